Context: an optimization exercise on an open-source flow, tuned for small area. The choices shown serve that exercise and are no tape-out recipe.
Where RTL was checked, it was by simulation tests only, not by an equivalence proof against the original.
The runs stand in the order in which they began. Some may have run side by side, so a run need not build on the results above it, and the first need not be the original design.
Not every run is shown, and edits may drop behaviour that the tests do not exercise.
For runs 1, 4, 6 and 7, only the layout was checked, not whether the RTL still works.
Power and IR drop assume default switching activity.

<file path="design/flow/run.sh">
#!/bin/bash
# synth_recipe.tcl (not shown) runs the flow's synth.tcl, then flattens the netlist and writes it again
# the make line also repeats each setting of config.mk as NAME=value (left out here)
make -C /OpenROAD-flow-scripts/flow DESIGN_CONFIG=/design/flow/config.mk WORK_HOME=/design/flow/orfs CLKGATE_MAP_FILE= SYNTH_SCRIPT=/design/flow/synth_recipe.tcl finish
</file>
<file path="design/flow/design.v">
`timescale 1ns / 1ps
module buttons(input clk,input btn_in,output btn_out);
reg temp1,temp2,temp3;
always@(posedge clk)
    begin
        temp1<=btn_in;
        temp2<=temp1;
        temp3<=temp2;
    end
assign btn_out = temp3;    
endmodule
`timescale 1ns / 1ps
module clock_divider(input clk, input reset, output tick);
reg [25:0] count;
reg clkOut;
always @(posedge clk)
begin
    if (reset)
    begin
        count <= 0;
        clkOut <= 0;
    end
    else
    begin
        count <= count + 1;
        if (count == 199)
        begin
            clkOut <= ~clkOut;
            count <=0;
        end
    end
end
assign tick = (count == 199) && !clkOut;
endmodule
`timescale 1ns / 1ps
module clk_divider(input clk, input reset, output tick);
reg [25:0] count;
reg clkOut;
always @(posedge clk)
begin
    if (reset)
    begin
        count <= 0;
        clkOut <= 0;
    end
    else
    begin
        count <= count + 1;
        if (count == 1)
        begin
            clkOut <= ~clkOut;
            count <=0;
        end
    end
end
assign tick = (count == 1) && !clkOut;
endmodule
`timescale 1ns / 1ps
module Digital_Clock(
    input clk,
    input reset,
    input set_time,
    input set_time_unchnged,
    input [5:0] set_min,
    input [5:0] set_sec,
    input up,
    input down,
    input set_alarm,
    input left,
    input right,
    input stop_watch,
    input timer,
    input start,
    input stop,
    output reg led,
    output reg [3:0] Anode_Activation,
    output reg [6:0] Cathode_Activation,
    output reg [4:0] hrs     
);
    reg [6:0] secs;
    reg [6:0] mins;
    reg [6:0] hrs2;
    reg [6:0] secs2;
    reg [6:0] mins2;
    reg [6:0] hrs3;
    reg [6:0] secs3;
    reg [6:0] mins3;
    reg [5:0] hrs9;
    reg [6:0] secs4;
    reg [5:0] mins4;
    reg [3:0]count;
    wire tick_1Hz;
    wire tick_100Hz;
    wire up1, down1;
    buttons up2(clk,up,up1);
    buttons down2(clk,down,down1);
    clock_divider cd(clk, reset, tick_1Hz);
    clk_divider cd1(clk, reset, tick_100Hz);
    always @(posedge clk) begin
        if (reset) begin  
            secs2 <= 0;
            mins2 <= 0;
            hrs2 <= 0;
            led<=0;
            secs <= 0;
            mins <= 0;
            hrs <= 0;
            secs3 <= 0;
            mins3 <= 0;
            hrs3 <= 0;
            count <= 11;
        end
        else if (tick_1Hz) begin
        begin              
                secs2 <= secs2 + 1;
                if (secs2 == 59) begin
                    secs2 <= 0;
                    mins2 <= mins2 + 1;
                    if (mins2 == 59) begin
                        mins2 <= 0;
                        hrs2 <= hrs2 + 1;
                        if (hrs2 == 23) begin
                            hrs2<=0;
                        end
                    end
                end
            end
     if(!stop_watch)begin
           if(!set_time && !timer && !set_time_unchnged)begin
             hrs<=hrs2;
             mins<=mins2;
             secs<=secs2;
           end
           else if(set_time) begin
                secs2<=secs;
                if(!right && up1) begin
                    if(mins2==59 && hrs2==23) begin
                        mins2 <= 0;
                        hrs2<=0;
                        mins <= 0;
                        hrs<=0;
                    end
                    else if(mins2==59) begin
                        mins2 <= 0;
                        hrs2<=hrs2+1;
                        mins <= 0;
                        hrs<=hrs+1;
                    end
                    else begin
                        mins2 <= mins2 + 1;
                        mins <= mins + 1;
                    end
                end
                if(right && up1) begin
                    if(hrs2==23) begin
                        hrs2<=0; 
                        hrs<=0;                  
                    end
                    else begin
                        hrs2 <= hrs2 + 1;
                        hrs <= hrs + 1;
                    end
                end
                if(!right && down1) begin
                    if(mins2==0 && hrs2==0) begin
                        mins2 <= 59;
                        hrs2<=23;
                        mins <= 59;
                        hrs<=23;
                    end
                    else if(mins2==0) begin
                        mins2 <= 59;
                        hrs2<=hrs2-1;
                        mins <= 59;
                        hrs<=hrs-1;
                    end
                    else begin
                        mins2 <= mins2 - 1;
                        mins <= mins - 1;
                    end
                end
                if(right && down1) begin
                    if(hrs2==0) begin
                        hrs2<=23; 
                        hrs<=23;                  
                    end
                    else begin
                        hrs2 <= hrs2 - 1;
                        hrs <= hrs - 1;
                    end
                end
            end
            else if(set_time_unchnged) begin
            if(timer)begin
            if(!(mins==0 && secs==0))begin
              if(secs==0)begin
                secs<=59;
                mins<=mins-1;      
              end
              else secs<=secs-1;
             end 
             end 
             else if(set_alarm) begin
                mins3 <= mins;
                secs3 <= secs;
                hrs3 <= hrs;
             end
              else if(!right && up1) begin
                    if(mins==59) begin
                        mins <= 0;
                        hrs<=hrs+1;
                    end
                    else begin
                        mins <= mins + 1;
                    end
                end
                if(right && up1) begin
                    if(hrs==23) begin
                        hrs <= 0;
                    end
                    else begin
                        hrs <= hrs + 1;
                    end
                end
            end
        if(set_alarm ==1 && hrs2 == hrs3 && mins2 == mins3 && secs2 == secs3) begin
            led <= 1;
            count<=0;
        end
        if(count<=10) begin
            if(count %2==0) begin
                led <= 0;
            end
            if(count %2==1) begin
                led <= 1;
            end
            count <= count +1;
        end
        end
        end
        end
      always@(posedge clk) begin
            if(reset) begin
              secs4<=0;
              mins4<=0;
              hrs9<=0;
            end
            else if(tick_100Hz) begin
            if(stop_watch && !start && !stop)begin
              secs4<=0;
              mins4<=0;
              hrs9<=0;
            end
            else if(stop_watch && start && !stop) begin
                secs4<= secs4+1;
                if(secs4==99) begin
                    secs4<=0;
                    mins4<=mins4+1;
                    if(mins4==59) begin
                        mins4<=0;
                        hrs9<=hrs9+1'b1;
                    end
                end
             end
            end
        end
    reg [3:0] LED_BCD;
    reg [7:0] refresh_counter;
    wire [1:0] LED_activation_counter;
    always @(posedge clk) begin
        if (reset == 1) begin
            refresh_counter <= 0;
        end else begin
            refresh_counter <= refresh_counter + 1;
        end
    end
    assign LED_activation_counter = refresh_counter[7:6];
    always @(*) begin
        case(LED_activation_counter)
            2'b00: begin
                Anode_Activation = 4'b0111; 
                if(!stop_watch)begin
                LED_BCD = mins/10;
                end
                else begin
                LED_BCD = mins4/10;
                end
            end
            2'b01: begin
                Anode_Activation = 4'b1011; 
                if(!stop_watch)begin
                LED_BCD = mins %10;
                end
                else begin
                LED_BCD = mins4 % 10;
                end
            end
            2'b10: begin
                Anode_Activation = 4'b1101; 
                if(!stop_watch)begin
                LED_BCD = secs/10;
                end
                else begin
                LED_BCD = secs4/10;
                end
            end
            2'b11: begin
                Anode_Activation = 4'b1110; 
               if(!stop_watch)begin
                LED_BCD = secs %10;
                end
                else begin
                LED_BCD = secs4%10;
                end
            end
        endcase
    end
    always @(*) begin
        case(LED_BCD)
            4'b0000: Cathode_Activation = 7'b0000001;  
            4'b0001: Cathode_Activation = 7'b1001111;  
            4'b0010: Cathode_Activation = 7'b0010010;  
            4'b0011: Cathode_Activation = 7'b0000110;  
            4'b0100: Cathode_Activation = 7'b1001100;  
            4'b0101: Cathode_Activation = 7'b0100100;  
            4'b0110: Cathode_Activation = 7'b0100000;  
            4'b0111: Cathode_Activation = 7'b0001111;  
            4'b1000: Cathode_Activation = 7'b0000000;  
            4'b1001: Cathode_Activation = 7'b0000100;  
            default: Cathode_Activation = 7'b0000001;  
        endcase
    end
endmodule
</file>
<file path="design/flow/constraint.sdc">
create_clock -name core_clock -period 10.0 [get_ports {clk}]
set_input_delay 2.0000 -clock core_clock [delete_from_list [all_inputs] [get_ports {clk}]]
set_output_delay 2.0000 -clock core_clock [all_outputs]
set_load 0.01 [all_outputs]
</file>
<file path="design/flow/config.mk">
export PLATFORM = sky130hd
export DESIGN_NAME = Digital_Clock
export DESIGN_NICKNAME = Digital_Clock
export VERILOG_FILES = /design/flow/design.v
export SDC_FILE = /design/flow/constraint.sdc
export NUM_CORES = 4
export LEC_CHECK = 0
export CAP_MARGIN = 20
export CORE_MARGIN = 2
export CORE_UTILIZATION = 40
export SLEW_MARGIN = 20
</file>
==> summary.txt, run 1 <==
status timing/DRC/antenna clean; clock buffer depth 2; synthesized cell area 0.00909 sq mm; Cells after DPL 1436; Max-Cap Viols 0; Clk Latency, worst-skew pair 430 ps; ratio of cells with drive above 1 in the final layout 0.0669; clk sinks 145; ANT cells 0; hpwl dp 15.7 mm; fin crit share 0.813; drt initial violations 697; Worst EP required around 8000 ps; clock power share 0.491; Setup CP Type primary input to primary output; power per cell area 129 mW/mm^2; crit-path max FO 29; Warnings, synthesis 4; TritonCTS clock tree done; min-delay src up2.temp1; core area 0.0224 sq mm; asr flop ratio synth 0; Final nets 1219; P_leak 3.50 nW; switching share of power 0.235; Die Y approximately 150 um; Post-CTS Setup Repair Bufs 0; logic gate share of total power 0.055; Main synth FF type dfxtp_1; Final Hold Violating Endpoints 0; first-pass GRT wire length roughly 38 mm; port bufs 28; Hold/Removal Path Class register to register; Hold-fix buffers, CTS 0; CP Launch Type primary input; synthesized area per cell 7.67 sq um; width of the die ~150 um; fmax 123 MHz; RSZ-0062 raised after global routing false; Total GRT Usage 0.192; Vias/cell between 5 and 6; H-tree levels 4; Crit Reg-Reg Startpoint mins2[0]; clock tree root driver cell clkbuf_16; Int Power between 0.9 and 1 mW; Yosys cell types 82; Detailed Route WL 22.8 mm; slew margin rel. 0.321; total gr overflow 0; Core Util, Final 0.450; sw power between 0.3 and 0.4 mW; sequential share of power 0.454; Vias 8380; wire length per cell between 15 and 20 um; Worst setup EP type primary output; measured slew at the worst slew-check pin roughly 1000 ps; Final Skew 13.1 ps; Synth Net Count 1233; DR pass1 iterations 5; leading registers by flop count cd.count (26), cd1.count (26), refresh_counter (8); minimum clock period 8130 ps; Worst EP arrival 6130 ps; Fillers 2241; Seq/Total Area, Yosys 0.319; Antenna Violating Nets Remaining 0; max-slew violations 0; flops & latches, synth 145; drt drc 0; row count 55; EDFF count, synth 0; count of final setup violators 0; cts bufs inserted 17; # IOs 42; Final Instance Count excl. Fillers 1466; largest net degree at the start of global routing 81; Clk pin slew, worst setup/hold paths 60 ps; # resized after CTS 0; Setup Total Neg Slack 0 ps; Cells after Synth 1184; GPL Wtd Cong approximately 0.81; Initial Util 0.405; crit path from stop_watch; vias in the first global route between 7k and 8k; Area growth syn-to-layout 11.0%; maximum vdd drop 0.101 mV; initial antenna violation count 0; Die ar. 0.0239 sq mm
-- power groups by stage --
stage          clock network, mW  logic [mW]  registers [mW]
3_3_place_gp                   0      0.0708           0.603
2_1_floorplan                  0      0.0526           0.601
3_5_place_dp                   0      0.0702           0.603
5_1_grt                    0.678      0.0790           0.591
4_1_cts                    0.653      0.0708           0.590
6_report                   0.638      0.0710           0.590
-- through the flow --
stage | instance area (sq um) | power, mW | setup WS, ps | hold slack (ps)
after detailed placement | 9510 | 0.673 | 1880 | 312
after global placement | 9510 | 0.674 | 1950 | 315
after global routing | 10100 | 1.35 | 1490 | 335
after floorplan | 9090 | 0.654 | 3220 | 310
final | 10100 | 1.30 | 1870 | 326
after CTS | 10100 | 1.31 | 1880 | 327
-- cells in the mapped netlist (all sizes together), types with 12 or more instances --
library cell	count	area share
nor2	147	0.061
dfxtp	145	0.32
nand2	122	0.050
a21oi	96	0.053
clkbuf	60	0.025
nand3	58	0.032
xor2	56	0.054
o21ai	55	0.030
inv	44	0.018
nor3	36	0.020
xnor2	33	0.032
ha	24	0.033
nand4	23	0.016
a211oi	21	0.017
nor4	20	0.015
and3	18	0.012
nand2b	17	0.012
or3	17	0.012
mux2i	14	0.016
and2	12	0.0085
buf	12	0.0087
-- final timing paths --
kind                                               to  slack, ps  cells past startpoint
worst min-delay path                        up2.temp2        330                      0
worst max register to register                 hrs[2]       6410                     12
worst min register to register              up2.temp2        330                      0
worst max-delay path            Cathode_Activation[2]       1870                     16
-- critical path: stages --
cell and delay, ps:
clkdlybuf4s50_1 450, buf_4 310, mux2i_1 460, mux2i_2 190, xnor2_1 300, o32ai_2 160, nor2_1 150, ha_1 240
o31ai_2 100, a2111o_1 410, o211a_2 170, inv_2 80, ha_1 180, nor2_1 60, o32ai_1 260, clkdlybuf4s50_1 580
-- logic make-up after synthesis --
family	count (synthesis)	share of synthesized area
and+or+nand+nor	513	0.275
AOI/OAI and AO/OA	266	0.186
xor gates and xnor gates	89	0.0858
DFF	145	0.319
buffers and inverters	116	0.0516
muxes	29	0.0468
adders and majority gates	26	0.0354
-- layout make-up --
class / count / area (sq um) / area share
Clock buffer: 22 / 474 / 0.0470
Multi-Input combinational cell: 923 / 5720 / 0.568
Timing Repair Buffer: 39 / 358 / 0.0355
Clock inverter: 8 / 104 / 0.0103
Sequential cell: 145 / 2900 / 0.288
Tap cell: 285 / 357 / 0.0354
Inverter: 44 / 165 / 0.0164
-- layer usage --
layer / track usage / routed length (um) / vias to the layer above
li1: - / - / 4197
met3: 0.0331 / 885 / 34
met5: 0 / 0 / -
met2: 0.303 / 10500 / 187
met4: 0.0600 / 367 / 0
met1: 0.268 / 11100 / 3962
-- cells in the final DEF (no fill, tap or decap), drive strengths merged, types with 5 or more instances in the layout --
| cell type | n |
|---|---|
| buf | 12 |
| a31oi | 11 |
| clkbuf | 22 |
| mux2 | 5 |
| o21a | 5 |
| or3 | 17 |
| o211ai | 7 |
| nand4 | 23 |
| inv | 46 |
| mux4 | 10 |
| nand3 | 58 |
| nor2 | 147 |
| xor2 | 56 |
| mux2i | 14 |
| xnor2 | 33 |
| nor4b | 7 |
| and3 | 18 |
| ha | 24 |
| nand2b | 17 |
| or2 | 5 |
| and2 | 12 |
| o22ai | 8 |
| o32ai | 5 |
| o21ai | 55 |
| nand2 | 122 |
| nor2b | 11 |
| dfxtp | 145 |
| o221ai | 5 |
| a21oi | 96 |
| nor4 | 20 |
| clkdlybuf4s50 | 27 |
| nor3 | 36 |
| o31ai | 10 |
| a211oi | 21 |
==> inputs of run 2 (changes only) <==
==> design/flow/design.v (replaced) <==
`timescale 1ns / 1ps
module Digital_Clock(
    input clk,
    input reset,
    input set_time,
    input set_time_unchnged,
    input [5:0] set_min,
    input [5:0] set_sec,
    input up,
    input down,
    input set_alarm,
    input left,
    input right,
    input stop_watch,
    input timer,
    input start,
    input stop,
    output reg led,
    output reg [3:0] Anode_Activation,
    output reg [6:0] Cathode_Activation,
    output reg [4:0] hrs
);
    reg [7:0] rc;
    reg [4:0] c25;
    always @(posedge clk) begin
        if (reset) begin
            rc <= 0;
            c25 <= 12;
        end else begin
            rc <= rc + 1;
            if (rc[3:0] == 4'd15)
                c25 <= (c25[4] & c25[3]) ? 5'd0 : c25 + 1;
        end
    end
    wire c_top = c25[4] & c25[3];
    wire tick_1Hz = c_top && rc[3:0] == 4'd7;
    wire samp = c_top && rc[3:0] == 4'd4;
    wire tick_100Hz = rc[1:0] == 2'b01;
    reg up1, down1;
    always @(posedge clk)
        if (samp) begin
            up1 <= up;
            down1 <= down;
        end
    reg [5:0] secs2, secs, secs3;
    reg [5:0] mins2;
    reg [6:0] mins, mins3;
    reg [4:0] hrs2, hrs3;
    reg [3:0] count;
    always @(posedge clk) begin
        if (reset) begin
            secs2 <= 0; mins2 <= 0; hrs2 <= 0;
            secs <= 0; mins <= 0; hrs <= 0;
            secs3 <= 0; mins3 <= 0; hrs3 <= 0;
            count <= 11;
        end else if (tick_1Hz) begin
            secs2 <= secs2 + 1;
            if (secs2 == 59) begin
                secs2 <= 0;
                mins2 <= mins2 + 1;
                if (mins2 == 59) begin
                    mins2 <= 0;
                    hrs2 <= hrs2 + 1;
                    if (hrs2 == 23) hrs2 <= 0;
                end
            end
            if (!stop_watch) begin
                if (!set_time && !timer && !set_time_unchnged) begin
                    hrs <= hrs2; mins <= mins2; secs <= secs2;
                end else if (set_time) begin
                    secs2 <= secs;
                    if (!right && up1) begin
                        if (mins2 == 59 && hrs2 == 23) begin
                            mins2 <= 0; hrs2 <= 0; mins <= 0; hrs <= 0;
                        end else if (mins2 == 59) begin
                            mins2 <= 0; hrs2 <= hrs2 + 1; mins <= 0; hrs <= hrs + 1;
                        end else begin
                            mins2 <= mins2 + 1; mins <= mins + 1;
                        end
                    end
                    if (right && up1) begin
                        if (hrs2 == 23) begin hrs2 <= 0; hrs <= 0; end
                        else begin hrs2 <= hrs2 + 1; hrs <= hrs + 1; end
                    end
                    if (!right && down1) begin
                        if (mins2 == 0 && hrs2 == 0) begin
                            mins2 <= 59; hrs2 <= 23; mins <= 59; hrs <= 23;
                        end else if (mins2 == 0) begin
                            mins2 <= 59; hrs2 <= hrs2 - 1; mins <= 59; hrs <= hrs - 1;
                        end else begin
                            mins2 <= mins2 - 1; mins <= mins - 1;
                        end
                    end
                    if (right && down1) begin
                        if (hrs2 == 0) begin hrs2 <= 23; hrs <= 23; end
                        else begin hrs2 <= hrs2 - 1; hrs <= hrs - 1; end
                    end
                end else if (set_time_unchnged) begin
                    if (timer) begin
                        if (!(mins == 0 && secs == 0)) begin
                            if (secs == 0) begin secs <= 59; mins <= mins - 1; end
                            else secs <= secs - 1;
                        end
                    end else if (set_alarm) begin
                        mins3 <= mins; secs3 <= secs; hrs3 <= hrs;
                    end else if (!right && up1) begin
                        if (mins == 59) begin mins <= 0; hrs <= hrs + 1; end
                        else mins <= mins + 1;
                    end
                    if (right && up1) begin
                        if (hrs == 23) hrs <= 0;
                        else hrs <= hrs + 1;
                    end
                end
                if (count == 11) begin
                    if (set_alarm && hrs2 == hrs3 && mins2 == mins3 && secs2 == secs3)
                        count <= 0;
                end else
                    count <= count + 1;
            end
        end
    end
    always @(*) led = ~count[0];
    reg [6:0] secs4;
    reg [5:0] mins4;
    always @(posedge clk) begin
        if (reset) begin
            secs4 <= 0; mins4 <= 0;
        end else if (tick_100Hz && stop_watch && !stop) begin
            if (!start) begin
                secs4 <= 0; mins4 <= 0;
            end else begin
                secs4 <= secs4 + 1;
                if (secs4 == 99) begin
                    secs4 <= 0;
                    mins4 <= (mins4 == 59) ? 6'd0 : mins4 + 1;
                end
            end
        end
    end
    wire [1:0] sel = rc[7:6];
    wire [6:0] v = sel[1] ? (stop_watch ? secs4 : {1'b0, secs})
                          : (stop_watch ? {1'b0, mins4} : mins);
    wire [3:0] LED_BCD = sel[0] ? v % 10 : v / 10;
    always @(*) begin
        case (sel)
            2'b00: Anode_Activation = 4'b0111;
            2'b01: Anode_Activation = 4'b1011;
            2'b10: Anode_Activation = 4'b1101;
            default: Anode_Activation = 4'b1110;
        endcase
        case (LED_BCD)
            4'd1: Cathode_Activation = 7'b1001111;
            4'd2: Cathode_Activation = 7'b0010010;
            4'd3: Cathode_Activation = 7'b0000110;
            4'd4: Cathode_Activation = 7'b1001100;
            4'd5: Cathode_Activation = 7'b0100100;
            4'd6: Cathode_Activation = 7'b0100000;
            4'd7: Cathode_Activation = 7'b0001111;
            4'd8: Cathode_Activation = 7'b0000000;
            4'd9: Cathode_Activation = 7'b0000100;
            default: Cathode_Activation = 7'b0000001;
        endcase
    end
endmodule
--- a/design/flow/config.mk
+++ b/design/flow/config.mk
@@ -5,7 +5,8 @@
 export SDC_FILE = /design/flow/constraint.sdc
 export NUM_CORES = 4
 export LEC_CHECK = 0
+export ABC_AREA = 1
 export CAP_MARGIN = 20
 export CORE_MARGIN = 2
-export CORE_UTILIZATION = 40
+export CORE_UTILIZATION = 65
 export SLEW_MARGIN = 20
==> summary.txt, run 2 <==
power per cell area 86.2 mW/mm^2 (-33%); DR pass1 iterations 5 (unchanged); GPL Wtd Cong 0.944 (+16%); Final Skew 7.17 ps (-5.93 ps); TritonCTS clock tree done; ratio of cells with drive above 1 in the final layout 0.0772 (+0.0103); Setup CP Type primary input to primary output; asr flop ratio synth 0 (unchanged); minimum clock period 9200 ps (+1070 ps); max reg flops 8; max-slew violations 0 (unchanged); ranking of synthesized cells by area dfxtp_1 (25%), nand2_1 (11%), inv_1 (6.9%); top-area cell type share of the netlist area 0.253 (-0.0663); Final Instance Count excl. Fillers 1156 (-21%); EDFF count, synth 2 (+2); Detailed Route WL 17.0 mm (-25%); total power 0.611 mW (-53%); CP endpoint Cathode_Activation[5]; clk sinks 85 (-41%); Synth top cells by count nand2_1 (200), inv_1 (121), nor2_1 (96); post-place instance area 0.00692 sq mm (-27%); Max-Cap Viols 0 (unchanged); first-pass GRT wire length 28.5 mm (-25%); synthesized cell area 0.00656 sq mm (-28%); cts bufs inserted 9 (-8); # IOs 42 (unchanged); wire length per cell 14.7 um (-5.3%); Setup Total Neg Slack 0 ps (unchanged); Reg2Reg Setup Slack 6850 ps (+440 ps); hold_ws 477 ps (+151 ps); port bufs 28 (unchanged); worst setup margin 799 ps (-1070 ps); CP max stage delay 760 ps (+180 ps); fin crit share 0.920 (+0.107); Crit Reg-Reg Startpoint rc[0]; Total GRT Usage 0.316 (+0.124); P_leak 3.07 nW (-12%); most common cell after layout, fill and taps aside nand2_1; Worst EP arrival 7200 ps (+1070 ps); slew margin rel. 0.602 (+0.281); ANT cells 0 (unchanged); # resized after CTS 0 (unchanged); crit-path max FO 11 (-62%); worst r2r dst mins[5]; Hold/Removal Path Class register to register; status timing/DRC/antenna clean; clock tree root driver cell clkbuf_8; largest net degree at the start of global routing 36 (-56%); measured slew at the worst slew-check pin 595 ps (-416 ps); Antenna Violating Nets Remaining 0 (unchanged); Yosys top cell by area dfxtp_1; Clk Latency, worst-skew pair 370 ps (-60 ps); Final Hold Violating Endpoints 0 (unchanged); Vias/cell 5.80 (+1.5%); CP Launch Type primary input; drt initial violations 621 (-11%); Worst EP required 8000 ps (about the same); maximum vdd drop 0.0926 mV (-8.7%); Post-CTS Setup Repair Bufs 0 (unchanged); Synth Net Count 1055 (-14%); Largest Register rc; H-tree levels 3 (-1); count of final setup violators 0 (unchanged); Warnings, synthesis 1 (-3); Clk pin slew, worst setup/hold paths 90 ps (+30 ps); clock buffer depth 2 (unchanged); Die Y 104 um (-32%); core area 0.00977 sq mm (-56%); Cells after DPL 1140 (-21%); Main synth FF type dfxtp_1; Area growth syn-to-layout 8.08%; Fillers 876 (-61%); Seq/Total Area, Yosys 0.262 (-0.0572); fmax 109 MHz (-12%); Final nets 1071 (-12%); Most common cell on crit path nand2_1; Yosys cell types 55 (-33%); most frequent cells in the layout nand2_1 (200), inv_1 (121), nor2_1 (96), dfxtp_1 (83), a21oi_1 (77); Hold-fix buffers, CTS 0 (unchanged); RSZ-0062 raised after global routing false; worst hold path depth 2 (+2); flops & latches, synth 85 (-41%); Vias 6706 (-20%); worst r2r path cells 15 (+3); vias in the first global route 6177 (-19%); row count 36 (-35%); Initial Util 0.672 (+0.267); synthesized area per cell 6.55 sq um (-15%); total gr overflow 0 (unchanged); count leader, synth nand2_1; width of the die 104 um (-32%); crit path max-delay cell type clkdlybuf4s50_1; drt drc 0 (unchanged); Die ar. 0.0109 sq mm (-54%); pre-CTS WS 843 ps (-1040 ps); post-route design area 0.00709 sq mm (-30%); Cells after Synth 1002 (-15%); crit path from stop_watch; hpwl dp 12.6 mm (-20%); Core Util, Final 0.726 (+0.276); initial antenna violation count 0 (unchanged); Worst setup EP type primary output
run 2: area by class of cell:
class | count | area [sq um] | area share
multi-input combinational | 754 | 4190 | 0.591
timing repair buffer | 37 | 348 | 0.0490
tap | 133 | 166 | 0.0235
inverter | 131 | 494 | 0.0697
sequential | 85 | 1720 | 0.243
clock inverter | 7 | 50.0 | 0.00705
clock buffer | 9 | 124 | 0.0175
run 2: cell families after synthesis:
group | count (synthesis) | share of synthesized area
DFF | 85 | 0.262
xor gates and xnor gates | 35 | 0.0467
adders and majority gates | 28 | 0.0534
buffers and inverters | 163 | 0.0993
and+or+nand+nor | 455 | 0.320
AOI/OAI and AO/OA | 236 | 0.218
run 2: worst min path at each step:
stage / start / slack, ps / endpoint
2_1_floorplan: mins3[2] / 440 / mins3[2]
3_3_place_gp: mins3[2] / 460 / mins3[2]
3_5_place_dp: mins3[2] / 470 / mins3[2]
4_1_cts: mins3[2] / 480 / mins3[2]
5_1_grt: mins3[2] / 520 / mins3[2]
6_report: mins3[2] / 480 / mins3[2]
run 2: worst max-delay path, delay by kind of cell:
kind,cells,cell delay [ps]
AOI/OAI and AO/OA,2,600
buffers and inverters,8,1920
and+or+nand+nor,20,2040
adders and majority gates,3,610
run 2: routing by layer:
layer	vias to the layer above	part of all wire	routed length, um	GRT usage
met1	3040	0.44	7540	0.405
li1	3402	-	-	-
met2	219	0.47	7990	0.535
met4	0	0.026	443	0.126
met3	45	0.062	1050	0.0445
met5	-	0	0	0
run 2: power breakdown:
part	leakage, nW	total, mW	internal [mW]	switching, mW
combinational	2.30	0.0386	0.0126	0.0260
clock	0.0853	0.231	0.0913	0.139
sequential	0.687	0.342	0.341	0.00137
total	3.07	0.611	0.445	0.167
==> inputs of run 3 (changes only) <==
==> design/flow/flow/run.sh (new file) <==
#!/bin/bash
# Standard synthesis, then the combinational logic re-mapped for area with a
# stronger ABC script (flip-flops untouched), then the standard layout.
set -euo pipefail
R=$PWD/orfs/results/sky130hd/Digital_Clock/base
bash standard.sh synth > synth_std.log 2>&1
cp $R/1_2_yosys.v synth_std.v
yosys -s flow/resynth.ys > resynth.log 2>&1
cp synth_resynth.v $R/1_2_yosys.v
rm -f $R/1_synth.odb $R/1_synth.sdc
bash standard.sh > layout.log 2>&1
==> design/flow/flow/resynth.abc (new file) <==
strash; &get -n; &deepsyn -T 30; &put; dch -f; map -a; topo; dnsize
==> design/flow/flow/resynth.ys (new file) <==
read_liberty -ignore_miss_func /OpenROAD-flow-scripts/flow/platforms/sky130hd/lib/sky130_fd_sc_hd__tt_025C_1v80.lib
read_verilog synth_std.v
hierarchy -top Digital_Clock
setattr -mod -set keep_hierarchy 1 sky130_fd_sc_hd__dfxtp_1 sky130_fd_sc_hd__edfxtp_1
flatten
opt -purge
abc -liberty /OpenROAD-flow-scripts/flow/platforms/sky130hd/lib/sky130_fd_sc_hd__tt_025C_1v80.lib -dont_use sky130_fd_sc_hd__lpflow_bleeder_1 -dont_use sky130_fd_sc_hd__lpflow_clkbufkapwr_1 -dont_use sky130_fd_sc_hd__lpflow_clkbufkapwr_16 -dont_use sky130_fd_sc_hd__lpflow_clkbufkapwr_2 -dont_use sky130_fd_sc_hd__lpflow_clkbufkapwr_4 -dont_use sky130_fd_sc_hd__lpflow_clkbufkapwr_8 -dont_use sky130_fd_sc_hd__lpflow_clkinvkapwr_1 -dont_use sky130_fd_sc_hd__lpflow_clkinvkapwr_16 -dont_use sky130_fd_sc_hd__lpflow_clkinvkapwr_2 -dont_use sky130_fd_sc_hd__lpflow_clkinvkapwr_4 -dont_use sky130_fd_sc_hd__lpflow_clkinvkapwr_8 -dont_use sky130_fd_sc_hd__lpflow_decapkapwr_12 -dont_use sky130_fd_sc_hd__lpflow_decapkapwr_3 -dont_use sky130_fd_sc_hd__lpflow_decapkapwr_4 -dont_use sky130_fd_sc_hd__lpflow_decapkapwr_6 -dont_use sky130_fd_sc_hd__lpflow_decapkapwr_8 -dont_use sky130_fd_sc_hd__lpflow_inputiso0n_1 -dont_use sky130_fd_sc_hd__lpflow_inputiso0p_1 -dont_use sky130_fd_sc_hd__lpflow_inputiso1n_1 -dont_use sky130_fd_sc_hd__lpflow_inputiso1p_1 -dont_use sky130_fd_sc_hd__lpflow_inputisolatch_1 -dont_use sky130_fd_sc_hd__lpflow_isobufsrc_1 -dont_use sky130_fd_sc_hd__lpflow_isobufsrc_16 -dont_use sky130_fd_sc_hd__lpflow_isobufsrc_2 -dont_use sky130_fd_sc_hd__lpflow_isobufsrc_4 -dont_use sky130_fd_sc_hd__lpflow_isobufsrc_8 -dont_use sky130_fd_sc_hd__lpflow_isobufsrckapwr_16 -dont_use sky130_fd_sc_hd__lpflow_lsbuf_lh_hl_isowell_tap_1 -dont_use sky130_fd_sc_hd__lpflow_lsbuf_lh_hl_isowell_tap_2 -dont_use sky130_fd_sc_hd__lpflow_lsbuf_lh_hl_isowell_tap_4 -dont_use sky130_fd_sc_hd__lpflow_lsbuf_lh_isowell_4 -dont_use sky130_fd_sc_hd__lpflow_lsbuf_lh_isowell_tap_1 -dont_use sky130_fd_sc_hd__lpflow_lsbuf_lh_isowell_tap_2 -dont_use sky130_fd_sc_hd__lpflow_lsbuf_lh_isowell_tap_4 -dont_use sky130_fd_sc_hd__probe_p_8 -dont_use sky130_fd_sc_hd__probec_p_8  -script flow/resynth.abc
opt_clean -purge
hilomap -singleton -hicell sky130_fd_sc_hd__conb_1 HI -locell sky130_fd_sc_hd__conb_1 LO
splitnets
opt_clean -purge
insbuf -buf sky130_fd_sc_hd__buf_1 A X
tee -o resynth_stat.txt stat -liberty /OpenROAD-flow-scripts/flow/platforms/sky130hd/lib/sky130_fd_sc_hd__tt_025C_1v80.lib
select Digital_Clock
write_verilog -noattr -nohex -nodec -selected synth_resynth.v
==> design/flow/standard.sh (new file) <==
#!/bin/bash
# synth_recipe.tcl (not shown) runs the flow's synth.tcl, then flattens the netlist and writes it again
# the make line also repeats each setting of config.mk as NAME=value (left out here)
make -C /OpenROAD-flow-scripts/flow DESIGN_CONFIG=/design/flow/config.mk WORK_HOME=/design/flow/orfs CLKGATE_MAP_FILE= SYNTH_SCRIPT=/design/flow/synth_recipe.tcl "${@:-finish}"
--- a/design/flow/config.mk
+++ b/design/flow/config.mk
@@ -5,7 +5,6 @@
 export SDC_FILE = /design/flow/constraint.sdc
 export NUM_CORES = 4
 export LEC_CHECK = 0
-export ABC_AREA = 1
 export CAP_MARGIN = 20
 export CORE_MARGIN = 2
 export CORE_UTILIZATION = 65
removed: design/flow/run.sh
==> summary.txt, run 3 <==
clock buffer depth 2 (unchanged); Detailed Route WL 12.8 mm (-25%); H-tree levels 3 (unchanged); fmax 117 MHz (+7.4%); core area 0.00683 sq mm (-30%); # resized after CTS 0 (unchanged); power per cell area 129 mW/mm^2 (+50%); CP Launch Type primary input; Clk Latency, worst-skew pair 360 ps (about the same); DR pass1 iterations 7 (+2); ANT cells 0 (unchanged); Met1 Wirelength 5.16 mm (-32%); post-place instance area 0.00502 sq mm (-27%); Max-Cap Viols 0 (unchanged); Clk pin slew, worst setup/hold paths 90 ps (about the same); vias in the first global route 4612 (-25%); Vias 5078 (-24%); Final Hold Violating Endpoints 0 (unchanged); most common cell after layout, fill and taps aside clkinv_1; uppermost layer routed met4; Final Skew 6.06 ps (-1.11 ps); max-slew violations 0 (unchanged); crit path max-delay cell type clkdlybuf4s50_1; Warnings, synthesis 1 (unchanged); minimum clock period 8570 ps (-632 ps); Vias/cell 6.02 (+3.7%); max reg flops 8 (unchanged); WL met3 1.26 mm (+20%); Setup CP Type primary input to primary output; Hold/Removal Path Class register to register; clock tree root driver cell clkbuf_8; Initial Util 0.676 (+0.00484); cts bufs inserted 9 (unchanged); slew margin rel. 0.445 (-0.158); Fillers 564 (-36%); initial antenna violation count 0 (unchanged); maximum vdd drop 0.0949 mV (+2.5%); Worst EP arrival 6570 ps (-630 ps); wire length per cell 15.1 um (+2.7%); # IOs 42 (unchanged); CP max stage delay 570 ps (-190 ps); Die ar. 0.00780 sq mm (-29%); Final nets 768 (-28%); Hold-fix buffers, CTS 0 (unchanged); Total GRT Usage 0.340 (+0.0239); largest net degree at the start of global routing 29 (-19%); status timing/DRC/antenna clean; drt drc 0 (unchanged); GPL Wtd Cong 0.973 (+3.1%); Die Y 88.3 um (-15%); worst setup margin 1430 ps (+632 ps); Setup Total Neg Slack 0 ps (unchanged); TritonCTS clock tree done; Worst EP required 8000 ps (about the same); Most common cell on crit path clkinv_1; measured slew at the worst slew-check pin 826 ps (+231 ps); pre-CTS WS 1550 ps (+702 ps); Area growth syn-to-layout 13.4%; synthesized area per cell 6.54 sq um (-0.23%); RSZ-0062 raised after global routing false; Largest Register rc; Antenna Violating Nets Remaining 0 (unchanged); ratio of cells with drive above 1 in the final layout 0.0241 (-0.0532); drt initial violations 513 (-17%); fin crit share 0.857 (-0.0632); hpwl dp 9.40 mm (-26%); Synth Net Count 732 (-31%); count of final setup violators 0 (unchanged); met2 wire length 5.95 mm (-26%); synthesized cell area 0.00462 sq mm (-30%); width of the die 88.3 um (-15%); crit-path max FO 6 (-5); total gr overflow 0 (unchanged); Post-CTS Setup Repair Bufs 0 (unchanged); clk sinks 85 (unchanged); P_leak 1.83 nW (-40%); worst-path cell chain clkdlybuf4s50_1 > clkinv_1 > nor2_1 > clkinv_1 > nor2_1 > a21oi_1 > o221ai_1 > clkinv_1 > nand2_1 > clkinv_1 > o21ai_0 > a21oi_1 > clkinv_1 > nor2_1 > a22oi_1 > nand2_1 > o21ai_0 > nand3_1 > o21ai_0 > nor3_1 > o21ai_0 > clkdlybuf4s50_1; first-pass GRT wire length 20.8 mm (-27%); post-route design area 0.00524 sq mm (-26%); row count 30 (-17%); port bufs 28 (unchanged); most frequent cells in the layout clkinv_1 (136), nor2_1 (116), nand2_1 (95), dfxtp_1 (83), o21ai_0 (58); Cells after Synth 707 (-29%); Worst setup EP type primary output
-- run 3: cell type report --
type	count	area, sq um	area share
clock buffers	9	124	0.0236
clock inverters	7	97.6	0.0186
inverters	135	507	0.0967
multi-input cells	482	2370	0.453
flip-flops and latches	85	1720	0.329
well taps	96	120	0.0229
repair buffers	30	295	0.0564
-- run 3: worst paths after layout --
path / from / end / slack, ps / cells past startpoint
hold reg to reg: rc[5] / rc[5] / 450 / 2
hold / removal: rc[5] / rc[5] / 450 / 2
setup / recovery: stop_watch / Cathode_Activation[0] / 1430 / 22
setup reg to reg: c25[3] / mins[3] / 6350 / 17
-- run 3: worst max-delay path: cells and delay by family --
| kind | cells | cell delay (ps) |
|---|---|---|
| buf+inv | 7 | 1910 |
| compound gates | 8 | 1600 |
| simple gates | 7 | 1040 |
-- run 3: metal layers --
metal | global-route usage | vias to the layer above
met1 | 0.430 | 2255
met5 | 0 | -
met4 | 0.156 | 0
met2 | 0.569 | 309
met3 | 0.0560 | 47
li1 | - | 2467
-- run 3: power breakdown --
group / switching (mW) / internal, mW
logic: 0.0374 / 0.0226
clock network: 0.134 / 0.142
registers: 0.00119 / 0.341
total: 0.173 / 0.505
-- run 3: through the flow --
step | cells | power, mW | hold slack [ps] | utilization
global placement | 828 | 0.405 | 422 | 0.734
detailed placement | 828 | 0.408 | 437 | 0.734
floorplan | 707 | 0.382 | 411 | -
global route | 844 | 0.697 | 469 | 0.767
finish | 844 | 0.678 | 451 | 0.767
CTS | 844 | 0.676 | 451 | 0.767
==> inputs of run 4 (changes only) <==
==> design/flow/design.v (replaced) <==
`timescale 1ns / 1ps
module Digital_Clock(
    input clk,
    input reset,
    input set_time,
    input set_time_unchnged,
    input [5:0] set_min,
    input [5:0] set_sec,
    input up,
    input down,
    input set_alarm,
    input left,
    input right,
    input stop_watch,
    input timer,
    input start,
    input stop,
    output reg led,
    output reg [3:0] Anode_Activation,
    output reg [6:0] Cathode_Activation,
    output reg [4:0] hrs
);
    reg [7:0] rc;
    reg [4:0] c25;
    always @(posedge clk) begin
        if (reset) begin
            rc <= 0;
            c25 <= 12;
        end else begin
            rc <= rc + 1;
            if (rc[3:0] == 4'd15)
                c25 <= (c25[4] & c25[3]) ? 5'd0 : c25 + 1;
        end
    end
    wire c_top = c25[4] & c25[3];
    wire tick = c_top && rc[3:0] == 4'd7;
    wire samp = c_top && rc[3:0] == 4'd4;
    wire t100 = rc[1:0] == 2'b01;
    reg U, D;
    always @(posedge clk)
        if (samp) begin
            U <= up;
            D <= down;
        end
    function [6:0] pm7(input [6:0] x, input dn);
        integer i;
        reg t;
        begin
            t = 1'b1;
            for (i = 0; i < 7; i = i + 1) begin
                pm7[i] = x[i] ^ t;
                t = t & (x[i] ^ dn);
            end
        end
    endfunction
    reg [5:0] S, M, s, As;
    reg [6:0] m, Am;
    reg [4:0] H, Ah;
    reg [3:0] count;
    wire W = stop_watch;
    wire R = right;
    wire Smax = S[5] & S[4] & S[3] & S[1] & S[0];
    wire Mmax = M[5] & M[4] & M[3] & M[1] & M[0];
    wire Mz = M == 0;
    wire Hmax = H[4] & H[2] & H[1] & H[0];
    wire Hz = H == 0;
    wire s0 = s == 0;
    wire m0 = m == 0;
    wire m59 = m == 59;
    wire h23 = hrs == 23;
    wire stm = set_time & !W;
    wire unm = !set_time & set_time_unchnged & !W;
    wire nrm = !set_time & !set_time_unchnged & !timer & !W;
    wire mdn = !R & D;
    wire mup = !R & U & !D;
    wire hdn = R ? D : (D & Mz);
    wire hup = R ? (U & !D) : (U & Mmax);
    wire Mdir = stm & mdn;
    wire [5:0] Mpm = pm7({1'b0, M}, Mdir);
    wire [5:0] Mnew = Mdir ? (Mz ? 6'd59 : Mpm) : (Mmax ? 6'd0 : Mpm);
    wire Men = stm & (mdn | mup) | Smax;
    wire Hdir = stm & hdn;
    wire [4:0] Hpm = pm7({2'b0, H}, Hdir);
    wire [4:0] Hnew = Hdir ? (Hz ? 5'd23 : Hpm) : (Hmax ? 5'd0 : Hpm);
    wire Hen = stm & (hdn | hup) | Smax & Mmax;
    wire mdir = set_time ? D : timer;
    wire [6:0] mpm = pm7(m, mdir);
    wire hdir = set_time & hdn;
    wire [4:0] hpm = pm7({2'b0, hrs}, hdir);
    wire [5:0] sdec = pm7({1'b0, s}, 1'b1);
    wire un_up = unm & !timer & !set_alarm & !R & U;
    wire tdec = unm & timer & !(m0 & s0);
    wire alarm_eq = set_alarm && H == Ah && M == Am && S == As;
    always @(posedge clk) begin
        if (reset) begin
            S <= 0; M <= 0; H <= 0;
            s <= 0; m <= 0; hrs <= 0;
            As <= 0; Am <= 0; Ah <= 0;
            count <= 11;
        end else if (tick) begin
            S <= stm ? s : (Smax ? 6'd0 : S + 6'd1);
            if (Men) M <= Mnew;
            if (Hen) H <= Hnew;
            if (nrm) begin
                s <= S; m <= {1'b0, M}; hrs <= H;
            end
            if (stm & mdn) m <= Mz ? 7'd59 : mpm;
            if (stm & mup) m <= Mmax ? 7'd0 : mpm;
            if (stm & hdn) hrs <= Hz ? 5'd23 : hpm;
            if (stm & hup) hrs <= Hmax ? 5'd0 : hpm;
            if (tdec) begin
                s <= s0 ? 6'd59 : sdec;
                if (s0) m <= mpm;
            end
            if (unm & !timer & set_alarm) begin
                As <= s; Am <= m; Ah <= hrs;
            end
            if (un_up) begin
                m <= m59 ? 7'd0 : mpm;
                if (m59) hrs <= hpm;
            end
            if (unm & R & U) hrs <= h23 ? 5'd0 : hpm;
            if (!W) begin
                if (count[3] & count[1] & count[0]) begin
                    if (alarm_eq) count <= 0;
                end else
                    count <= count + 1;
            end
        end
    end
    always @(*) led = ~count[0];
    reg [3:0] Xt, Xo, Wo;
    reg [2:0] Wt;
    wire sw_en = t100 & W & !stop;
    wire z = reset | (sw_en & !start);
    wire c0 = sw_en;
    wire c1 = c0 & Xo[0] & Xo[3];
    wire c2 = c1 & Xt[0] & Xt[3];
    wire c3 = c2 & Wo[0] & Wo[3];
    always @(posedge clk) begin
        Xo[0] <= !z & (Xo[0] ^ c0);
        Xo[1] <= !z & (Xo[1] ^ (c0 & Xo[0] & !Xo[3]));
        Xo[2] <= !z & (Xo[2] ^ (c0 & Xo[0] & Xo[1]));
        Xo[3] <= !z & (Xo[3] ^ (c0 & Xo[0] & (Xo[1] & Xo[2] | Xo[3])));
        Xt[0] <= !z & (Xt[0] ^ c1);
        Xt[1] <= !z & (Xt[1] ^ (c1 & Xt[0] & !Xt[3]));
        Xt[2] <= !z & (Xt[2] ^ (c1 & Xt[0] & Xt[1]));
        Xt[3] <= !z & (Xt[3] ^ (c1 & Xt[0] & (Xt[1] & Xt[2] | Xt[3])));
        Wo[0] <= !z & (Wo[0] ^ c2);
        Wo[1] <= !z & (Wo[1] ^ (c2 & Wo[0] & !Wo[3]));
        Wo[2] <= !z & (Wo[2] ^ (c2 & Wo[0] & Wo[1]));
        Wo[3] <= !z & (Wo[3] ^ (c2 & Wo[0] & (Wo[1] & Wo[2] | Wo[3])));
        Wt[0] <= !z & (Wt[0] ^ c3);
        Wt[1] <= !z & (Wt[1] ^ (c3 & Wt[0] & !Wt[2]));
        Wt[2] <= !z & (Wt[2] ^ (c3 & Wt[0] & (Wt[1] | Wt[2])));
    end
    wire [1:0] sel = rc[7:6];
    wire [6:0] v = sel[1] ? {1'b0, s} : m;
    wire [3:0] tdig = sel[0] ? v % 10 : v / 10;
    reg [3:0] wdig;
    always @(*)
        case (sel)
            2'b00: wdig = {1'b0, Wt};
            2'b01: wdig = Wo;
            2'b10: wdig = Xt;
            default: wdig = Xo;
        endcase
    wire [3:0] LED_BCD = W ? wdig : tdig;
    always @(*) begin
        case (sel)
            2'b00: Anode_Activation = 4'b0111;
            2'b01: Anode_Activation = 4'b1011;
            2'b10: Anode_Activation = 4'b1101;
            default: Anode_Activation = 4'b1110;
        endcase
        case (LED_BCD)
            4'd1: Cathode_Activation = 7'b1001111;
            4'd2: Cathode_Activation = 7'b0010010;
            4'd3: Cathode_Activation = 7'b0000110;
            4'd4: Cathode_Activation = 7'b1001100;
            4'd5: Cathode_Activation = 7'b0100100;
            4'd6: Cathode_Activation = 7'b0100000;
            4'd7: Cathode_Activation = 7'b0001111;
            4'd8: Cathode_Activation = 7'b0000000;
            4'd9: Cathode_Activation = 7'b0000100;
            default: Cathode_Activation = 7'b0000001;
        endcase
    end
endmodule
==> design/flow/flow/run.sh (replaced) <==
#!/bin/bash
# Standard synthesis, then the combinational logic re-mapped for area with a
# stronger ABC script (flip-flops untouched), then the standard layout
# with smaller port buffers and clock buffers and power (area) recovery.
set -euo pipefail
R=$PWD/orfs/results/sky130hd/Digital_Clock/base
bash standard.sh synth > synth_std.log 2>&1
cp $R/1_2_yosys.v synth_std.v
yosys -s flow/resynth.ys > resynth.log 2>&1
cp synth_resynth.v $R/1_2_yosys.v
rm -f $R/1_synth.odb $R/1_synth.sdc
bash standard.sh finish \
  "BUFFER_PORTS_ARGS=-buffer_cell sky130_fd_sc_hd__buf_1" \
  "CTS_ARGS=-sink_clustering_enable -repair_clock_nets -dont_use_dummy_load -buf_list {sky130_fd_sc_hd__clkbuf_8}" \
  "RECOVER_POWER=100" > layout.log 2>&1
--- a/design/flow/config.mk
+++ b/design/flow/config.mk
@@ -7,5 +7,5 @@
 export LEC_CHECK = 0
 export CAP_MARGIN = 20
 export CORE_MARGIN = 2
-export CORE_UTILIZATION = 65
+export CORE_UTILIZATION = 70
 export SLEW_MARGIN = 20
==> summary.txt, run 4 <==
Final Hold Violating Endpoints 0 (unchanged); # resized after CTS 0 (unchanged); Worst EP arrival 4410 ps (-2160 ps); delay-heaviest family, CP compound AO/OA/AOI/OAI gates; CP max stage delay 560 ps (about the same); # IOs 42 (unchanged); slew margin rel. 0.122 (-0.323); synthesized cell area 0.00472 sq mm (+2.2%); worst setup margin 3590 ps (+2160 ps); sequential share of power 0.586 (+0.082); CP Launch Type primary input; Initial Util 0.735 (+0.0587); CP bufs+invs 3 (-4); most common cell after layout, fill and taps aside clkinv_1; drt initial violations 552 (+7.6%); maximum vdd drop 0.144 mV (+52%); ANT cells 0 (unchanged); port bufs 28 (unchanged); Core Util, Final 0.787 (+0.0204); minimum clock period 6410 ps (-2160 ps); most frequent cells in the layout clkinv_1 (129), nor2_1 (116), nand2_1 (91), dfxtp_1 (85), o21ai_0 (75); Post-CTS Setup Repair Bufs 0 (unchanged); clk sinks 87 (+2.4%); Detailed Route WL 12.6 mm (-1.7%); hpwl dp 9.41 mm (+0.13%); width of the die 86.1 um (-2.5%); Antenna Violating Nets Remaining 0 (unchanged); Largest Register rc; crit path max-delay cell type clkbuf_1; Die ar. 0.00742 sq mm (-4.9%); ratio of cells with drive above 1 in the final layout 0.0213 (-0.00276); Cells after Synth 715 (+1.1%); Final Skew 30.0 ps (+23.9 ps); Max-Cap Viols 0 (unchanged); largest net degree at the start of global routing 29 (unchanged); Total GRT Usage 0.358 (+0.0180); Worst setup EP type primary output; fin crit share 0.641 (-0.216); fmax 156 MHz (+34%); status timing/DRC/antenna clean; clock power share 0.321 (-0.087); logic gate share of total power 0.093 (+0.005); first-pass GRT wire length 21.2 mm (+1.9%); drt drc 0 (unchanged); core area 0.00642 sq mm (-6.0%); Warnings, synthesis 1 (unchanged); clock buffer depth 2 (unchanged); P_leak 1.73 nW (-5.4%); Hold-fix buffers, CTS 0 (unchanged); count of final setup violators 0 (unchanged); TritonCTS clock tree done; pre-CTS WS 3720 ps (+2170 ps); Area growth syn-to-layout 7.10%; Clk pin slew, worst setup/hold paths 70 ps (-20 ps); sw power 0.156 mW (-9.8%); Int Power 0.449 mW (-11%); clock tree root driver cell clkbuf_8; max-slew violations 0 (unchanged); Hold/Removal Path Class register to register; row count 29 (-3.3%); Setup CP Type primary input to primary output; switching share of power 0.258 (+0.00269); Clk Latency, worst-skew pair 370 ps (about the same); Synth Net Count 740 (+1.1%); synthesized area per cell 6.60 sq um (+1.0%); crit-path max FO 12 (+6); Setup Total Neg Slack 0 ps (unchanged); leading registers by flop count rc (8), Am (7), m (7); vias in the first global route 4590 (-0.48%); power per cell area 120 mW/mm^2 (-7.5%); hold_ws 464 ps (+12.9 ps); H-tree levels 3 (unchanged); DR pass1 iterations 5 (-2); wire length per cell 15.2 um (+0.22%); worst-path cell chain clkbuf_1 > nor2_1 > o21ai_0 > o22ai_1 > a31oi_1 > clkinv_1 > a21oi_1 > a21oi_1 > nor2_1 > o221a_2 > and2_0 > buf_1; cts bufs inserted 9 (unchanged); GPL Wtd Cong 0.976 (+0.34%); Vias/cell 6.21 (+3.2%); initial antenna violation count 0 (unchanged); total power 0.605 mW (-11%); Final nets 778 (+1.3%); Worst EP required 8000 ps (about the same); total gr overflow 0 (unchanged); RSZ-0062 raised after global routing false; max reg flops 8 (unchanged); Die Y 86.1 um (-2.5%); measured slew at the worst slew-check pin 1320 ps (+492 ps); Vias 5141 (+1.2%)
==> run 4: tightest hold or removal path, cell delays in order, from the launching register on <==
cell,delay [ps]
dfxtp_1,320
clkinv_1,50
a21oi_1,50
==> run 4: final timing paths <==
check | start | end | slack, ps | cells after the start
worst max-delay path | stop_watch | Cathode_Activation[6] | 3590 | 12
worst min-delay path | Wt[0] | Wt[0] | 460 | 2
worst max register to register | c25[3] | Am[2] | 6360 | 10
worst min register to register | Wt[0] | Wt[0] | 460 | 2
==> run 4: layout make-up <==
cell class | count | area, sq um
clock buffers | 9 | 124
fillers | 498 | 1370
inverters | 129 | 484
multi-input cells | 494 | 2460
flip-flops and latches | 87 | 1760
well taps | 77 | 96.3
repair buffers | 32 | 128
==> run 4: layer usage <==
metal,part of all wire,wire length (um),global-route usage
met1,0.43,5350,0.500
met2,0.43,5440,0.540
met3,0.12,1460,0.0962
met4,0.025,310,0.114
met5,0,0,0
==> run 4: power groups by stage <==
stage / Clock, mW / Combinational [mW] / Sequential [mW]
after global routing: 0.206 / 0.0629 / 0.355
after global placement: 0 / 0.0530 / 0.363
after detailed placement: 0 / 0.0547 / 0.363
final: 0.194 / 0.0563 / 0.355
after floorplan: 0 / 0.0385 / 0.362
after CTS: 0.191 / 0.0550 / 0.355
==> run 4: stage by stage <==
stage	instance area [sq um]	instances
floorplan	4720	715
global placement	4940	819
detailed placement	4940	819
CTS	5060	828
global route	5060	828
finish	5060	828
==> inputs of run 5 (changes only) <==
==> design/flow/design.v: back to that of run 2 <==
==> design/flow/flow/resynth.abc (replaced) <==
strash; &get -n; &deepsyn -T 30; &put; dch -f; amap -F 50 -A 100 -C 5000 -E 0.01; topo; dnsize
==> summary.txt, run 5 <==
status failed layout checks; SO Viols max-capacitance violations, max-slew violations; post-place instance area 0.00464 sq mm (-6.0%); count of final setup violators 0 (unchanged); area of the multi-input gates 0.00232 sq mm (-5.9%); Final Instance Count excl. Fillers 711 (-14%); clock buffer depth 2 (unchanged); P_leak 1.50 nW (-13%); core area 0.00624 sq mm (-2.8%); row count 29 (unchanged); Synth Net Count 626 (-15%); Clk pin slew, worst setup/hold paths 80 ps (about the same); Cells after DPL 702 (-14%); Setup Total Neg Slack 0 ps (unchanged); slew margin rel. -0.0829 (-0.205); total gr overflow 0 (unchanged); Final Skew 29.8 ps (-0.189 ps); most frequent cells in the layout clkinv_1 (106), nor2_1 (85), dfxtp_1 (83), o22ai_1 (43), o21ai_0 (40); Initial Util 0.714 (-0.0213); delay-heaviest family, CP compound AO/OA/AOI/OAI gates; Die Y 83.8 um (-2.7%); fin crit share 0.813 (+0.172); post-route design area 0.00476 sq mm (-5.8%); hpwl dp 9.44 mm (+0.38%); width of the die 83.8 um (-2.7%); maximum vdd drop 0.130 mV (-10%); port bufs 28 (unchanged); Worst EP arrival 6130 ps (+1720 ps); Worst EP required 8000 ps (about the same); Hold/Removal Path Class register to register; ratio of cells with drive above 1 in the final layout 0.0142 (-0.00711); Detailed Route WL 12.8 mm (+2.0%); # resized after CTS 0 (unchanged); Clk Latency, worst-skew pair 380 ps (about the same); Largest Register rc; worst-path cell chain clkbuf_1 > clkinv_1 > nand2_1 > o22ai_1 > o21ai_0 > clkinv_1 > a22oi_1 > or2_0 > a21oi_1 > a31oi_1 > clkinv_1 > o21ai_0 > a31o_1 > o21ai_0 > nor2_1 > nor2_1 > nor2_1 > clkinv_1 > a2bb2oi_1 > buf_1; DR pass1 iterations 8 (+3); RSZ-0062 raised after global routing false; worst r2r path cells 18 (+8); max reg flops 8 (unchanged); Final Hold Violating Endpoints 0 (unchanged); CP max stage delay 450 ps (-110 ps); Vias/cell 6.87 (+11%); Max-Cap Viols 1 (+1); largest net degree at the start of global routing 35 (+21%); CP Depth 20 (+8); vias in the first global route 4401 (-4.1%); synthesized area per cell 7.41 sq um (+12%); Reg area 0.00172 sq mm (-2.3%); crit path from stop_watch; ANT cells 0 (unchanged); CP endpoint Cathode_Activation[0]; Warnings, synthesis 1 (unchanged); measured slew at the worst slew-check pin 1620 ps (+307 ps); worst r2r dst mins[2]; GPL Wtd Cong 0.952 (-2.5%); Total GRT Usage 0.373 (+0.0154); synthesized cell area 0.00445 sq mm (-5.6%); TritonCTS clock tree done; minimum clock period 8130 ps (+1720 ps); Reg2Reg Setup Slack 4580 ps (-1780 ps); Area growth syn-to-layout 6.97%; crit path max-delay cell type o21ai_0; Most Crowded Layer GR met2; Antenna Violating Nets Remaining 0 (unchanged); grt met1 use 0.491 (-0.00855); M2 GR Usage 0.608 (+0.0682); Vias 4886 (-5.0%); initial antenna violation count 0 (unchanged); first-pass GRT wire length 21.1 mm (-0.88%); Setup CP Type primary input to primary output; crit-path max FO 7 (-5); most common cell after layout, fill and taps aside clkinv_1; Worst setup EP type primary output; Cells after Synth 601 (-16%); hold_ws 457 ps (-7.16 ps); power per cell area 119 mW/mm^2 (-0.80%); Crit Reg-Reg Startpoint rc[0]; clk sinks 85 (-2.3%); Hold-fix buffers, CTS 0 (unchanged); drt drc 0 (unchanged); cts bufs inserted 9 (unchanged); drt initial violations 596 (+8.0%); grt met3 use 0.0663 (-0.0300); CP bufs+invs 6 (+3); Final nets 661 (-15%); H-tree levels 3 (unchanged); CP Launch Type primary input; # IOs 42 (unchanged); clock tree root driver cell clkbuf_8; Post-CTS Setup Repair Bufs 0 (unchanged); max-slew violations 35 (+35); Fillers 491 (-1.4%); fmax 123 MHz (-21%); Die ar. 0.00702 sq mm (-5.4%); Most common cell on crit path clkinv_1; wire length per cell 18.0 um (+19%)
run 5: layer usage:
| metal | routed length, um | vias to the layer above |
|---|---|---|
| li1 | - | 2290 |
| met1 | 5220 | 2223 |
| met2 | 5750 | 320 |
| met3 | 1360 | 53 |
| met4 | 489 | 0 |
| met5 | 0 | - |
run 5: metrics by stage:
step	total power [mW]	utilization	worst slack, ps
after floorplan	0.368	-	2950
after global placement	0.379	0.744	2250
after detailed placement	0.380	0.744	2020
after CTS	0.563	0.764	1990
after global routing	0.577	0.763	1330
final	0.566	0.763	1870
run 5: cell type report:
class	instances	area share
timing repair buffer	29	0.0228
multi-input combinational	405	0.486
clock buffer	9	0.0260
inverter	106	0.0835
tap	77	0.0202
sequential	85	0.361
run 5: how the worst min path moves through the flow:
stage,end,slack (ps),cells after the start,startpoint
3_3_place_gp,rc[0],440,1,rc[0]
4_1_cts,secs4[6],460,1,secs4[6]
5_1_grt,mins4[3],500,2,mins4[3]
3_5_place_dp,secs4[6],450,1,secs4[6]
2_1_floorplan,rc[0],420,1,rc[0]
6_report,secs4[6],460,1,secs4[6]
run 5: report_power, final:
part           internal, mW  switching [mW]  leakage, nW
clock network        0.0806           0.112       0.0647
registers             0.341         0.00117        0.687
logic               0.00864          0.0225        0.746
total                 0.430           0.136         1.50
==> inputs of run 6 (changes only) <==
==> design/flow/design.v: back to that of run 4 <==
==> summary.txt, run 6 <==
Cells after Synth 614 (+2.2%); GPL Wtd Cong 0.973 (+2.3%); max reg flops 8 (unchanged); width of the die 84.8 um (+1.2%); synthesized area per cell 7.44 sq um (+0.33%); Initial Util 0.723 (+0.00943); # resized after CTS 0 (unchanged); CP Launch Type primary input; crit-path max FO 11 (+4); delay-heaviest family, CP compound AO/OA/AOI/OAI gates; ratio of cells with drive above 1 in the final layout 0.0184 (+0.00421); core area 0.00631 sq mm (+1.2%); most common cell after layout, fill and taps aside clkinv_1; Final Hold Violating Endpoints 0 (unchanged); Synth Net Count 639 (+2.1%); worst setup margin 3470 ps (+1600 ps); crit path max-delay cell type o311ai_0; max-slew violations 32 (-8.6%); fin crit share 0.653 (-0.160); worst r2r dst s[1]; first-pass GRT wire length 22.1 mm (+5.1%); drt drc 0 (unchanged); CP max stage delay 600 ps (+150 ps); pre-CTS WS 3500 ps (+1480 ps); Setup Total Neg Slack 0 ps (unchanged); ANT cells 0 (unchanged); Warnings, synthesis 1 (unchanged); hpwl dp 9.81 mm (+3.9%); cts bufs inserted 9 (unchanged); Final nets 679 (+2.7%); drt initial violations 542 (-9.1%); Antenna Violating Nets Remaining 0 (unchanged); Total GRT Usage 0.380 (+0.00710); hold_ws 477 ps (+19.5 ps); # IOs 42 (unchanged); Die Y 84.8 um (+1.2%); Area growth syn-to-layout 7.45%; worst-path cell chain clkbuf_1 > clkinv_1 > o311ai_0 > o21bai_1 > nor3b_1 > o211ai_1 > o21ai_0 > buf_1; initial antenna violation count 0 (unchanged); clk sinks 87 (+2.4%); power per cell area 122 mW/mm^2 (+2.6%); Worst EP arrival 4530 ps (-1600 ps); clock tree root driver cell clkbuf_8; fmax 153 MHz (+25%); Clk Latency, worst-skew pair 370 ps (about the same); CP endpoint Cathode_Activation[2]; CP Depth 8 (-60%); worst r2r path cells 12 (-6); wire length per cell 18.1 um (+0.70%); Setup CP Type primary input to primary output; crit path from stop_watch; Crit Reg-Reg Startpoint rc[0]; Vias 5066 (+3.7%); Hold-fix buffers, CTS 0 (unchanged); Detailed Route WL 13.2 mm (+3.2%); Hold/Removal Path Class register to register; maximum vdd drop 0.0953 mV (-27%); H-tree levels 3 (unchanged); status failed layout checks; count of final setup violators 0 (unchanged); vias in the first global route 4701 (+6.8%); Final Skew 21.6 ps (-8.20 ps); slew margin rel. -0.0665 (+0.0164); total gr overflow 0 (unchanged); RSZ-0062 raised after global routing false; Post-CTS Setup Repair Bufs 0 (unchanged); Vias/cell 6.95 (+1.1%); Core Util, Final 0.777 (+0.0136); Worst EP required 8000 ps (about the same); most frequent cells in the layout clkinv_1 (116), dfxtp_1 (85), nor2_1 (71), o22ai_1 (65), o21ai_0 (45); port bufs 28 (unchanged); Largest Register rc; leading registers by flop count rc (8), Am (7), m (7); TritonCTS clock tree done; row count 29 (unchanged); Final Instance Count excl. Fillers 729 (+2.5%); DR pass1 iterations 17 (+9); Clk pin slew, worst setup/hold paths 80 ps (about the same); Die ar. 0.00718 sq mm (+2.4%); Max-Cap Viols 1 (unchanged); Cells after DPL 720 (+2.6%); Reg2Reg Setup Slack 6570 ps (+1990 ps); P_leak 1.59 nW (+6.2%); clock buffer depth 2 (unchanged); largest net degree at the start of global routing 32 (-8.6%); SO Viols max-capacitance violations, max-slew violations; minimum clock period 6530 ps (-1600 ps); CP bufs+invs 3 (-3); measured slew at the worst slew-check pin 1600 ps (-24.6 ps); Worst setup EP type primary output; synthesized cell area 0.00457 sq mm (+2.5%)
[run 6: where the power goes]
part	internal [mW]	switching, mW
Clock	0.0806	0.113
Combinational	0.0161	0.0354
Sequential	0.350	0.00306
Total	0.447	0.151
[run 6: metal layers]
layer	global-route usage	wire length, um
met2	0.560	5690
met1	0.526	5450
met4	0.177	511
met5	0	0
met3	0.0934	1570
[run 6: how the worst min path moves through the flow]
stage	startpoint	endpoint	slack, ps	cells after the start
after floorplan	c25[4]	c25[4]	440	2
after global placement	rc[0]	rc[0]	450	1
after detailed placement	Am[6]	Am[6]	460	2
after CTS	Am[6]	Am[6]	480	2
after global routing	count[2]	count[2]	500	1
final	count[2]	count[2]	480	1
[run 6: area by class of cell]
class	instances	area [sq um]
inverter	116	435
sequential	87	1760
timing repair buffer	34	139
tap	77	96.3
clock buffer	9	124
fill	483	1410
multi-input combinational	406	2350
[run 6: stage by stage]
stage               cell area, sq um  power [mW]
detailed placement              4790       0.411
global route                    4910       0.614
finish                          4910       0.598
floorplan                       4570       0.393
global placement                4790       0.409
CTS                             4920       0.595
==> inputs of run 7 (changes only) <==
==> design/flow/flow/run.sh (replaced) <==
#!/bin/bash
# Standard synthesis, then the combinational logic re-mapped for area with a
# stronger ABC script (flip-flops untouched), then the standard layout
# with smaller port buffers and no dummy clock loads.
set -euo pipefail
R=$PWD/orfs/results/sky130hd/Digital_Clock/base
bash standard.sh synth > synth_std.log 2>&1
cp $R/1_2_yosys.v synth_std.v
yosys -s flow/resynth.ys > resynth.log 2>&1
cp synth_resynth.v $R/1_2_yosys.v
rm -f $R/1_synth.odb $R/1_synth.sdc
bash standard.sh finish \
  "BUFFER_PORTS_ARGS=-buffer_cell sky130_fd_sc_hd__buf_1" \
  "CTS_ARGS=-sink_clustering_enable -repair_clock_nets -dont_use_dummy_load -buf_list {sky130_fd_sc_hd__clkbuf_8}" > layout.log 2>&1
==> summary.txt, run 7 <==
Worst EP required 8000 ps (about the same); H-tree levels 3 (unchanged); max-slew violations 0 (-100%); GPL Wtd Cong 0.973 (unchanged); width of the die 84.8 um (unchanged); Hold/Removal Path Class register to register; Synth Net Count 639 (unchanged); Hold-fix buffers, CTS 0 (unchanged); total power 0.599 mW (+0.21%); Setup CP Type primary input to primary output; drt drc 0 (unchanged); # IOs 42 (unchanged); Post-CTS Setup Repair Bufs 0 (unchanged); Die ar. 0.00718 sq mm (unchanged); sw power 0.152 mW (+0.47%); Die Y 84.8 um (unchanged); core area 0.00631 sq mm (unchanged); drt initial violations 542 (unchanged); logic gate share of total power 0.087 (about the same); vias in the first global route 4701 (unchanged); most frequent cells in the layout clkinv_1 (116), dfxtp_1 (85), nor2_1 (71), o22ai_1 (65), o21ai_0 (45); Setup Total Neg Slack 0 ps (unchanged); Vias/cell 6.95 (about the same); Clk pin slew, worst setup/hold paths 80 ps (about the same); TritonCTS clock tree done; Initial Util 0.723 (unchanged); Detailed Route WL 13.3 mm (+0.29%); CP Launch Type primary input; maximum vdd drop 0.0950 mV (-0.30%); ANT cells 0 (unchanged); min-delay src count[2]; worst r2r dst s[5]; row count 29 (unchanged); Most common cell on crit path buf_1; worst hold path depth 1 (unchanged); Largest Register rc; Reg2Reg Setup Slack 6610 ps (+40 ps); most common cell after layout, fill and taps aside clkinv_1; Max-Cap Viols 0 (-1); P_leak 1.60 nW (+0.68%); Area growth syn-to-layout 7.70%; delay-heaviest family, CP compound AO/OA/AOI/OAI gates; port bufs 28 (unchanged); Clk Latency, worst-skew pair 370 ps (about the same); DR pass1 iterations 9 (-8); Int Power 0.447 mW (+0.12%); max reg flops 8 (unchanged); clk sinks 87 (unchanged); Worst setup EP type primary output; worst-path cell chain buf_1 > clkinv_1 > o311ai_0 > o21bai_1 > nor3b_1 > o211ai_1 > o21ai_0 > buf_1; power per cell area 122 mW/mm^2 (about the same); hpwl dp 9.81 mm (unchanged); Antenna Violating Nets Remaining 0 (unchanged); Cells after Synth 614 (unchanged); WHS Endpoint count[2]; minimum clock period 6550 ps (+15.0 ps); Total GRT Usage 0.380 (unchanged); switching share of power 0.254 (+0.000678); Final Skew 22.3 ps (+0.693 ps); crit path max-delay cell type o311ai_0; Crit Reg-Reg Startpoint rc[0]; measured slew at the worst slew-check pin 905 ps (-695 ps); worst r2r path cells 11 (-1); fin crit share 0.655 (+0.00150); largest net degree at the start of global routing 32 (unchanged); RSZ-0062 raised after global routing false; clock tree root driver cell clkbuf_8; ratio of cells with drive above 1 in the final layout 0.0230 (+0.00460); CP bufs+invs 3 (unchanged); count of final setup violators 0 (unchanged); synthesized area per cell 7.44 sq um (unchanged); wire length per cell 18.2 um (+0.29%); leading registers by flop count rc (8), Am (7), m (7); cts bufs inserted 9 (unchanged); Final nets 679 (unchanged); initial antenna violation count 0 (unchanged); Final Hold Violating Endpoints 0 (unchanged); synthesized cell area 0.00457 sq mm (unchanged); clock power share 0.323 (about the same); total gr overflow 0 (unchanged); clock buffer depth 2 (unchanged); Fillers 479 (-0.83%); fmax 153 MHz (-0.23%); CP max stage delay 600 ps (about the same); crit-path max FO 11 (unchanged); first-pass GRT wire length 22.1 mm (unchanged); slew margin rel. 0.392 (+0.458); Vias 5070 (+0.079%); Worst EP arrival 4550 ps (+20 ps); sequential share of power 0.589 (about the same); status timing/DRC/antenna clean; # resized after CTS 0 (unchanged); Warnings, synthesis 1 (unchanged)
[run 7: power groups by stage]
stage               sequential (mW)  clock, mW  combinational, mW
floorplan                     0.360          0             0.0329
global placement              0.361          0             0.0487
detailed placement            0.361          0             0.0501
CTS                           0.353      0.192             0.0504
global route                  0.353      0.205             0.0570
finish                        0.353      0.194             0.0523
[run 7: cell type report]
class | count | area (sq um) | area share
timing repair buffer | 34 | 150 | 0.0305
inverter | 116 | 435 | 0.0885
sequential | 87 | 1760 | 0.358
multi-input combinational | 406 | 2350 | 0.478
clock buffer | 9 | 124 | 0.0252
tap | 77 | 96.3 | 0.0196
[run 7: worst max-delay path by stage]
stage	startpoint	endpoint	slack, ps	cells past startpoint
5_1_grt	stop_watch	Cathode_Activation[6]	3230	8
6_report	stop_watch	Cathode_Activation[2]	3450	8
2_1_floorplan	stop_watch	Cathode_Activation[6]	4460	6
4_1_cts	stop_watch	Cathode_Activation[2]	3500	8
3_5_place_dp	stop_watch	Cathode_Activation[2]	3500	8
3_3_place_gp	stop_watch	Cathode_Activation[2]	3630	8
[run 7: through the flow]
| stage | cell area (sq um) | instances | setup slack [ps] | hold WS, ps | util |
|---|---|---|---|---|---|
| 3_3_place_gp | 4790 | 720 | 3630 | 450 | 0.759 |
| 5_1_grt | 4920 | 729 | 3230 | 500 | 0.779 |
| 2_1_floorplan | 4570 | 614 | 4460 | 436 | - |
| 6_report | 4920 | 729 | 3450 | 477 | 0.779 |
| 3_5_place_dp | 4790 | 720 | 3500 | 463 | 0.759 |
| 4_1_cts | 4920 | 729 | 3500 | 476 | 0.779 |
[run 7: per-layer routing]
layer,up-vias,wire length (um),GRT usage
met5,-,0,0
met4,0,556,0.177
met3,72,1660,0.0934
met2,353,5610,0.560
met1,2267,5440,0.526
li1,2378,-,-
==> inputs of run 8 (changes only) <==
--- a/design/flow/design.v
+++ b/design/flow/design.v
@@ -54,7 +54,8 @@
         end
     endfunction
     reg [5:0] S, M, s, As;
-    reg [6:0] m, Am;
+    reg [6:0] m;
+    reg [5:0] Am;    
     reg [4:0] H, Ah;
     reg [3:0] count;
     wire W = stop_watch;
@@ -113,7 +114,8 @@
                 if (s0) m <= mpm;
             end
             if (unm & !timer & set_alarm) begin
-                As <= s; Am <= m; Ah <= hrs;
+                As <= s; Ah <= hrs;
+                Am <= {m[5:2] | {4{m[6]}}, m[1:0]};
             end
             if (un_up) begin
                 m <= m59 ? 7'd0 : mpm;
@@ -129,43 +131,22 @@
         end
     end
     always @(*) led = ~count[0];
-    reg [3:0] Xt, Xo, Wo;
-    reg [2:0] Wt;
+    reg [6:0] secs4;
+    reg [5:0] mins4;
     wire sw_en = t100 & W & !stop;
-    wire z = reset | (sw_en & !start);
-    wire c0 = sw_en;
-    wire c1 = c0 & Xo[0] & Xo[3];
-    wire c2 = c1 & Xt[0] & Xt[3];
-    wire c3 = c2 & Wo[0] & Wo[3];
+    wire s4max = secs4[6] & secs4[5] & secs4[1] & secs4[0];
+    wire m4max = mins4[5] & mins4[4] & mins4[3] & mins4[1] & mins4[0];
     always @(posedge clk) begin
-        Xo[0] <= !z & (Xo[0] ^ c0);
-        Xo[1] <= !z & (Xo[1] ^ (c0 & Xo[0] & !Xo[3]));
-        Xo[2] <= !z & (Xo[2] ^ (c0 & Xo[0] & Xo[1]));
-        Xo[3] <= !z & (Xo[3] ^ (c0 & Xo[0] & (Xo[1] & Xo[2] | Xo[3])));
-        Xt[0] <= !z & (Xt[0] ^ c1);
-        Xt[1] <= !z & (Xt[1] ^ (c1 & Xt[0] & !Xt[3]));
-        Xt[2] <= !z & (Xt[2] ^ (c1 & Xt[0] & Xt[1]));
-        Xt[3] <= !z & (Xt[3] ^ (c1 & Xt[0] & (Xt[1] & Xt[2] | Xt[3])));
-        Wo[0] <= !z & (Wo[0] ^ c2);
-        Wo[1] <= !z & (Wo[1] ^ (c2 & Wo[0] & !Wo[3]));
-        Wo[2] <= !z & (Wo[2] ^ (c2 & Wo[0] & Wo[1]));
-        Wo[3] <= !z & (Wo[3] ^ (c2 & Wo[0] & (Wo[1] & Wo[2] | Wo[3])));
-        Wt[0] <= !z & (Wt[0] ^ c3);
-        Wt[1] <= !z & (Wt[1] ^ (c3 & Wt[0] & !Wt[2]));
-        Wt[2] <= !z & (Wt[2] ^ (c3 & Wt[0] & (Wt[1] | Wt[2])));
+        if (reset | sw_en & !start) begin
+            secs4 <= 0; mins4 <= 0;
+        end else if (sw_en) begin
+            secs4 <= s4max ? 7'd0 : secs4 + 7'd1;
+            if (s4max) mins4 <= m4max ? 6'd0 : mins4 + 6'd1;
+        end
     end
     wire [1:0] sel = rc[7:6];
-    wire [6:0] v = sel[1] ? {1'b0, s} : m;
-    wire [3:0] tdig = sel[0] ? v % 10 : v / 10;
-    reg [3:0] wdig;
-    always @(*)
-        case (sel)
-            2'b00: wdig = {1'b0, Wt};
-            2'b01: wdig = Wo;
-            2'b10: wdig = Xt;
-            default: wdig = Xo;
-        endcase
-    wire [3:0] LED_BCD = W ? wdig : tdig;
+    wire [6:0] v = sel[1] ? (W ? secs4 : {1'b0, s}) : (W ? {1'b0, mins4} : m);
+    wire [3:0] LED_BCD = sel[0] ? v % 10 : v / 10;
     always @(*) begin
         case (sel)
             2'b00: Anode_Activation = 4'b0111;
==> summary.txt, run 8 <==
maximum vdd drop 0.109 mV (+15%); vias in the first global route 4238 (-9.8%); max reg flops 8 (unchanged); Largest Register rc; Die Y 83.9 um (-0.97%); most common cell after layout, fill and taps aside clkinv_1; Worst setup EP type primary output; largest net degree at the start of global routing 26 (-19%); Detailed Route WL 12.6 mm (-5.3%); GPL Wtd Cong 0.968 (-0.57%); minimum clock period 7930 ps (+1390 ps); count of final setup violators 0 (unchanged); logic gate share of total power 0.085 (-0.002); Worst EP required 8000 ps (about the same); TritonCTS clock tree done; fmax 126 MHz (-17%); ANT cells 0 (unchanged); CP max stage delay 420 ps (-180 ps); Synth Net Count 629 (-1.6%); # resized after CTS 0 (unchanged); drt initial violations 429 (-21%); most frequent cells in the layout clkinv_1 (112), dfxtp_1 (82), nor2_1 (81), o22ai_1 (48), o21ai_0 (45); synthesized area per cell 7.41 sq um (-0.41%); status timing/DRC/antenna clean; leading registers by flop count rc (8), m (7), secs4 (7); Initial Util 0.713 (-0.0106); Clk Latency, worst-skew pair 370 ps (about the same); width of the die 83.9 um (-0.97%); power per cell area 121 mW/mm^2 (-1.0%); Vias/cell 6.75 (-2.9%); Final Instance Count excl. Fillers 716 (-1.8%); row count 29 (unchanged); crit path max-delay cell type clkinv_1; total power 0.579 mW (-3.3%); DR pass1 iterations 6 (-3); M2 GR Usage 0.581 (+0.0206); Max-Cap Viols 0 (unchanged); Die ar. 0.00705 sq mm (-1.9%); clock buffer depth 2 (unchanged); grt met1 use 0.482 (-0.0446); Final Skew 27.2 ps (+4.94 ps); Most common cell on crit path o21ai_0; first-pass GRT wire length 20.3 mm (-8.4%); clock power share 0.328 (+0.005); H-tree levels 3 (unchanged); Cells after DPL 707 (-1.8%); Reg2Reg Setup Slack 5910 ps (-700 ps); Hold-fix buffers, CTS 0 (unchanged); Int Power 0.434 mW (-3.1%); Final Hold Violating Endpoints 0 (unchanged); ratio of cells with drive above 1 in the final layout 0.0188 (-0.00423); Vias 4834 (-4.7%); slew margin rel. 0.476 (+0.0845); fin crit share 0.793 (+0.139); switching share of power 0.251 (-0.00228); sw power 0.146 mW (-4.2%); Setup Total Neg Slack 0 ps (unchanged); Post-CTS Setup Repair Bufs 0 (unchanged); hpwl dp 9.45 mm (-3.7%); Cells after Synth 604 (-1.6%); Total GRT Usage 0.359 (-0.0219); Worst EP arrival 5930 ps (+1380 ps); P_leak 1.55 nW (-3.2%); # IOs 42 (unchanged); CP Launch Type primary input; crit-path max FO 7 (-4); Antenna Violating Nets Remaining 0 (unchanged); Setup CP Type primary input to primary output; drt drc 0 (unchanged); clock tree root driver cell clkbuf_8; RSZ-0062 raised after global routing false; sequential share of power 0.587 (-0.002); Most Crowded Layer GR met2; wire length per cell 17.5 um (-3.6%); Final nets 666 (-1.9%); total gr overflow 0 (unchanged); initial antenna violation count 0 (unchanged); max-slew violations 0 (unchanged); port bufs 28 (unchanged); grt met3 use 0.0534 (-0.0400); clk sinks 84 (-3.4%); Area growth syn-to-layout 7.36%; measured slew at the worst slew-check pin 780 ps (-125 ps); Clk pin slew, worst setup/hold paths 90 ps (about the same); synthesized cell area 0.00447 sq mm (-2.0%); cts bufs inserted 9 (unchanged); Warnings, synthesis 1 (unchanged); core area 0.00628 sq mm (-0.57%); worst-path cell chain buf_1 > clkinv_1 > nor2_1 > clkinv_1 > o22ai_1 > nor2_1 > nor2_1 > clkinv_1 > o21ai_0 > o21ai_0 > nor2_1 > nor4_1 > o21ai_0 > o21ai_0 > a21oi_1 > clkinv_1 > o21a_1 > or2_0 > o21ai_0 > buf_1; Hold/Removal Path Class register to register
==> run 8: final timing paths <==
kind         cells past startpoint  startpoint                     to
max reg2reg                     11       rc[3]                  As[1]
min reg2reg                      1       rc[0]                  rc[0]
min                              1       rc[0]                  rc[0]
max                             20  stop_watch  Cathode_Activation[1]
==> run 8: metal layers <==
metal | vias to the layer above | share of wire
met5 | - | 0
met4 | 0 | 0.029
met3 | 45 | 0.094
met2 | 295 | 0.46
met1 | 2183 | 0.42
li1 | 2311 | -
==> run 8: metrics by stage <==
stage | worst slack (ps) | area, sq um | utilization | hold WS, ps
6_report | 2070 | 4800 | 0.765 | 478
3_5_place_dp | 2240 | 4680 | 0.745 | 461
3_3_place_gp | 2320 | 4680 | 0.745 | 437
5_1_grt | 1730 | 4800 | 0.765 | 494
4_1_cts | 2200 | 4800 | 0.765 | 479
2_1_floorplan | 3300 | 4470 | - | 422
==> run 8: power groups by stage <==
| stage | combinational, mW | clock (mW) | sequential (mW) |
|---|---|---|---|
| after floorplan | 0.0319 | 0 | 0.347 |
| after global placement | 0.0456 | 0 | 0.348 |
| after detailed placement | 0.0476 | 0 | 0.348 |
| after CTS | 0.0479 | 0.189 | 0.340 |
| after global routing | 0.0538 | 0.202 | 0.340 |
| final | 0.0489 | 0.190 | 0.340 |
==> run 8: layout make-up <==
cell class	instances	area, sq um
inverters	112	420
flip-flops and latches	84	1700
well taps	77	96.3
fillers	515	1480
multi-input cells	403	2330
repair buffers	31	128
clock buffers	9	124
==> run 8: worst max-delay path: cells and delay by family <==
family                 cells  cell delay [ps]
AO/OA/AOI/OAI              8             1480
buffers and inverters      6             1480
AND/OR/NAND/NOR            6              980
==> inputs of run 9 (changes only) <==
--- a/design/flow/flow/run.sh
+++ b/design/flow/flow/run.sh
@@ -11,4 +11,4 @@
 rm -f $R/1_synth.odb $R/1_synth.sdc
 bash standard.sh finish \
   "BUFFER_PORTS_ARGS=-buffer_cell sky130_fd_sc_hd__buf_1" \
-  "CTS_ARGS=-sink_clustering_enable -repair_clock_nets -dont_use_dummy_load -buf_list {sky130_fd_sc_hd__clkbuf_8}" > layout.log 2>&1
+  "CTS_ARGS=-sink_clustering_enable -repair_clock_nets -dont_use_dummy_load -buf_list {sky130_fd_sc_hd__clkbuf_8} -sink_clustering_size 25 -sink_clustering_max_diameter 100" > layout.log 2>&1
==> summary.txt, run 9 <==
Hold-fix buffers, CTS 0 (unchanged); TritonCTS clock tree done; # IOs 42 (unchanged); Setup CP Type primary input to primary output; logic gate share of total power 0.057 (-0.028); drt drc 0 (unchanged); Clk Latency, worst-skew pair 350 ps (-20 ps); Post-CTS Setup Repair Bufs 0 (unchanged); worst setup margin 1980 ps (-85.4 ps); clk sinks 84 (unchanged); clock tree root driver cell clkbuf_8; Hold/Removal Path Class register to register; row count 28 (-3.4%); Int Power 0.427 mW (-1.5%); P_leak 1.53 nW (-1.5%); # resized after CTS 0 (unchanged); core area 0.00603 sq mm (-4.0%); Crit Reg-Reg Startpoint M[0]; Detailed Route WL 12.5 mm (-0.45%); status timing/DRC/antenna clean; Max-Cap Viols 0 (unchanged); slew margin rel. 0.246 (-0.230); count of final setup violators 0 (unchanged); WHS Endpoint rc[0]; ratio of cells with drive above 1 in the final layout 0.0192 (+0.000451); min-delay src rc[0]; GPL Wtd Cong 0.966 (-0.24%); hpwl dp 9.23 mm (-2.3%); DR pass1 iterations 5 (-1); H-tree levels 3 (unchanged); Worst EP arrival 6020 ps (+90 ps); worst hold path depth 1 (unchanged); wire length per cell 17.9 um (+2.0%); Die ar. 0.00697 sq mm (-1.1%); Area growth syn-to-layout 7.39% (about the same); port bufs 28 (unchanged); most common cell after layout, fill and taps aside clkinv_1; largest net degree at the start of global routing 31 (+19%); Vias 4863 (+0.60%); hold_ws 462 ps (-16.0 ps); Final nets 651 (-2.3%); Final Skew 15.8 ps (-11.4 ps); initial antenna violation count 0 (unchanged); crit path from stop_watch; Worst EP required 8000 ps (about the same); Antenna Violating Nets Remaining 0 (unchanged); Vias/cell 6.96 (+3.0%); cts bufs inserted 9 (unchanged); Cells after Synth 589 (-2.5%); width of the die 83.5 um (-0.56%); worst r2r dst hrs[3]; vias in the first global route 4523 (+6.7%); Synth Net Count 614 (-2.4%); synthesized area per cell 7.51 sq um (+1.3%); Clk pin slew, worst setup/hold paths 70 ps (-20 ps); synthesized cell area 0.00442 sq mm (-1.2%); Setup Total Neg Slack 0 ps (unchanged); worst r2r path cells 14 (+3); max-slew violations 0 (unchanged); Die Y 83.5 um (-0.56%); drt initial violations 576 (+34%); minimum clock period 8020 ps (+85.4 ps); RSZ-0062 raised after global routing false; Warnings, synthesis 1 (unchanged); power per cell area 118 mW/mm^2 (-2.4%); ANT cells 0 (unchanged); leading registers by flop count rc (8), m (7), secs4 (7); max reg flops 8 (unchanged); Total GRT Usage 0.355 (-0.00336); total gr overflow 0 (unchanged); Reg2Reg Setup Slack 5780 ps (-130 ps); pre-CTS WS 2090 ps (-152 ps); crit-path max FO 9 (+2); clock power share 0.337 (+0.009); most frequent cells in the layout clkinv_1 (112), dfxtp_1 (82), nor2_1 (66), o22ai_1 (46), o21ai_0 (40); measured slew at the worst slew-check pin 1120 ps (+340 ps); fmax 125 MHz (-1.1%); CP Launch Type primary input; Largest Register rc; Final Hold Violating Endpoints 0 (unchanged); first-pass GRT wire length 20.6 mm (+1.6%); fin crit share 0.802 (+0.00854); sw power 0.132 mW (-9.5%); Worst setup EP type primary output; switching share of power 0.236 (-0.0157); Core Util, Final 0.788 (+0.0228); maximum vdd drop 0.0962 mV (-12%); Initial Util 0.734 (+0.0210); clock buffer depth 2 (unchanged); sequential share of power 0.606 (+0.019)
run 9: cell types whose count changed in the layout (fill, tap and decap cells not counted), moves of 3 or more:
cell / delta
a21oi_1: +9
o32ai_1: -3
o22a_1: -3
a222oi_1: +3
nor2_1: -15
a31oi_1: +8
o221a_1: -3
o21ai_0: -5
nor3_1: -4
run 9: area by class of cell:
type / count / area [sq um]
Sequential cell: 84 / 1700
Multi-Input combinational cell: 388 / 2280
Inverter: 112 / 420
Timing Repair Buffer: 31 / 128
Fill cell: 436 / 1280
Tap cell: 75 / 93.8
Clock buffer: 9 / 124
run 9: worst max path at each step:
stage                            end  slack (ps)  cells after the start
2_1_floorplan  Cathode_Activation[3]        3230                     15
3_3_place_gp   Cathode_Activation[3]        2250                     17
5_1_grt        Cathode_Activation[3]        1580                     17
6_report       Cathode_Activation[3]        1980                     17
4_1_cts        Cathode_Activation[3]        2070                     17
3_5_place_dp   Cathode_Activation[3]        2090                     17
run 9: power groups by stage:
stage | combinational [mW] | clock, mW | sequential [mW]
after global routing | 0.0344 | 0.198 | 0.339
final | 0.0318 | 0.188 | 0.339
after floorplan | 0.0192 | 0 | 0.346
after detailed placement | 0.0301 | 0 | 0.346
after global placement | 0.0292 | 0 | 0.346
after CTS | 0.0304 | 0.184 | 0.339
run 9: through the flow:
stage,power [mW],cell area (sq um),instances
after detailed placement,0.377,4620,690
after global placement,0.375,4620,690
after CTS,0.553,4750,699
after floorplan,0.365,4420,589
final,0.559,4750,699
after global routing,0.571,4750,699
run 9: routing by layer:
| metal | track usage | up-vias | wire (um) |
|---|---|---|---|
| li1 | - | 2269 | - |
| met4 | 0.154 | 0 | 386 |
| met2 | 0.558 | 311 | 5590 |
| met1 | 0.481 | 2241 | 5190 |
| met5 | 0 | - | 0 |
| met3 | 0.0663 | 42 | 1340 |
run 9: worst max-delay path: stages:
cell and delay, ps:
buf_1 360, clkinv_1 290, nor2_1 450, a222oi_1 190
o21ai_0 150, clkinv_1 130, o21ai_0 320, clkinv_1 200
nand2_1 100, a32oi_1 50, o311ai_0 670, clkinv_1 230
nand2_1 190, o21ai_0 140, and3_1 200, or2_0 210
buf_1 130
==> inputs of run 10 (changes only) <==
==> design/flow/flow/run.sh (replaced) <==
#!/bin/bash
# Standard synthesis, then the combinational logic re-mapped for area with a
# stronger ABC script (flip-flops untouched), then the standard layout
# with smaller port buffers and no dummy clock loads.
set -euo pipefail
R=$PWD/orfs/results/sky130hd/Digital_Clock/base
bash standard.sh synth > synth_std.log 2>&1
cp $R/1_2_yosys.v synth_std.v
bash flow/resynth.sh 1 2 3 4 5 6 7 8 > resynth.log 2>&1
cp synth_resynth.v $R/1_2_yosys.v
rm -f $R/1_synth.odb $R/1_synth.sdc
bash standard.sh finish \
  "BUFFER_PORTS_ARGS=-buffer_cell sky130_fd_sc_hd__buf_1" \
  "CTS_ARGS=-sink_clustering_enable -repair_clock_nets -dont_use_dummy_load -buf_list {sky130_fd_sc_hd__clkbuf_8}" > layout.log 2>&1
==> design/flow/flow/resynth.sh (new file) <==
#!/bin/bash
# Re-map the combinational logic of the standard synthesis (synth_std.v) for
# area: ABC's deepsyn with several random seeds, NUM_CORES at a time; the smallest
# mapped netlist is copied to synth_resynth.v. Flip-flops are not touched.
set -uo pipefail
SEEDS="$*"
for s in $SEEDS; do
  echo "strash; &get -n; &deepsyn -T 30 -S $s; &put; dch -f; amap -F 50 -A 100 -C 5000 -E 0.01; topo; dnsize" > resynth_$s.abc
  sed "s/SEED/$s/g" flow/resynth.ys.in > resynth_$s.ys
  yosys -s resynth_$s.ys > resynth_$s.log 2>&1 &
  while [[ $(jobs -r | wc -l) -ge ${NUM_CORES:-4} ]]; do sleep 1; done
done
wait
best=; barea=
for s in $SEEDS; do
  a=$(grep "Chip area for top module" resynth_${s}_stat.txt 2>/dev/null | awk '{print $NF}')
  echo "seed $s: ${a:-failed}"
  [[ -n "$a" && -s synth_resynth_$s.v ]] || continue
  if [[ -z "$best" ]] || awk "BEGIN{exit !($a < $barea)}"; then best=$s; barea=$a; fi
done
[[ -n "$best" ]] || { echo "no resynthesis succeeded"; exit 1; }
echo "best seed $best: $barea"
cp synth_resynth_$best.v synth_resynth.v
==> design/flow/flow/resynth.ys.in (new file) <==
read_liberty -ignore_miss_func /OpenROAD-flow-scripts/flow/platforms/sky130hd/lib/sky130_fd_sc_hd__tt_025C_1v80.lib
read_verilog synth_std.v
hierarchy -top Digital_Clock
setattr -mod -set keep_hierarchy 1 sky130_fd_sc_hd__dfxtp_1 sky130_fd_sc_hd__edfxtp_1
flatten
opt -purge
abc -liberty /OpenROAD-flow-scripts/flow/platforms/sky130hd/lib/sky130_fd_sc_hd__tt_025C_1v80.lib -dont_use sky130_fd_sc_hd__lpflow_bleeder_1 -dont_use sky130_fd_sc_hd__lpflow_clkbufkapwr_1 -dont_use sky130_fd_sc_hd__lpflow_clkbufkapwr_16 -dont_use sky130_fd_sc_hd__lpflow_clkbufkapwr_2 -dont_use sky130_fd_sc_hd__lpflow_clkbufkapwr_4 -dont_use sky130_fd_sc_hd__lpflow_clkbufkapwr_8 -dont_use sky130_fd_sc_hd__lpflow_clkinvkapwr_1 -dont_use sky130_fd_sc_hd__lpflow_clkinvkapwr_16 -dont_use sky130_fd_sc_hd__lpflow_clkinvkapwr_2 -dont_use sky130_fd_sc_hd__lpflow_clkinvkapwr_4 -dont_use sky130_fd_sc_hd__lpflow_clkinvkapwr_8 -dont_use sky130_fd_sc_hd__lpflow_decapkapwr_12 -dont_use sky130_fd_sc_hd__lpflow_decapkapwr_3 -dont_use sky130_fd_sc_hd__lpflow_decapkapwr_4 -dont_use sky130_fd_sc_hd__lpflow_decapkapwr_6 -dont_use sky130_fd_sc_hd__lpflow_decapkapwr_8 -dont_use sky130_fd_sc_hd__lpflow_inputiso0n_1 -dont_use sky130_fd_sc_hd__lpflow_inputiso0p_1 -dont_use sky130_fd_sc_hd__lpflow_inputiso1n_1 -dont_use sky130_fd_sc_hd__lpflow_inputiso1p_1 -dont_use sky130_fd_sc_hd__lpflow_inputisolatch_1 -dont_use sky130_fd_sc_hd__lpflow_isobufsrc_1 -dont_use sky130_fd_sc_hd__lpflow_isobufsrc_16 -dont_use sky130_fd_sc_hd__lpflow_isobufsrc_2 -dont_use sky130_fd_sc_hd__lpflow_isobufsrc_4 -dont_use sky130_fd_sc_hd__lpflow_isobufsrc_8 -dont_use sky130_fd_sc_hd__lpflow_isobufsrckapwr_16 -dont_use sky130_fd_sc_hd__lpflow_lsbuf_lh_hl_isowell_tap_1 -dont_use sky130_fd_sc_hd__lpflow_lsbuf_lh_hl_isowell_tap_2 -dont_use sky130_fd_sc_hd__lpflow_lsbuf_lh_hl_isowell_tap_4 -dont_use sky130_fd_sc_hd__lpflow_lsbuf_lh_isowell_4 -dont_use sky130_fd_sc_hd__lpflow_lsbuf_lh_isowell_tap_1 -dont_use sky130_fd_sc_hd__lpflow_lsbuf_lh_isowell_tap_2 -dont_use sky130_fd_sc_hd__lpflow_lsbuf_lh_isowell_tap_4 -dont_use sky130_fd_sc_hd__probe_p_8 -dont_use sky130_fd_sc_hd__probec_p_8  -script resynth_SEED.abc
opt_clean -purge
hilomap -singleton -hicell sky130_fd_sc_hd__conb_1 HI -locell sky130_fd_sc_hd__conb_1 LO
splitnets
opt_clean -purge
insbuf -buf sky130_fd_sc_hd__buf_1 A X
tee -o resynth_SEED_stat.txt stat -liberty /OpenROAD-flow-scripts/flow/platforms/sky130hd/lib/sky130_fd_sc_hd__tt_025C_1v80.lib
select Digital_Clock
write_verilog -noattr -nohex -nodec -selected synth_resynth_SEED.v
removed: design/flow/flow/resynth.abc
removed: design/flow/flow/resynth.ys
==> summary.txt, run 10 <==
status timing/DRC/antenna clean; minimum clock period 8120 ps (+105 ps); worst hold path depth 2 (+1); first-pass GRT wire length 19.9 mm (-3.4%); row count 28 (unchanged); Worst EP required 8000 ps (about the same); # resized after CTS 0 (unchanged); delay-heaviest family, CP compound AO/OA/AOI/OAI gates; clock buffer depth 2 (unchanged); WHS Endpoint c25[1]; Worst EP arrival 6120 ps (+100 ps); Final nets 650 (-0.15%); Antenna Violating Nets Remaining 0 (unchanged); clk sinks 84 (unchanged); Final Skew 36.1 ps (+20.3 ps); GPL Wtd Cong 0.955 (-1.1%); total power 0.571 mW (+2.1%); Crit Reg-Reg Startpoint c25[3]; count of final setup violators 0 (unchanged); maximum vdd drop 0.0981 mV (+1.9%); measured slew at the worst slew-check pin 1040 ps (-77.4 ps); # IOs 42 (unchanged); Vias 4675 (-3.9%); H-tree levels 3 (unchanged); Setup Total Neg Slack 0 ps (unchanged); Die ar. 0.00688 sq mm (-1.2%); Reg2Reg Setup Slack 5840 ps (+60 ps); core area 0.00596 sq mm (-1.2%); worst r2r dst As[1]; power per cell area 122 mW/mm^2 (+3.5%); Setup CP Type primary input to primary output; Largest Register rc; CP bufs+invs 3 (-3); hpwl dp 8.88 mm (-3.8%); Hold-fix buffers, CTS 0 (unchanged); total gr overflow 0 (unchanged); wire length per cell 17.1 um (-4.3%); most frequent cells in the layout clkinv_1 (106), dfxtp_1 (82), nor2_1 (77), o22ai_1 (51), o21ai_0 (49); crit path from stop_watch; Cells after Synth 589 (unchanged); crit path max-delay cell type a221oi_1; Final Hold Violating Endpoints 0 (unchanged); clock tree root driver cell clkbuf_8; Clk pin slew, worst setup/hold paths 100 ps (+30 ps); min-delay src c25[1]; Warnings, synthesis 1 (unchanged); DR pass1 iterations 6 (+1); initial antenna violation count 0 (unchanged); slew margin rel. 0.297 (+0.0511); CP Launch Type primary input; max reg flops 8 (unchanged); Hold/Removal Path Class register to register; Clk Latency, worst-skew pair 380 ps (+30 ps); worst r2r path cells 10 (-4); cts bufs inserted 9 (unchanged); Worst setup EP type primary output; crit-path max FO 8 (-1); hold_ws 469 ps (+6.85 ps); ratio of cells with drive above 1 in the final layout 0.0177 (-0.00157); ANT cells 0 (unchanged); Max-Cap Viols 0 (unchanged); leading registers by flop count rc (8), m (7), secs4 (7); synthesized area per cell 7.41 sq um (-1.3%); pre-CTS WS 2050 ps (-30.9 ps); Vias/cell 6.70 (-3.7%); RSZ-0062 raised after global routing false; drt drc 0 (unchanged); CP max stage delay 440 ps (-230 ps); worst-path cell chain buf_1 > clkinv_1 > nand2_1 > o22ai_1 > a221oi_1 > nor2b_1 > o21ai_0 > o21ai_0 > o22ai_1 > and3_1 > a21oi_1 > o22ai_1 > o311ai_0 > nor2_1 > o21a_1 > or2_0 > buf_1; fin crit share 0.812 (+0.0105); TritonCTS clock tree done; Initial Util 0.733 (-0.00103); Synth Net Count 614 (unchanged); Fillers 448 (+2.8%); most common cell after layout, fill and taps aside clkinv_1; P_leak 1.47 nW (-3.9%); Area growth syn-to-layout 7.31% (about the same); port bufs 28 (unchanged); Die Y 82.9 um (-0.62%); width of the die 82.9 um (-0.62%); drt initial violations 459 (-20%); worst setup margin 1880 ps (-105 ps); vias in the first global route 4336 (-4.1%); Most common cell on crit path o22ai_1; max-slew violations 0 (unchanged); synthesized cell area 0.00436 sq mm (-1.3%); fmax 123 MHz (-1.3%); Detailed Route WL 11.9 mm (-4.5%); Total GRT Usage 0.352 (-0.00345); largest net degree at the start of global routing 28 (-9.7%); Post-CTS Setup Repair Bufs 0 (unchanged)
==> run 10: cell count changes in the layout (fill, tap and decap cells not counted), sizes merged, moves of 6 or more <==
cell    change
nor2       +11
a211oi      +9
o21ai       +9
o221ai      -8
a21oi       -7
o21a        +7
clkinv      -6
==> run 10: worst reg2reg max path, cell delays in order, from the launching register on <==
cell and delay (ps):
dfxtp_1 390, nand4_1 140, nor2_1 730, clkinv_1 590, nor2_1 360, clkinv_1 160
nor4b_1 290, buf_4 240, clkinv_1 420, nand2_1 530, o22ai_1 150
==> run 10: worst max-delay path by stage <==
stage / slack, ps / cells past startpoint / endpoint
3_5_place_dp: 2050 / 17 / Cathode_Activation[3]
6_report: 1880 / 17 / Cathode_Activation[3]
4_1_cts: 2030 / 17 / Cathode_Activation[3]
3_3_place_gp: 2190 / 17 / Cathode_Activation[3]
2_1_floorplan: 3100 / 16 / Cathode_Activation[3]
5_1_grt: 1410 / 16 / Cathode_Activation[1]
==> run 10: area by class of cell <==
cell class | count | area [sq um] | area share
flip-flops and latches | 84 | 1700 | 0.363
multi-input cells | 394 | 2240 | 0.479
clock buffers | 9 | 124 | 0.0265
repair buffers | 30 | 120 | 0.0257
well taps | 75 | 93.8 | 0.0200
inverters | 106 | 398 | 0.0850
==> run 10: metal layers <==
layer  share of wire  up-vias  track usage
met5               0        -            0
li1                -     2237            -
met3            0.10       55       0.0974
met2            0.45      297        0.567
met4           0.038        0        0.152
met1            0.41     2086        0.441
==> run 10: through the flow <==
| step | area [sq um] | util | std cells |
|---|---|---|---|
| after floorplan | 4360 | - | 589 |
| after CTS | 4680 | 0.786 | 698 |
| after detailed placement | 4560 | 0.765 | 689 |
| after global placement | 4560 | 0.765 | 689 |
| after global routing | 4680 | 0.786 | 698 |
| final | 4680 | 0.786 | 698 |
==> run 10: report_power, final <==
group,internal (mW),leakage (nW),switching [mW]
clock,0.0806,0.0647,0.111
sequential,0.337,0.679,0.00190
combinational,0.0126,0.723,0.0271
==> inputs of run 11 (changes only) <==
--- a/design/flow/flow/run.sh
+++ b/design/flow/flow/run.sh
@@ -6,7 +6,15 @@
 R=$PWD/orfs/results/sky130hd/Digital_Clock/base
 bash standard.sh synth > synth_std.log 2>&1
 cp $R/1_2_yosys.v synth_std.v
-bash flow/resynth.sh 1 2 3 4 5 6 7 8 > resynth.log 2>&1
+cp $R/1_2_yosys.v synth_standard.v
+# Three rounds, each starting from the previous round's best netlist.
+for round in 1 2 3; do
+  echo "round $round" >> resynth.log
+  bash flow/resynth.sh 1 2 3 4 5 6 7 8 >> resynth.log 2>&1
+  mkdir -p resynth_round$round
+  mv resynth_[0-9]* synth_resynth_[0-9]* resynth_round$round/
+  cp synth_resynth.v synth_std.v
+done
 cp synth_resynth.v $R/1_2_yosys.v
 rm -f $R/1_synth.odb $R/1_synth.sdc
 bash standard.sh finish \
==> summary.txt, run 11 <==
status timing/DRC/antenna clean; clk sinks 84 (unchanged); count of final setup violators 0 (unchanged); drt initial violations 455 (-0.87%); Clk Latency, worst-skew pair 370 ps (about the same); post-route design area 0.00463 sq mm (-1.1%); minimum clock period 8170 ps (+45.6 ps); Fillers 454 (+1.3%); initial antenna violation count 0 (unchanged); Total GRT Usage 0.357 (+0.00536); Hold/Removal Path Class register to register; area of the multi-input gates 0.00224 sq mm (-0.11%); port bufs 28 (unchanged); RSZ-0062 raised after global routing false; # IOs 42 (unchanged); largest net degree at the start of global routing 35 (+25%); Worst EP required 8000 ps (about the same); fmax 122 MHz (-0.56%); clock buffer depth 2 (unchanged); most common cell after layout, fill and taps aside clkinv_1; hpwl dp 8.59 mm (-3.3%); slew margin rel. 0.293 (-0.00427); drt drc 0 (unchanged); # resized after CTS 0 (unchanged); Setup Total Neg Slack 0 ps (unchanged); Area growth syn-to-layout 7.59%; Reg2Reg Setup Slack 5410 ps (-430 ps); crit-path max FO 9 (+1); wire length per cell 17.0 um (-0.64%); total gr overflow 0 (unchanged); power per cell area 123 mW/mm^2 (+0.98%); GPL Wtd Cong 0.969 (+1.5%); ratio of cells with drive above 1 in the final layout 0.0198 (+0.00218); synthesized cell area 0.00430 sq mm (-1.3%); Max-Cap Viols 0 (unchanged); clock tree root driver cell clkbuf_8; measured slew at the worst slew-check pin 1050 ps (+6.33 ps); Largest Register rc; vias in the first global route 3970 (-8.4%); core area 0.00592 sq mm (-0.59%); Final Skew 25.7 ps (-10.4 ps); ANT cells 0 (unchanged); P_leak 1.52 nW (+3.5%); fin crit share 0.817 (+0.00456); worst hold path depth 2 (unchanged); worst r2r dst H[4]; first-pass GRT wire length 18.4 mm (-7.3%); Crit Reg-Reg Startpoint c25[3]; Reg area 0.00170 sq mm (unchanged); Final nets 632 (-2.8%); TritonCTS clock tree done; width of the die 82.4 um (-0.64%); Die ar. 0.00679 sq mm (-1.3%); Antenna Violating Nets Remaining 0 (unchanged); min-delay src Am[5]; CP Launch Type primary input; Synth Net Count 595 (-3.1%); H-tree levels 3 (unchanged); Hold-fix buffers, CTS 0 (unchanged); worst r2r path cells 11 (+1); Setup CP Type primary input to primary output; Post-CTS Setup Repair Bufs 0 (unchanged); row count 28 (unchanged); DR pass1 iterations 6 (unchanged); Initial Util 0.727 (-0.00560); post-place instance area 0.00451 sq mm (-1.1%); most frequent cells in the layout clkinv_1 (91), dfxtp_1 (82), nor2_1 (75), o21ai_0 (46), o22ai_1 (44); synthesized area per cell 7.55 sq um (+1.9%); leading registers by flop count rc (8), m (7), secs4 (7); Worst EP arrival 6170 ps (+50 ps); Detailed Route WL 11.6 mm (-3.2%); cts bufs inserted 9 (unchanged); Vias 4512 (-3.5%); WHS Endpoint Am[5]; max reg flops 8 (unchanged); Worst setup EP type primary output; maximum vdd drop 0.112 mV (+14%); Vias/cell 6.64 (-0.93%); Clk pin slew, worst setup/hold paths 60 ps (-40 ps); max-slew violations 0 (unchanged); Final Hold Violating Endpoints 0 (unchanged); Die Y 82.4 um (-0.64%); Cells after Synth 570 (-3.2%); Cells after DPL 671 (-2.6%); Warnings, synthesis 1 (unchanged); Final Instance Count excl. Fillers 680 (-2.6%)
[run 11: worst max-delay path by stage]
stage / from / endpoint
after CTS: stop_watch / Cathode_Activation[3]
after floorplan: stop_watch / Cathode_Activation[3]
final: stop_watch / Cathode_Activation[3]
after global routing: stop_watch / Cathode_Activation[3]
after detailed placement: stop_watch / Cathode_Activation[3]
after global placement: stop_watch / Cathode_Activation[3]
[run 11: routing by layer]
| layer | part of all wire | global-route usage | vias to the layer above |
|---|---|---|---|
| li1 | - | - | 2178 |
| met1 | 0.41 | 0.449 | 2024 |
| met2 | 0.47 | 0.590 | 263 |
| met3 | 0.093 | 0.0728 | 47 |
| met4 | 0.032 | 0.160 | 0 |
| met5 | 0 | 0 | - |
[run 11: critical path, cell delays in order]
cell and delay, ps:
buf_1 420, clkinv_1 320, nand2_1 260, o22ai_1 100, a311oi_1 530, nor2_1 180
nor3_1 220, a21oi_1 100, or3_1 350, a21oi_1 240, nor2_1 110, clkinv_1 70
a31oi_1 50, nand3_1 120, o311ai_0 280, o21a_1 270, nor2_1 130, o21a_1 150
or2_0 110, buf_1 150
[run 11: area by class of cell]
cell class | count | area share
Multi-Input combinational cell | 390 | 0.484
Timing Repair Buffer | 31 | 0.0276
Sequential cell | 84 | 0.367
Tap cell | 75 | 0.0203
Inverter | 91 | 0.0738
Clock buffer | 9 | 0.0267
[run 11: where the power goes]
group / switching [mW] / internal (mW) / total (mW)
logic: 0.0282 / 0.0138 / 0.0419
registers: 0.00266 / 0.338 / 0.340
clock network: 0.107 / 0.0805 / 0.188
[run 11: through the flow]
step / util / power, mW / worst slack (ps) / hold WS (ps)
3_3_place_gp: 0.761 / 0.387 / 2130 / 438
2_1_floorplan: - / 0.374 / 3000 / 422
4_1_cts: 0.782 / 0.568 / 1910 / 463
6_report: 0.782 / 0.570 / 1830 / 468
3_5_place_dp: 0.761 / 0.389 / 1940 / 454
5_1_grt: 0.782 / 0.585 / 1420 / 482
==> inputs of run 12 (changes only) <==
--- a/design/flow/flow/run.sh
+++ b/design/flow/flow/run.sh
@@ -7,8 +7,8 @@
 bash standard.sh synth > synth_std.log 2>&1
 cp $R/1_2_yosys.v synth_std.v
 cp $R/1_2_yosys.v synth_standard.v
-# Three rounds, each starting from the previous round's best netlist.
-for round in 1 2 3; do
+# Five rounds, each starting from the previous round's best netlist.
+for round in 1 2 3 4 5; do
   echo "round $round" >> resynth.log
   bash flow/resynth.sh 1 2 3 4 5 6 7 8 >> resynth.log 2>&1
   mkdir -p resynth_round$round
==> summary.txt, run 12 <==
Crit Reg-Reg Startpoint rc[3]; logic gate share of total power 0.048 (-0.026); crit-path max FO 12 (+3); Vias 4624 (+2.5%); crit path max-delay cell type buf_1; # IOs 42 (unchanged); Post-CTS Setup Repair Bufs 0 (unchanged); Setup Total Neg Slack 0 ps (unchanged); Int Power 0.425 mW (-1.5%); measured slew at the worst slew-check pin 846 ps (-203 ps); minimum clock period 8270 ps (+106 ps); Largest Register rc; max-slew violations 0 (unchanged); Vias/cell 6.77 (+2.0%); sw power 0.128 mW (-7.0%); synthesized area per cell 7.49 sq um (-0.84%); worst setup margin 1730 ps (-106 ps); total gr overflow 0 (unchanged); hpwl dp 8.72 mm (+1.6%); count of final setup violators 0 (unchanged); Most common cell on crit path clkinv_1; row count 28 (unchanged); Final nets 635 (+0.47%); clock buffer depth 2 (unchanged); worst r2r path cells 18 (+7); Total GRT Usage 0.363 (+0.00597); Die Y 82.4 um (about the same); width of the die 82.4 um (about the same); Warnings, synthesis 1 (unchanged); RSZ-0062 raised after global routing false; total power 0.554 mW (-2.8%); clock tree root driver cell clkbuf_8; Setup CP Type primary input to primary output; vias in the first global route 3916 (-1.4%); # resized after CTS 0 (unchanged); delay-heaviest family, CP compound AO/OA/AOI/OAI gates; ANT cells 0 (unchanged); Initial Util 0.726 (-0.00106); leading registers by flop count rc (8), m (7), secs4 (7); initial antenna violation count 0 (unchanged); Hold/Removal Path Class register to register; Detailed Route WL 11.7 mm (+1.4%); maximum vdd drop 0.139 mV (+24%); clk sinks 84 (unchanged); fin crit share 0.827 (+0.0106); wire length per cell 17.2 um (+0.92%); power per cell area 120 mW/mm^2 (-2.5%); core area 0.00592 sq mm (unchanged); CP bufs+invs 6 (+2); port bufs 28 (unchanged); cts bufs inserted 9 (unchanged); GPL Wtd Cong 0.975 (+0.58%); Final Skew 30.5 ps (+4.83 ps); fmax 121 MHz (-1.3%); drt initial violations 469 (+3.1%); Clk Latency, worst-skew pair 370 ps (about the same); Reg2Reg Setup Slack 5840 ps (+430 ps); sequential share of power 0.611 (+0.014); most common cell after layout, fill and taps aside clkinv_1; WHS Endpoint count[2]; drt drc 0 (unchanged); Fillers 453 (-0.22%); DR pass1 iterations 5 (-1); CP Launch Type primary input; Hold-fix buffers, CTS 0 (unchanged); switching share of power 0.232 (-0.0104); ratio of cells with drive above 1 in the final layout 0.0181 (-0.00174); worst hold path depth 1 (-1); min-delay src count[2]; worst r2r dst M[4]; CP max stage delay 500 ps (-30 ps); Clk pin slew, worst setup/hold paths 70 ps (about the same); Worst EP arrival 6270 ps (+100 ps); Antenna Violating Nets Remaining 0 (unchanged); Worst EP required 8000 ps (about the same); Synth Net Count 599 (+0.67%); synthesized cell area 0.00430 sq mm (-0.15%); slew margin rel. 0.431 (+0.137); TritonCTS clock tree done; H-tree levels 3 (unchanged); P_leak 1.51 nW (-0.87%); Cells after Synth 574 (+0.70%); Worst setup EP type primary output; max reg flops 8 (unchanged); worst-path cell chain buf_1 > clkinv_1 > nor2_1 > a32oi_1 > o221ai_1 > clkinv_1 > nor2_1 > clkinv_1 > and3_1 > nor3_1 > clkinv_1 > nand2_1 > o32ai_1 > a31oi_1 > a21oi_1 > o32ai_1 > nor2_1 > o21a_1 > o21a_1 > or2_0 > buf_1; hold_ws 456 ps (-11.5 ps); status timing/DRC/antenna clean; Die ar. 0.00678 sq mm (-0.15%); clock power share 0.341 (+0.012); Final Hold Violating Endpoints 0 (unchanged); Max-Cap Viols 0 (unchanged); pre-CTS WS 1950 ps (+8.72 ps); most frequent cells in the layout clkinv_1 (105), dfxtp_1 (82), nor2_1 (80), o22ai_1 (49), o21ai_0 (44); first-pass GRT wire length 18.5 mm (+0.56%); Core Util, Final 0.779 (-0.00275); Area growth syn-to-layout 7.37%; largest net degree at the start of global routing 24 (-31%)
==> run 12: cell count changes in the layout (fill, tap and decap cells not counted), moves of 6 or more <==
cell	before	now
nand3_1	13	7
a32o_1	9	3
a221oi_1	2	8
clkinv_1	91	105
==> run 12: metal layers <==
layer | global-route usage | vias up | wire length [um]
li1 | - | 2189 | -
met1 | 0.511 | 2083 | 5080
met2 | 0.532 | 289 | 4990
met3 | 0.0696 | 63 | 1190
met4 | 0.177 | 0 | 466
met5 | 0 | - | 0
==> run 12: worst reg2reg max path: stages (launching register included) <==
cell and delay, ps:
dfxtp_1 320, clkinv_1 60, nand4_1 120, nor2_1 490
clkinv_1 440, nor2_1 230, clkinv_1 100, nor2_1 120
clkinv_1 110, nor4_1 400, clkinv_1 260, nand2_1 150
nand2_1 80, o22ai_1 210, clkinv_1 170, or3_1 370
o21ai_0 140, a2bb2oi_1 190, nor2_1 60
==> run 12: cell type report <==
cell class | count | area, sq um | area share
flip-flops and latches | 84 | 1700 | 0.369
inverters | 105 | 394 | 0.0854
clock buffers | 9 | 124 | 0.0268
repair buffers | 30 | 118 | 0.0255
multi-input cells | 380 | 2180 | 0.473
well taps | 75 | 93.8 | 0.0203
==> run 12: power by group through the flow <==
stage	combinational, mW	sequential, mW	clock, mW
2_1_floorplan	0.0151	0.346	0
3_3_place_gp	0.0244	0.346	0
3_5_place_dp	0.0250	0.346	0
4_1_cts	0.0252	0.338	0.189
5_1_grt	0.0288	0.338	0.197
6_report	0.0263	0.338	0.189
==> run 12: how the worst max path moves through the flow <==
stage,start,endpoint,cells past startpoint
after detailed placement,stop_watch,Cathode_Activation[3],22
after CTS,stop_watch,Cathode_Activation[3],22
after global routing,stop_watch,Cathode_Activation[3],22
after floorplan,stop_watch,Cathode_Activation[3],18
final,stop_watch,Cathode_Activation[3],21
after global placement,stop_watch,Cathode_Activation[3],21
==> run 12: stage by stage <==
step / instances / area (sq um)
4_1_cts: 682 / 4610
3_3_place_gp: 673 / 4490
5_1_grt: 683 / 4610
2_1_floorplan: 574 / 4300
3_5_place_dp: 673 / 4490
6_report: 683 / 4610
==> inputs of run 13 (changes only) <==
--- a/design/flow/flow/run.sh
+++ b/design/flow/flow/run.sh
@@ -7,14 +7,22 @@
 bash standard.sh synth > synth_std.log 2>&1
 cp $R/1_2_yosys.v synth_std.v
 cp $R/1_2_yosys.v synth_standard.v
-# Five rounds, each starting from the previous round's best netlist.
-for round in 1 2 3 4 5; do
+# Six rounds, each starting from the best netlist so far.
+best_area=
+for round in 1 2 3 4 5 6; do
   echo "round $round" >> resynth.log
   bash flow/resynth.sh 1 2 3 4 5 6 7 8 >> resynth.log 2>&1
   mkdir -p resynth_round$round
   mv resynth_[0-9]* synth_resynth_[0-9]* resynth_round$round/
-  cp synth_resynth.v synth_std.v
+  a=$(tail -1 resynth.log | awk '{print $NF}')
+  if [[ -z "$best_area" ]] || awk "BEGIN{exit !($a < $best_area)}"; then
+    best_area=$a
+    cp synth_resynth.v synth_best.v
+  fi
+  echo "best so far: $best_area" >> resynth.log
+  cp synth_best.v synth_std.v
 done
+cp synth_best.v synth_resynth.v
 cp synth_resynth.v $R/1_2_yosys.v
 rm -f $R/1_synth.odb $R/1_synth.sdc
 bash standard.sh finish \
==> summary.txt, run 13 <==
Final Hold Violating Endpoints 0 (unchanged); worst r2r dst H[4]; GPL Wtd Cong 0.963 (-1.3%); power per cell area 124 mW/mm^2 (+3.6%); synthesized cell area 0.00429 sq mm (-0.15%); Crit Reg-Reg Startpoint rc[3]; count of final setup violators 0 (unchanged); Hold/Removal Path Class register to register; worst hold path depth 1 (unchanged); Reg2Reg Setup Slack 5470 ps (-370 ps); Worst EP arrival 6910 ps (+640 ps); fin crit share 0.891 (+0.0639); clock tree root driver cell clkbuf_8; core area 0.00592 sq mm (unchanged); Die Y 82.3 um (about the same); maximum vdd drop 0.124 mV (-11%); Worst EP required 8000 ps (about the same); width of the die 82.3 um (about the same); Core Util, Final 0.780 (+0.000846); min-delay src count[2]; max reg flops 8 (unchanged); # resized after CTS 0 (unchanged); cts bufs inserted 9 (unchanged); worst r2r path cells 12 (-6); worst-path cell chain buf_1 > clkinv_1 > nand2_1 > o22ai_1 > a311oi_1 > clkinv_1 > nand2_1 > clkinv_1 > o21ai_0 > o21ai_0 > or3_1 > a21boi_0 > nor2_1 > clkinv_1 > a31oi_1 > a222oi_1 > clkinv_1 > o21a_1 > nor2_1 > o21a_1 > or2_0 > buf_1; most frequent cells in the layout clkinv_1 (99), dfxtp_1 (82), nor2_1 (72), o22ai_1 (56); total gr overflow 0 (unchanged); ratio of cells with drive above 1 in the final layout 0.0198 (+0.00171); CP Launch Type primary input; row count 28 (unchanged); Setup CP Type primary input to primary output; DR pass1 iterations 5 (unchanged); crit-path max FO 10 (-2); Initial Util 0.725 (-0.00106); Hold-fix buffers, CTS 0 (unchanged); fmax 112 MHz (-7.2%); H-tree levels 3 (unchanged); max-slew violations 0 (unchanged); Setup Total Neg Slack 0 ps (unchanged); WHS Endpoint count[2]; minimum clock period 8910 ps (+639 ps); ANT cells 0 (unchanged); hpwl dp 8.82 mm (+1.1%); Synth Net Count 596 (-0.50%); RSZ-0062 raised after global routing false; Worst setup EP type primary output; Final nets 633 (-0.31%); crit path max-delay cell type a222oi_1; # IOs 42 (unchanged); CP bufs+invs 7 (+1); clk sinks 84 (unchanged); most common cell after layout, fill and taps aside clkinv_1; Warnings, synthesis 1 (unchanged); Post-CTS Setup Repair Bufs 0 (unchanged); clock buffer depth 2 (unchanged); Antenna Violating Nets Remaining 0 (unchanged); Fillers 430 (-5.1%); Die ar. 0.00677 sq mm (-0.13%); Final Skew 26.7 ps (-3.76 ps); drt initial violations 555 (+18%); Clk pin slew, worst setup/hold paths 90 ps (+20 ps); delay-heaviest family, CP compound AO/OA/AOI/OAI gates; port bufs 28 (unchanged); Cells after Synth 571 (-0.52%); Largest Register rc; leading registers by flop count rc (8), m (7), secs4 (7); Vias 4558 (-1.4%); Max-Cap Viols 0 (unchanged); Most common cell on crit path clkinv_1; slew margin rel. 0.391 (-0.0399); first-pass GRT wire length 18.7 mm (+0.56%); measured slew at the worst slew-check pin 911 ps (+64.3 ps); Detailed Route WL 12.0 mm (+2.0%); status timing/DRC/antenna clean; Area growth syn-to-layout 7.64%; wire length per cell 17.5 um (+2.3%); vias in the first global route 4042 (+3.2%); TritonCTS clock tree done; CP max stage delay 450 ps (-50 ps); largest net degree at the start of global routing 27 (+13%); Vias/cell 6.69 (-1.1%); synthesized area per cell 7.52 sq um (+0.38%); initial antenna violation count 0 (unchanged); P_leak 1.51 nW (+0.53%); Total GRT Usage 0.363 (-0.000462); Clk Latency, worst-skew pair 360 ps (about the same); drt drc 0 (unchanged)
run 13: how the worst max path moves through the flow:
stage / depth (start not counted) / endpoint / slack (ps) / startpoint
2_1_floorplan: 20 / Cathode_Activation[3] / 2410 / stop_watch
3_3_place_gp: 22 / Cathode_Activation[3] / 1450 / stop_watch
3_5_place_dp: 22 / Cathode_Activation[3] / 1220 / stop_watch
4_1_cts: 22 / Cathode_Activation[3] / 1220 / stop_watch
5_1_grt: 22 / Cathode_Activation[3] / 700 / stop_watch
6_report: 22 / Cathode_Activation[3] / 1090 / stop_watch
run 13: final cells by class:
type                    instances  area, sq um  area share
clock buffers                   9          124      0.0268
inverters                      99          372      0.0804
multi-input cells             383         2200       0.476
flip-flops and latches         84         1700       0.368
well taps                      75         93.8      0.0203
repair buffers                 31          128      0.0276
run 13: power by group:
group	total, mW	switching, mW	internal [mW]
Clock	0.190	0.109	0.0807
Sequential	0.341	0.00312	0.338
Combinational	0.0434	0.0293	0.0141
Total	0.574	0.142	0.432
run 13: per-layer routing:
metal  wire length, um  global-route usage  vias up
li1                  -                   -     2182
met5                 0                   0        -
met2              5550               0.592      243
met1              4930               0.458     2088
met4               423               0.168        0
met3              1050              0.0761       45
run 13: worst register-to-register path, delay by kind of cell (launching register included):
kind | cells | cell delay, ps
simple gates | 5 | 2050
flops | 1 | 310
compound gates | 5 | 1510
buf+inv | 2 | 600
run 13: per-stage QoR:
stage               instance area [sq um]  hold WS, ps  power [mW]  setup WS, ps  std cells
CTS                                  4620          467       0.569          1220        681
global placement                     4490          435       0.388          1450        672
floorplan                            4290          423       0.375          2410        571
global route                         4620          494       0.587           703        681
detailed placement                   4490          451       0.390          1220        672
finish                               4620          472       0.574          1090        681
==> inputs of run 14 (changes only) <==
--- a/design/flow/flow/run.sh
+++ b/design/flow/flow/run.sh
@@ -11,7 +11,7 @@
 best_area=
 for round in 1 2 3 4 5 6; do
   echo "round $round" >> resynth.log
-  bash flow/resynth.sh 1 2 3 4 5 6 7 8 >> resynth.log 2>&1
+  bash flow/resynth.sh $(seq $(( (round-1)*12 % 100 + 1 )) $(( (round-1)*12 % 100 + 12 ))) >> resynth.log 2>&1
   mkdir -p resynth_round$round
   mv resynth_[0-9]* synth_resynth_[0-9]* resynth_round$round/
   a=$(tail -1 resynth.log | awk '{print $NF}')
==> summary.txt, run 14 <==
minimum clock period 8510 ps (-402 ps); Die Y 82.3 um (about the same); width of the die 82.3 um (about the same); Initial Util 0.724 (about the same); vias in the first global route 4261 (+5.4%); Warnings, synthesis 1 (unchanged); Setup CP Type primary input to primary output; Hold/Removal Path Class register to register; # IOs 42 (unchanged); clk sinks 84 (unchanged); most frequent cells in the layout clkinv_1 (109), dfxtp_1 (82), nor2_1 (77), o22ai_1 (59), o21ai_0 (47); synthesized cell area 0.00429 sq mm (about the same); power per cell area 122 mW/mm^2 (-1.6%); Max-Cap Viols 0 (unchanged); Cells after Synth 581 (+1.8%); Final Hold Violating Endpoints 0 (unchanged); initial antenna violation count 0 (unchanged); first-pass GRT wire length 19.1 mm (+2.6%); drt drc 0 (unchanged); leading registers by flop count rc (8), m (7), secs4 (7); drt initial violations 522 (-5.9%); TritonCTS clock tree done; Post-CTS Setup Repair Bufs 0 (unchanged); Most common cell on crit path clkinv_1; Largest Register rc; Fillers 458 (+6.5%); Die ar. 0.00677 sq mm (about the same); Worst setup EP type primary output; DR pass1 iterations 5 (unchanged); ratio of cells with drive above 1 in the final layout 0.0163 (-0.00352); clock buffer depth 2 (unchanged); Worst EP arrival 6510 ps (-400 ps); synthesized area per cell 7.38 sq um (-1.8%); Area growth syn-to-layout 7.27%; most common cell after layout, fill and taps aside clkinv_1; Final nets 641 (+1.3%); CP max stage delay 390 ps (-60 ps); GPL Wtd Cong 1.04 (+8.1%); Total GRT Usage 0.372 (+0.00970); worst setup margin 1490 ps (+402 ps); Detailed Route WL 11.7 mm (-1.8%); hpwl dp 9.01 mm (+2.2%); fmax 117 MHz (+4.7%); pre-CTS WS 1600 ps (+385 ps); H-tree levels 3 (unchanged); crit-path max FO 7 (-3); crit path max-delay cell type a221oi_1; RSZ-0062 raised after global routing false; largest net degree at the start of global routing 26 (-3.7%); Worst EP required 8000 ps (about the same); CP Launch Type primary input; slew margin rel. 0.323 (-0.0679); fin crit share 0.851 (-0.0402); Synth Net Count 606 (+1.7%); clock tree root driver cell clkbuf_8; port bufs 28 (unchanged); core area 0.00592 sq mm (unchanged); P_leak 1.50 nW (-0.99%); measured slew at the worst slew-check pin 1010 ps (+94.6 ps); worst-path cell chain buf_1 > clkinv_1 > nand2_1 > o22ai_1 > a221oi_1 > clkinv_1 > nand2_1 > clkinv_1 > o21ai_0 > o21ai_0 > clkinv_1 > nor2_1 > clkinv_1 > o22ai_1 > and3_1 > o311ai_0 > o21ai_0 > o311ai_0 > nor2_1 > o21a_1 > or2_0 > nor2_1 > buf_1; # resized after CTS 0 (unchanged); Antenna Violating Nets Remaining 0 (unchanged); Final Skew 21.0 ps (-5.73 ps); wire length per cell 17.0 um (-2.9%); Vias 4623 (+1.4%); Hold-fix buffers, CTS 0 (unchanged); maximum vdd drop 0.139 mV (+12%); Clk Latency, worst-skew pair 350 ps (about the same); Clk pin slew, worst setup/hold paths 90 ps (about the same); row count 28 (unchanged); count of final setup violators 0 (unchanged); total gr overflow 0 (unchanged); max-slew violations 0 (unchanged); max reg flops 8 (unchanged); status timing/DRC/antenna clean; Setup Total Neg Slack 0 ps (unchanged); ANT cells 0 (unchanged); total power 0.562 mW (-2.1%); cts bufs inserted 9 (unchanged); Vias/cell 6.71 (+0.25%)
[run 14: final timing paths]
check | start | endpoint | slack, ps | cells past startpoint
max reg2reg | rc[0] | H[4] | 5930 | 16
max | stop_watch | Cathode_Activation[5] | 1490 | 23
min reg2reg | rc[0] | rc[0] | 470 | 1
min | rc[0] | rc[0] | 470 | 1
[run 14: final cells by class]
cell class              count  area [sq um]  share of cell area
clock buffers               9           124              0.0269
inverters                 109           409              0.0890
multi-input cells         383          2160               0.469
flip-flops and latches     84          1700               0.370
well taps                  75          93.8              0.0204
repair buffers             29           113              0.0245
[run 14: through the flow]
step,hold slack [ps],instance area (sq um),util,std cells
2_1_floorplan,422,4290,-,581
3_3_place_gp,436,4480,0.756,680
3_5_place_dp,456,4480,0.756,680
4_1_cts,476,4600,0.777,689
5_1_grt,502,4600,0.777,689
6_report,472,4600,0.777,689
[run 14: critical path, delay by kind of cell]
kind | cells | cell delay [ps]
AOI/OAI and AO/OA | 9 | 2120
and+or+nand+nor | 7 | 1130
buffers and inverters | 7 | 1240
[run 14: per-layer routing]
| metal | vias to the layer above | share of wire | wire length [um] | GRT usage |
|---|---|---|---|---|
| met3 | 57 | 0.092 | 1080 | 0.0880 |
| met2 | 269 | 0.46 | 5410 | 0.597 |
| met4 | 0 | 0.046 | 536 | 0.200 |
| li1 | 2185 | - | - | - |
| met1 | 2112 | 0.40 | 4720 | 0.462 |
| met5 | - | 0 | 0 | 0 |
[run 14: power breakdown]
| group | switching (mW) | internal (mW) |
|---|---|---|
| clock network | 0.105 | 0.0806 |
| registers | 0.00226 | 0.337 |
| logic | 0.0255 | 0.0121 |

[separate check: timing with driven ports]
The flow's constraints put no driver on any port. The routed layouts listed below were extracted and timed again, unchanged, in two steps.
Step 1 sets driving cells, clkbuf_16 on the clock port and buf_2 on the other inputs (assumed; they add their load-dependent delay and slew).
Step 2 adds t to the input delays and takes it off the output delays; t is the mean of the earliest and latest rising clock arrival at the registers after step 1. Input paths then give back, and output paths get back, about the clock's delay inside the block.
a / b / c = no drivers / after step 1 / after step 2; a / b = the first two.
run | t, ns | slack for setup (ns) | hold slack, ns
run 1 | 0.466 | 1.871 / 1.849 / 1.849 | 0.326 / 0.326 / 0.326
run 2 | 0.398 | 0.799 / 0.773 / 0.773 | 0.477 / 0.477 / 0.477
run 3 | 0.395 | 1.431 / 1.388 / 1.388 | 0.451 / 0.451 / 0.451
run 4 | 0.383 | 3.590 / 3.564 / 3.564 | 0.464 / 0.464 / 0.464
run 5 | 0.397 | 1.867 / 1.837 / 1.837 | 0.457 / 0.457 / 0.457
run 6 | 0.389 | 3.470 / 3.443 / 3.443 | 0.477 / 0.477 / 0.477
run 7 | 0.391 | 3.455 / 3.426 / 3.426 | 0.477 / 0.477 / 0.477
run 8 | 0.393 | 2.067 / 2.044 / 2.044 | 0.478 / 0.478 / 0.478
run 9 | 0.376 | 1.982 / 1.950 / 1.950 | 0.462 / 0.462 / 0.462
run 10 | 0.393 | 1.877 / 1.856 / 1.856 | 0.469 / 0.469 / 0.469
run 11 | 0.385 | 1.831 / 1.807 / 1.807 | 0.468 / 0.468 / 0.468
run 12 | 0.386 | 1.726 / 1.702 / 1.702 | 0.456 / 0.456 / 0.456
run 13 | 0.379 | 1.086 / 1.063 / 1.063 | 0.472 / 0.472 / 0.472
run 14 | 0.371 | 1.489 / 1.460 / 1.460 | 0.472 / 0.472 / 0.472
For run 3, which loses most, drivers alone change the setup slack by -0.043 ns; drivers and shift together by -0.043 ns.
